Source: an optimization exercise on an open RTL-to-GDS flow (aim: small area and a short achievable clock period). Production flows keep margins and buffers that such runs may drop. At most, simulation tests tie the RTL to the original design; equivalence was not proved. Runs are listed by start time; runs that overlapped did not see each other's results, and the first one shown may already differ from the original design. Not every run is shown, and edits may drop behaviour that the tests do not exercise. For run 1, only the layout was checked, not whether the RTL still works. No activity file was given, so power comes from the tool's default toggle rates.

File: flow/config.mk
export PLATFORM = sky130hd
export DESIGN_NAME = Risc_32_bit
export DESIGN_NICKNAME = Risc_32_bit
export VERILOG_FILES = /design/flow/design.v
export SDC_FILE = /design/flow/constraint.sdc
export NUM_CORES = 4
export LEC_CHECK = 0
export CAP_MARGIN = 20
export CORE_MARGIN = 2
export CORE_UTILIZATION = 40
export SLEW_MARGIN = 20
File: flow/constraint.sdc
create_clock -name core_clock -period 8.5 [get_ports {clk}]
set_input_delay 1.7000 -clock core_clock [delete_from_list [all_inputs] [get_ports {clk}]]
set_output_delay 1.7000 -clock core_clock [all_outputs]
set_load 0.01 [all_outputs]
File: flow/design.v
module mux4_1 #(parameter BIT_WIDTH = 32)
(
  input      [1:0]           sel,
  input      [BIT_WIDTH-1:0] in0,
  input      [BIT_WIDTH-1:0] in1,
  input      [BIT_WIDTH-1:0] in2,
  input      [BIT_WIDTH-1:0] in3,
  output reg [BIT_WIDTH-1:0] out 
);
always @(*) begin
  case (sel)
    2'b00: out = in0;
    2'b01: out = in1;
    2'b10: out = in2;
    2'b11: out = in3;
    default : out = 0;
  endcase
end
endmodule
module ALU(
  input  [31:0] a             ,   
  input  [31:0] b             ,   
  input  [3:0]  ALUSel        ,  
  output reg [31:0] alu_result,   
  output zero_flag             
  );
  parameter ALUadd  =  4'b0000;
  parameter ALUsub  =  4'b0001;
  parameter ALUsll  =  4'b0010;
  parameter ALUslt  =  4'b0011;
  parameter ALUsltu =  4'b0100;
  parameter ALUxor  =  4'b0101;
  parameter ALUsrl  =  4'b0110;
  parameter ALUsra  =  4'b0111;
  parameter ALUor   =  4'b1000;
  parameter ALUand  =  4'b1001;
  parameter ALUnop  =  4'b1111;
  assign zero_flag = (alu_result == 32'd0) ? 1'b1: 1'b0;
  always @(*)
    begin 
    case(ALUSel)
      ALUadd : alu_result = a + b;  
      ALUsub : alu_result = a - b;  
      ALUsll : alu_result = a << b[4:0];
      ALUslt : alu_result = $signed(a) < $signed(b);
      ALUsltu: alu_result = a < b;
      ALUxor : alu_result = a ^ b;
      ALUsrl : alu_result = a >> b[4:0];
      ALUsra : alu_result = ({32{a[31]}} << {6'd32 - {1'b0, a[4:0]}}) |
                (a >> b[4:0]);
      ALUor  : alu_result = a | b;
      ALUand : alu_result = a & b;
      ALUnop : alu_result = 0;
      default:alu_result = 0;  
    endcase
  end
endmodule
module Branch_Comparator
(
  input        BrUn    ,
  input  [31:0]ex_DataA,
  input  [31:0]ex_DataB,
  output  reg  BrEq    ,
  output  reg  BrLt     
);
always @(*) begin
  if (BrUn) begin
      BrEq = (ex_DataA == ex_DataB) ? 1'b1 : 1'b0;
      BrLt = (ex_DataA < ex_DataB) ? 1'b1 : 1'b0;
  end
  else begin
      BrEq = ($signed(ex_DataA) == $signed(ex_DataB)) ? 1'b1 : 1'b0;
      BrLt = ($signed(ex_DataA) <  $signed(ex_DataB)) ? 1'b1 : 1'b0;
  end
end
endmodule
module Imm_Gen (
  input     [31:0] inst       ,
  input     [2:0]  ImmSel     ,
  output reg[31:0] imm         
);
  always @(*) begin : proc_imm
    case (ImmSel)
      3'b000: imm = {{20{inst[31]}},inst[31:20]};
      3'b001: imm = {{20{inst[31]}},inst[31:25], inst[11:7]};
      3'b010: imm = {{20{inst[31]}}, inst[7], inst[30:25], inst[11:8], 1'b0};
      3'b011: imm = {{12{inst[31]}}, inst[19:12], inst[20], inst[30:21], 1'b0};
      3'b100: imm = {inst[31:12],12'b0};
      default : imm = 32'b0;
    endcase
  end
endmodule
module Control_Unit(
    input            clk    ,
    input            rst_n  ,
    input            BrEq   ,
    input            BrLT   ,
    input      [6:0] opcode ,
    input      [6:0] funct7 ,
    input      [2:0] funct3 ,
    output reg [2:0] ImmSel ,
    output reg [1:0] PCSel  ,
    output reg       BrUn   ,
    output reg       ASel   ,
    output reg       BSel   ,
    output reg       MemRW  ,
    output reg       RegWEn ,
    output reg [1:0] WBSel  ,
    output reg [3:0] ALUSel  
);
parameter ImmSelI = 3'b000;
parameter ImmSelS = 3'b001;
parameter ImmSelB = 3'b010;
parameter ImmSelJ = 3'b011;
parameter ImmSelU = 3'b100;
parameter ImmSelR = 3'b111;
parameter ALUadd  =  4'b0000;
parameter ALUsub  =  4'b0001;
parameter ALUsll  =  4'b0010;
parameter ALUslt  =  4'b0011;
parameter ALUsltu =  4'b0100;
parameter ALUxor  =  4'b0101;
parameter ALUsrl  =  4'b0110;
parameter ALUsra  =  4'b0111;
parameter ALUor   =  4'b1000;
parameter ALUand  =  4'b1001;
parameter ALUnop  =  4'b1111;
parameter NoP     = 7'b0000000;
parameter R       = 7'b0110011;
parameter addi    = 7'b0010011;
parameter lw      = 7'b0000011;
parameter sw      = 7'b0100011;
parameter SB      = 7'b1100011;
parameter jalr    = 7'b1100111;
parameter jal     = 7'b1101111;
parameter auipc   = 7'b0010111;
always @(*)
begin
    ImmSel      = ImmSelR;
    PCSel       = 0;
    BrUn        = 0;
    ASel        = 0;
    BSel        = 0;
    MemRW       = 0;
    RegWEn      = 0;
    WBSel       = 2'b00;
    ALUSel      = ALUnop;
    case(opcode)
    R:
        case(funct3)
        3'b000:
            case(funct7)
            7'b0000000:  
                begin
                    PCSel       = 0;  
                    ImmSel      = ImmSelR;
                    ASel        = 0;  
                    BSel        = 0;  
                    ALUSel      = ALUadd;
                    MemRW       = 0;  
                    RegWEn      = 1;
                    WBSel       = 2'b01;  
                end
            7'b0100000:  
                begin
                    PCSel       = 0;  
                    ImmSel      = ImmSelR;
                    ASel        = 0;  
                    BSel        = 0;  
                    ALUSel      = ALUsub;
                    MemRW       = 0;  
                    RegWEn      = 1;
                    WBSel       = 2'b01;  
                end
            endcase
        3'b001:  
            begin
                PCSel           = 0;  
                ImmSel          = ImmSelR;
                ASel            = 0;  
                BSel            = 0;  
                ALUSel          = ALUsll;
                MemRW           = 0; 
                RegWEn          = 1;
                WBSel           = 2'b01;  
            end
        3'b010:  
            begin
                PCSel           = 0;  
                ImmSel          = ImmSelR;
                ASel            = 0;  
                BSel            = 0;  
                ALUSel          = ALUslt;
                MemRW           = 0;  
                RegWEn          = 1;
                WBSel           = 2'b01;  
            end
        3'b011:  
            begin
                PCSel           = 0;  
                ImmSel          = ImmSelR;
                ASel            = 0;  
                BSel            = 0;  
                ALUSel          = ALUsltu;
                MemRW           = 0;  
                RegWEn          = 1;
                WBSel           = 2'b01;  
            end
        3'b100:  
            begin
                PCSel           = 0;  
                ImmSel          = ImmSelR;
                ASel            = 0;  
                BSel            = 0;  
                ALUSel          = ALUxor;
                MemRW           = 0;  
                RegWEn          = 1;
                WBSel           = 2'b01;  
            end
        3'b101:
            case(funct7)
            7'b0000000:  
                begin
                    PCSel       = 0;  
                    ImmSel      = ImmSelR;
                    ASel        = 0;  
                    BSel        = 0;  
                    ALUSel      = ALUsrl;
                    MemRW       = 0;  
                    RegWEn      = 1;
                    WBSel       = 2'b01;  
                end
            7'b0100000:  
                begin
                    PCSel       = 0;  
                    ImmSel      = ImmSelR;
                    ASel        = 0;  
                    BSel        = 0;  
                    ALUSel      = ALUsra;
                    MemRW       = 0;  
                    RegWEn      = 1;
                    WBSel       = 2'b01;  
                end
            endcase
        3'b110:  
            begin
                PCSel           = 0;  
                ImmSel          = ImmSelR;
                ASel            = 0;  
                BSel            = 0;  
                ALUSel          = ALUor;
                MemRW           = 0;  
                RegWEn          = 1;
                WBSel           = 2'b01;  
            end
        3'b111:  
            begin
                PCSel           = 0;  
                ImmSel          = ImmSelR;
                ASel            = 0;  
                BSel            = 0;  
                ALUSel          = ALUand;
                MemRW           = 0;  
                RegWEn          = 1;
                WBSel           = 2'b01;  
            end
        endcase
    addi:
        begin
            PCSel               = 0;  
            ImmSel              = ImmSelI;  
            ASel                = 0;  
            BSel                = 1;  
            ALUSel              = ALUadd;
            MemRW               = 0;  
            RegWEn              = 1;
            WBSel               = 2'b01;  
        end
    lw:
        begin
            PCSel               = 0;  
            ImmSel              = ImmSelI;  
            BrUn                = 1'b0;
            ASel                = 0;  
            BSel                = 1;  
            ALUSel              = ALUadd;
            MemRW               = 0;  
            RegWEn              = 1;
            WBSel               = 2'b00;  
            end
    sw:
        begin
            PCSel               = 0;  
            ImmSel              = ImmSelS;  
            BrUn                = 1'b0;
            ASel                = 0;  
            BSel                = 1;  
            ALUSel              = ALUadd;
            MemRW               = 1;  
            RegWEn              = 0;
            WBSel               = 2'b00;
            end
    SB:
        case(funct3)
        3'b000:  
            begin
                PCSel           = (BrEq) ? 1 : 0;  
                ImmSel          = ImmSelB;  
                ASel            = 1;  
                BSel            = 1;  
                ALUSel          = ALUadd;
                MemRW           = 0;  
                RegWEn          = 0;
                WBSel           = 2'b00;
            end
        3'b001:  
            begin
                PCSel           = (BrLT) ? 0 : 1;  
                ImmSel          = ImmSelB;  
                ASel            = 1;  
                BSel            = 1;  
                ALUSel          = ALUadd;
                MemRW           = 0;  
                RegWEn          = 0;
                WBSel           = 2'b00;
            end
        3'b100:  
            begin
                PCSel           = (BrLT) ? 1 : 0;  
                ImmSel          = ImmSelB;  
                BrUn            = 0;
                ASel            = 1;  
                BSel            = 1;  
                ALUSel          = ALUadd;
                MemRW           = 0; 
                RegWEn          = 0;
                WBSel           = 2'b00;
            end
        3'b101:  
            begin
                PCSel           = (BrLT) ? 1 : 0;  
                ImmSel          = ImmSelB;  
                BrUn            = 1;
                ASel            = 1;  
                BSel            = 1;  
                ALUSel          = ALUadd;
                MemRW           = 0;  
                RegWEn          = 0;
                WBSel           = 2'b00;
            end
        endcase
    jalr:
        begin
            PCSel               = 2;  
            ImmSel              = ImmSelI;  
            ASel                = 0;  
            BSel                = 1;  
            ALUSel              = ALUadd;
            MemRW               = 0;  
            RegWEn              = 1;
            WBSel               = 2'b10;  
        end
    jal:
        begin
            PCSel               = 2;  
            ImmSel              = ImmSelJ;  
            ASel                = 1;  
            BSel                = 1;  
            ALUSel              = ALUadd;
            MemRW               = 0;  
            RegWEn              = 1;
            WBSel               = 2'b10;  
        end
    auipc:
        begin
            PCSel               = 0;  
            ImmSel              = ImmSelU;  
            BrUn                = 1'b0;
            ASel                = 1;  
            BSel                = 1;  
            ALUSel              = ALUadd;
            MemRW               = 0;  
            RegWEn              = 1;
            WBSel               = 2'b01;  
        end
    default: ALUSel             = ALUnop;
    endcase
end
endmodule
module Forwarding_Unit(
      input  wire [4:0]  ex_rs1     ,
      input  wire [4:0]  ex_rs2     ,
      input  wire [4:0]  mem_rd     ,
      input  wire [4:0]  wb_rd      ,
      input              mem_RegWEn ,
      input              wb_RegWEn  ,
      input              mem_MemRW  ,
      output reg  [1:0]  ForwardASel,
      output reg  [1:0]  ForwardBSel 
  );
always @(*)
  begin
    if ((mem_RegWEn == 1)&&(mem_MemRW == 1)&&(mem_rd!=5'b00000)&&(mem_rd==ex_rs1))
      begin
        ForwardASel = 2'b10;
      end
    else
      begin
        ForwardASel = 2'b00;
      end
    if ((mem_RegWEn == 1)&&(mem_MemRW == 1)&&(mem_rd!= 5'b00000)&&(mem_rd==ex_rs2))
      begin
        ForwardBSel = 2'b10;
      end
    else
      begin
        ForwardBSel = 2'b00;
      end
    if ((wb_RegWEn == 1)&&(mem_MemRW == 0)&&(wb_rd!= 5'b00000)&&(wb_rd==ex_rs1))
      begin
        ForwardASel = 2'b01;
      end
    else
      begin
        ForwardASel = 2'b00;
      end
    if ((wb_RegWEn == 1)&&(mem_MemRW == 0)&&(wb_rd!= 5'b00000)&&(wb_rd==ex_rs2))
      begin
        ForwardBSel = 2'b01;
      end
    else
      begin
        ForwardBSel = 2'b00;
      end
  end
endmodule
module Hazard_Detection_Unit(
      input              clk            ,
      input              rst_n          ,
      input  wire[4:0]   id_rs1         ,
      input  wire[4:0]   id_rs2         ,
      input  wire[4:0]   ex_rd          ,
      input      [6:0]   opcode         ,
      input              ex_MemRW       ,
      output reg         PCWrite        ,
      output             Reg_IF_ID_Data  
);
parameter NoP     = 7'b0000000;
parameter R       = 7'b0110011;
parameter addi    = 7'b0010011;
parameter lw      = 7'b0000011;
parameter sw      = 7'b0100011;
parameter SB      = 7'b1100011;
parameter jalr    = 7'b1100111;
parameter jal     = 7'b1101111;
parameter auipc   = 7'b0010111;
  reg [1:0] cnt0    ;
  reg [1:0] cnt1    ;
  wire      cnt_en0 ;
  reg       cnt_en1 ;
  wire      PCWrite0;
  wire      PCWrite1;
  assign cnt_en0 = ((opcode == SB) || (opcode == jalr)) ? 1 : 0;
  assign PCWrite0= ((cnt0 == 1) || (cnt0 == 2)) ? 0 : 1;
  assign PCWrite1= (cnt1 == 1) ? 0 : 1;
  assign Reg_IF_ID_Data = ((cnt0 == 1) || (cnt0 == 2)) ? 0 : 1;
  always @(posedge clk or negedge rst_n) begin
    if(~rst_n) begin
      cnt0 <= 0;
    end else begin
      if (cnt_en0) begin
        if (cnt0 < 2) begin
          cnt0 <= cnt0 +1;
        end else cnt0 <= 0;
      end 
      else cnt0 <= 0;
    end
  end
  always @(posedge clk or negedge rst_n) begin
    if(~rst_n) begin
      cnt1 <= 0;
    end else begin
      if (cnt_en1) begin
        if (cnt1 < 1) begin
          cnt1 <= cnt1 +1;
        end else cnt1 <= 0;
      end 
      else cnt1 <= 0;
    end
  end
  always @(*) begin
    if((ex_MemRW == 0) && (ex_rd == id_rs1) && (ex_rd != 0)) begin
      cnt_en1          = 1;
    end
    else begin
      cnt_en1          = 0;
    end
    if((ex_MemRW == 0) && (ex_rd == id_rs2) && (ex_rd != 0)) begin
      cnt_en1          = 1;
    end
    else begin
      cnt_en1          = 0;
    end
  end
  always @(*) begin : proc_PCWrite
    if ((opcode == SB) || (opcode == jalr)) begin
      PCWrite = PCWrite0;
    end 
    else PCWrite = PCWrite1;
  end
endmodule
module Register_Array (
    input  wire               clk    ,
    input  wire               rst_n  ,
    input  wire               RegWEn ,
    input  wire [4:0]         AddrD  ,
    input  wire [31:0]        DataD  ,
    input  wire [4:0]         AddrA  ,
    output reg  [31:0]        DataA  ,
    input  wire [4:0]         AddrB  ,
    output reg  [31:0]        DataB   
);
    reg[31:0]  regs[0:31];
    always @ (posedge clk) begin
        if (!rst_n) begin
            regs[0]  <=0;
            regs [1] <=0;
            regs [2] <=0;
            regs [3] <=0;
            regs [4] <=0;
            regs [5] <=0;
            regs [6] <=0;
            regs [7] <=0;
            regs [8] <=0;
            regs [9] <=0;
            regs [10]<=0;
            regs [11]<=0;
            regs [12]<=0;
            regs [13]<=0;
            regs [14]<=0;
            regs [15]<=0;
            regs [16]<=0;
            regs [17]<=0;
            regs [18]<=0;
            regs [19]<=0;
            regs [20]<=0;
            regs [21]<=0;
            regs [22]<=0;
            regs [23]<=0;
            regs [24]<=0;
            regs [25]<=0;
            regs [26]<=0;
            regs [27]<=0;
            regs [28]<=0;
            regs [29]<=0;
            regs [30]<=0;
            regs [31]<=0;
        end
        else begin
            if (RegWEn && AddrD != 0) begin
                regs[AddrD] <= DataD;
            end
        end
    end
    always @ (*) begin
        if (!rst_n || AddrA == 0) begin
            DataA <= 0;
        end else if (!RegWEn && AddrA == AddrD) begin
            DataA <= DataD;
        end else begin
            DataA <= regs[AddrA];
        end
    end
    always @ (*) begin
        if (!rst_n || AddrB == 0) begin
            DataB <= 0;
        end else if (!RegWEn && AddrB == AddrD) begin
            DataB <= DataD;
        end else begin
            DataB <= regs[AddrB];
        end
    end
endmodule
module Reg_IF_ID (
  input  wire        clk    ,
  input  wire        rst_n  ,
  input  wire [31:0] if_pc  ,
  input  wire [31:0] if_inst,
  output reg  [31:0] id_pc  ,
  output reg  [31:0] id_inst 
);
  always @ (posedge clk or negedge rst_n) begin
    if (!rst_n) begin
      id_pc   <= 0;
      id_inst <= 0;
    end else begin
      id_pc   <= if_pc;
      id_inst <= if_inst;
    end
  end
endmodule  
module Reg_ID_EX (
  input  wire        clk        ,
  input  wire        rst_n      ,
  input  wire [31:0] id_inst    ,
  input  wire [31:0] id_pc      ,
  input  wire [31:0] id_DataA   ,
  input  wire [31:0] id_DataB   ,
  input  wire [4:0]  id_rd      ,
  input  wire [4:0]  id_rs1     ,
  input  wire [4:0]  id_rs2     ,
  input       [2:0]  id_ImmSel  ,
  input       [1:0]  id_PCSel   ,
  input              id_BrUn    ,
  input              id_ASel    ,
  input              id_BSel    ,
  input              id_MemRW   ,
  input              id_RegWEn  ,
  input       [1:0]  id_WBSel   ,
  input       [3:0]  id_ALUSel  ,
  input       [31:0] id_imm     ,
  output reg  [31:0] ex_inst    ,
  output reg  [31:0] ex_DataA   ,
  output reg  [31:0] ex_DataB   ,
  output reg  [31:0] ex_pc      ,
  output reg  [4:0]  ex_rd      ,
  output reg  [4:0]  ex_rs1     ,
  output reg  [4:0]  ex_rs2     ,
  output reg  [2:0]  ex_ImmSel  ,
  output reg  [31:0] ex_imm     ,
  output reg  [1:0]  ex_PCSel   ,
  output reg         ex_BrUn    ,
  output reg         ex_ASel    ,
  output reg         ex_BSel    ,
  output reg         ex_MemRW   ,
  output reg         ex_RegWEn  ,
  output reg  [1:0]  ex_WBSel   ,
  output reg  [3:0]  ex_ALUSel   
);
  always @ (posedge clk) begin
    if (!rst_n) begin
      ex_imm   <= 0;
      ex_inst  <= 0;
      ex_pc    <= 0;
      ex_DataA <= 0;
      ex_DataB <= 0;
      ex_PCSel <= 0;
      ex_BrUn  <= 0;
      ex_ASel  <= 0;
      ex_BSel  <= 0;
      ex_MemRW <= 0;
      ex_RegWEn<= 0;
      ex_rd    <= 0;
      ex_rs1   <= 0;
      ex_rs2   <= 0;
      ex_ALUSel<= 0;
      ex_ImmSel<= 0;
      ex_WBSel <= 0;
    end else if (1) begin
      ex_imm   <= id_imm   ;
      ex_inst  <= id_inst  ;
      ex_pc    <= id_pc    ;
      ex_DataA <= id_DataA ;
      ex_DataB <= id_DataB ;
      ex_PCSel <= id_PCSel ;
      ex_BrUn  <= id_BrUn  ;
      ex_ASel  <= id_ASel  ;
      ex_BSel  <= id_BSel  ;
      ex_MemRW <= id_MemRW ;
      ex_RegWEn<= id_RegWEn;
      ex_rd    <= id_rd    ;
      ex_rs1   <= id_rs1   ;
      ex_rs2   <= id_rs2   ;
      ex_ALUSel<= id_ALUSel;
      ex_ImmSel<= id_ImmSel;
      ex_WBSel <= id_WBSel ;
    end
  end
endmodule  
module Reg_EX_MEM (
  input  wire        clk        ,
  input  wire        rst_n      ,
  input  wire        ex_MemRW   ,
  input  wire        ex_RegWEn  ,
  input  wire [4:0]  ex_rd      ,
  input  wire [31:0] ex_pc      ,
  input  wire [31:0] ex_imm     ,
  input  wire [31:0] ex_DataB   ,
  input  wire [31:0] ex_ALU_out ,
  input  wire [1:0]  ex_WBSel   ,
  input  wire [4:0]  ex_rs2     ,
  output reg         mem_RegWEn ,
  output reg         mem_MemRW  ,
  output reg  [1:0]  mem_WBSel  ,
  output reg  [31:0] mem_imm    ,
  output reg  [4:0]  mem_rd     ,
  output reg  [4:0]  mem_rs2    ,
  output reg  [31:0] mem_ALU_out,
  output reg  [31:0] mem_DataB  ,
  output reg  [31:0] mem_pc      
);
  always @ (posedge clk) begin
    if (!rst_n) begin
      mem_RegWEn   <= 0;
      mem_pc       <= 0;
      mem_ALU_out  <= 0;
      mem_DataB    <= 0;
      mem_imm      <= 0;
      mem_MemRW    <= 0;
      mem_rd       <= 0;
      mem_WBSel    <= 0;
      mem_rs2      <= 0;
    end else if (1) begin
      mem_RegWEn   <= ex_RegWEn ;
      mem_pc       <= ex_pc     ;
      mem_ALU_out  <= ex_ALU_out;
      mem_DataB    <= ex_DataB  ;
      mem_imm      <= ex_imm    ;
      mem_MemRW    <= ex_MemRW  ;
      mem_rd       <= ex_rd     ;
      mem_WBSel    <= ex_WBSel  ;
      mem_rs2      <= ex_rs2    ;
    end
  end
endmodule  
module Reg_MEM_WB (
  input  wire        clk        ,
  input  wire        rst_n      ,
  input  wire        mem_RegWEn ,
  input  wire [4:0]  mem_rd     ,
  input  wire [31:0] mem_pc     ,
  input  wire [31:0] mem_imm    ,
  input  wire [31:0] mem_DataB  ,
  input  wire [31:0] mem_ALU_out,
  input  wire [31:0] mem_WBData ,
  output reg         wb_RegWEn  ,
  output reg  [31:0] wb_WBData  ,
  output reg  [4:0]  wb_rd      , 
  output reg  [31:0] wb_ALU_out , 
  output reg  [31:0] wb_DataB   , 
  output reg  [31:0] wb_pc      ,
  output reg  [31:0] wb_imm     
);
  always @ (posedge clk) begin
    if (!rst_n) begin
      wb_WBData   <= 0;
      wb_RegWEn   <= 0;
      wb_pc       <= 0;
      wb_ALU_out  <= 0;
      wb_DataB    <= 0;
      wb_imm      <= 0;
      wb_rd       <= 0;
    end
    else begin
      wb_WBData   <= mem_WBData ;
      wb_RegWEn   <= mem_RegWEn ;
      wb_pc       <= mem_pc     ;
      wb_ALU_out  <= mem_ALU_out;
      wb_DataB    <= mem_DataB  ;
      wb_imm      <= mem_imm    ;
      wb_rd       <= mem_rd     ;
    end
  end
endmodule  
module Reg_PC(
  input         clk             ,
  input         rst_n           ,
  input  [31:0] ALU_out         ,
  input  [31:0] jump_pc         ,
  input         PCWrite         , 
  input  [1:0]  PCSel           , 
  output [31:0] pc_next           
  );
  reg [31:0] pc_curr;
  wire[31:0] pc_plus_1;
  assign pc_plus_1 = pc_curr + 32'h0001;
  assign pc_next = PCWrite ? pc_curr : 0; 
  always @(posedge clk or negedge rst_n) begin : proc_pc
    if(~rst_n) begin
      pc_curr <= 0;
    end else begin
      if (PCWrite == 0) begin
        pc_curr <=  pc_curr;
      end
      else begin
        if (PCSel == 1) begin
          pc_curr <= ALU_out;
        end
        else begin
          if (PCSel == 0) begin
            pc_curr <= pc_plus_1;
          end
          else pc_curr <= jump_pc;
        end
      end
    end
  end
endmodule
module State_IF (
  input        clk         ,   
  input        rst_n       ,   
  input [31:0] ex_ALU_out  ,
  input        PCWrite     ,
  input [31:0] jump_pc     ,
  input [1:0]  PCSel       ,
  input [31:0] imem_rdata  ,
  output[31:0] instruction ,
  output[31:0] pc           
);
  wire [31:0] pc_next;
  assign pc = pc_next;
  Reg_PC Reg_PC_i
  (
  .clk         (clk        ),
  .rst_n       (rst_n      ),
  .ALU_out     (ex_ALU_out ),
  .jump_pc     (jump_pc    ),
  .PCWrite     (PCWrite    ),
  .PCSel       (PCSel      ),
  .pc_next     (pc_next    ) 
  );
  assign instruction = imem_rdata;
endmodule
module Execute_Unit(
  input        clk        ,
  input        rst_n      ,
  input        id_BrUn    ,
  input        id_ASel    ,
  input        id_BSel    ,
  input [31:0] ex_pc      ,
  input [31:0] mem_ALU_out,
  input [1:0]  ForwardASel, 
  input [1:0]  ForwardBSel, 
  input [31:0] ex_DataA   ,
  input [31:0] ex_DataB   ,
  input [31:0] imm        ,
  input [31:0] wb_WBData  ,
  input [3:0]  ex_ALUSel      ,
  output[31:0] ex_ALU_out     ,
  output       ex_BrEq        ,
  output       ex_BrLT        ,
  output[31:0] ex_ForwardDataB 
);
  wire [31:0] ALU_DataA   ;
  wire [31:0] ALU_DataB   ;
  wire [31:0] ForwardDataA;
  wire [31:0] ForwardDataB;
  wire zero_flag;
  assign ex_ForwardDataB = ForwardDataB;
  assign ALU_DataA = id_ASel ? ex_pc : ForwardDataA;
  assign ALU_DataB = id_BSel ? imm   : ForwardDataB;
  mux4_1 ForwardA_mux
  (
  .sel(ForwardASel ),
  .in0(ex_DataA    ),
  .in1(wb_WBData   ),
  .in2(mem_ALU_out ),
  .in3(32'd0       ),
  .out(ForwardDataA) 
  );
  mux4_1 ForwardB_mux
  (
  .sel(ForwardBSel ),
  .in0(ex_DataB    ),
  .in1(wb_WBData   ),
  .in2(mem_ALU_out ),
  .in3(32'd0       ),
  .out(ForwardDataB) 
  );
  Branch_Comparator Branch_Comparator_i
  (
  .BrUn       (id_BrUn    ),
  .ex_DataA   (ex_DataA   ),
  .ex_DataB   (ex_DataB   ),
  .BrEq       (ex_BrEq    ),
  .BrLt       (ex_BrLT    ) 
  );
  ALU ALU_Unit
  (
  .a          (ALU_DataA   ),
  .b          (ALU_DataB   ),
  .ALUSel     (ex_ALUSel   ),
  .alu_result (ex_ALU_out  ),
  .zero_flag  (zero_flag   ) 
  );
endmodule
module Risc_32_bit
(
  input         clk       ,
  input         rst_n     ,
  output [31:0] imem_addr ,
  input  [31:0] imem_rdata,
  output [31:0] dmem_addr ,
  output [31:0] dmem_wdata,
  output        dmem_we   ,
  input  [31:0] dmem_rdata
);
  parameter ImmSelI = 3'b000;
  parameter ImmSelS = 3'b001;
  parameter ImmSelB = 3'b010;
  parameter ImmSelJ = 3'b011;
  parameter ImmSelU = 3'b100;
  parameter ImmSelR = 3'b111;
  wire [31:0] if_inst;
  wire [31:0] if_pc  ;
  wire [31:0] id_pc    ;
  wire [6:0]  id_opcode;
  wire [31:0] id_inst  ;
  wire [4:0]  id_rd    ;
  wire [4:0]  id_rs1   ;
  wire [4:0]  id_rs2   ;
  wire [2:0]  id_funct3;
  wire [6:0]  id_funct7;
  wire [2:0]  id_ImmSel;
  wire [31:0] id_imm   ;
  wire [1:0]  id_PCSel ;
  wire        id_BrUn  ;
  wire        id_ASel  ;
  wire        id_BSel  ;
  wire        id_MemRW ;
  wire        id_RegWEn;
  wire [1:0]  id_WBSel ;
  wire [3:0]  id_ALUSel;
  wire [31:0] id_DataA ;
  wire [31:0] id_DataB ;
  wire [31:0] id_jump_pc;
  wire [31:0] ex_imm         ;
  wire        ex_we          ;
  wire [31:0] ex_DataA       ;
  wire [31:0] ex_DataB       ;
  wire [31:0] ex_pc          ;
  wire [4:0]  ex_rd          ;
  wire [4:0]  ex_rs1         ;
  wire [4:0]  ex_rs2         ;
  wire [2:0]  ex_ImmSel      ;
  wire        ex_BrEq        ;
  wire        ex_BrLT        ;
  wire [1:0]  ex_PCSel       ;
  wire        ex_BrUn        ;
  wire        ex_ASel        ;
  wire        ex_BSel        ;
  wire        ex_MemRW       ;
  wire        ex_RegWEn      ;
  wire [1:0]  ex_WBSel       ;
  wire [3:0]  ex_ALUSel      ;
  wire [31:0] ex_inst        ;
  wire [31:0] ex_ALU_out     ;
  wire [31:0] ex_ForwardDataB;
  wire        mem_RegWEn ;
  wire        mem_MemRW  ;
  wire [4:0]  mem_rd     ;
  wire [31:0] mem_imm    ;
  wire [31:0] mem_ALU_out;
  wire [31:0] mem_DataB  ;
  wire [31:0] mem_pc     ;
  wire [31:0] mem_WBData ;
  wire [1:0]  mem_WBSel  ;
  wire [4:0]  mem_rs2    ;
  wire        wb_RegWEn  ;
  wire [4:0]  wb_rd      ;
  wire [31:0] wb_ALU_out ;
  wire [31:0] wb_DataB   ;
  wire [31:0] wb_pc      ;
  wire [31:0] wb_WBData  ;
  wire [31:0] wb_imm     ;
  wire        PCWrite    ;
  wire        Reg_IF_ID_Data  ;
  wire [1:0]  ForwardASel;
  wire [1:0]  ForwardBSel;
  State_IF State_IF_if
  (
  .clk        (clk         ),
  .rst_n      (rst_n       ),
  .ex_ALU_out (ex_ALU_out  ),
  .PCWrite    (PCWrite     ),
  .jump_pc    (id_jump_pc  ),
  .PCSel      (id_PCSel    ),
  .imem_rdata (imem_rdata  ),
  .instruction(if_inst     ),
  .pc         (if_pc       ) 
  );
  assign imem_addr = if_pc;
  Reg_IF_ID Reg_IF_ID_i
  (
  .clk    (clk    ),
  .rst_n  (rst_n  ),
  .if_pc  (if_pc  ),
  .if_inst(if_inst),
  .id_pc  (id_pc  ),
  .id_inst(id_inst) 
  );
  assign id_opcode = id_inst[6:0];
  assign id_rd     = ((id_ImmSel != ImmSelS) || (id_ImmSel != ImmSelB)) ? id_inst[11:7] : 0;
  assign id_rs1    = ((id_ImmSel != ImmSelJ) || (id_ImmSel != ImmSelU)) ? id_inst[19:15]: 0;
  assign id_rs2    = ((id_ImmSel == ImmSelR) || (id_ImmSel == ImmSelB) || (id_ImmSel== ImmSelS)) ? id_inst[24:20] : 0; 
  assign id_funct3 = id_inst[14:12];
  assign id_funct7 = id_inst[31:25];
  assign id_jump_pc= (id_ImmSel == ImmSelB) ? (id_pc + id_imm) : 0;
  Control_Unit Control_Unit_i
  (
   .clk        (clk        ),
   .rst_n      (rst_n      ),
   .funct7     (id_funct7  ),
   .funct3     (id_funct3  ),
   .BrEq       (ex_BrEq    ),
   .BrLT       (ex_BrLT    ),
   .ImmSel     (id_ImmSel  ),
   .opcode     (id_opcode  ),
   .PCSel      (id_PCSel   ),
   .BrUn       (id_BrUn    ),
   .ASel       (id_ASel    ),
   .BSel       (id_BSel    ),
   .RegWEn     (id_RegWEn  ),
   .MemRW      (id_MemRW   ),
   .WBSel      (id_WBSel   ),
   .ALUSel     (id_ALUSel  ) 
  );
  Register_Array Register_Array_i
  (
  .clk          (clk       ),
  .rst_n        (rst_n     ),
  .RegWEn       (wb_RegWEn ),
  .AddrD        (wb_rd     ),
  .DataD        (wb_WBData ),
  .AddrA        (id_rs1    ),
  .AddrB        (id_rs2    ),
  .DataA        (id_DataA  ),
  .DataB        (id_DataB  ) 
  );
  Imm_Gen ImmGen_i
  (
  .inst       (id_inst    ),
  .ImmSel     (id_ImmSel  ),
  .imm        (id_imm     ) 
  );
  Reg_ID_EX Reg_ID_EX
  (
  .clk      (clk      ),
  .rst_n    (rst_n    ),
  .id_inst  (id_inst  ),
  .id_pc    (id_pc    ),
  .id_DataA (id_DataA ),
  .id_DataB (id_DataB ),
  .id_rd    (id_rd    ),
  .id_rs1   (id_rs1   ),
  .id_rs2   (id_rs2   ),
  .id_imm   (id_imm   ),
  .id_ImmSel(id_ImmSel),
  .id_PCSel (id_PCSel ),
  .id_BrUn  (id_BrUn  ),
  .id_ASel  (id_ASel  ),
  .id_BSel  (id_BSel  ),
  .id_MemRW (id_MemRW ),
  .id_RegWEn(id_RegWEn),
  .id_WBSel (id_WBSel ),
  .id_ALUSel(id_ALUSel),
  .ex_inst  (ex_inst  ),
  .ex_DataA (ex_DataA ),
  .ex_DataB (ex_DataB ),
  .ex_pc    (ex_pc    ),
  .ex_rd    (ex_rd    ),
  .ex_rs1   (ex_rs1   ),
  .ex_rs2   (ex_rs2   ),
  .ex_imm   (ex_imm   ),
  .ex_ImmSel(ex_ImmSel),
  .ex_PCSel (ex_PCSel ),
  .ex_BrUn  (ex_BrUn  ),
  .ex_ASel  (ex_ASel  ),
  .ex_BSel  (ex_BSel  ),
  .ex_MemRW (ex_MemRW ),
  .ex_RegWEn(ex_RegWEn),
  .ex_WBSel (ex_WBSel ),
  .ex_ALUSel(ex_ALUSel) 
  );
  Execute_Unit Execute_Unit_i
  (
  .clk            (clk            ),
  .rst_n          (rst_n          ),
  .id_BrUn        (ex_BrUn        ),
  .id_ASel        (ex_ASel        ),
  .id_BSel        (ex_BSel        ),
  .ex_pc          (ex_pc          ),
  .mem_ALU_out    (mem_ALU_out    ),
  .ForwardASel    (ForwardASel    ),
  .ForwardBSel    (ForwardBSel    ),
  .ex_DataA       (ex_DataA       ),
  .ex_DataB       (ex_DataB       ),
  .imm            (ex_imm         ),
  .wb_WBData      (wb_WBData      ),
  .ex_ALUSel      (ex_ALUSel      ),
  .ex_ALU_out     (ex_ALU_out     ),
  .ex_ForwardDataB(ex_ForwardDataB),
  .ex_BrEq        (ex_BrEq        ),
  .ex_BrLT        (ex_BrLT        ) 
  );
  Reg_EX_MEM Reg_EX_MEM
  (
  .clk        (clk        ),
  .rst_n      (rst_n      ),
  .ex_RegWEn  (ex_RegWEn  ),
  .ex_imm     (ex_imm     ),
  .ex_MemRW   (ex_MemRW   ),
  .ex_rd      (ex_rd      ),
  .ex_rs2     (ex_rs2     ),
  .ex_pc      (ex_pc      ),
  .ex_DataB   (ex_DataB   ),
  .ex_ALU_out (ex_ALU_out ),
  .ex_WBSel   (ex_WBSel   ),
  .mem_imm    (mem_imm    ),
  .mem_RegWEn (mem_RegWEn ),
  .mem_MemRW  (mem_MemRW  ),
  .mem_rd     (mem_rd     ),
  .mem_rs2    (mem_rs2    ),
  .mem_ALU_out(mem_ALU_out),
  .mem_DataB  (mem_DataB  ),
  .mem_pc     (mem_pc     ),
  .mem_WBSel  (mem_WBSel  ) 
  );
  wire [31:0] DataB_out;
  assign dmem_addr  = mem_ALU_out;
  assign dmem_wdata = ex_ForwardDataB;
  assign dmem_we    = mem_MemRW;
  assign DataB_out  = (mem_MemRW == 0) ? dmem_rdata : 32'd0;
  Reg_MEM_WB Reg_MEM_WB_i
  (
  .clk        (clk        ),
  .rst_n      (rst_n      ),
  .mem_RegWEn (mem_RegWEn ),
  .mem_rd     (mem_rd     ),
  .mem_pc     (mem_pc     ),
  .mem_imm    (mem_imm    ),
  .mem_WBData (mem_WBData ),
  .mem_DataB  (DataB_out  ),  
  .mem_ALU_out(mem_ALU_out),
  .wb_imm     (wb_imm     ),
  .wb_RegWEn  (wb_RegWEn  ),
  .wb_rd      (wb_rd      ),
  .wb_ALU_out (wb_ALU_out ),
  .wb_DataB   (wb_DataB   ),
  .wb_WBData  (wb_WBData  ),
  .wb_pc      (wb_pc      ) 
  );
  wire [31:0] mem_pc_plus_1 = mem_pc + 32'h0001;
  mux4_1 WBMux_i
  (
  .sel(mem_WBSel    ),
  .in0(DataB_out    ),
  .in1(mem_ALU_out  ),
  .in2(mem_pc_plus_1),
  .in3(32'd0        ),
  .out(mem_WBData    ) 
  );
  Hazard_Detection_Unit Hazard_Detection_Unit_i
  (
  .clk            (clk           ),
  .rst_n          (rst_n         ),
  .opcode         (id_opcode     ),
  .id_rs1         (id_rs1        ),
  .id_rs2         (id_rs2        ),
  .ex_rd          (ex_rd         ),
  .ex_MemRW       (ex_MemRW      ),
  .PCWrite        (PCWrite       ),
  .Reg_IF_ID_Data (Reg_IF_ID_Data) 
  );
  Forwarding_Unit Forwarding_Unit_i
  (
  .ex_rs1     (ex_rs1     ),
  .ex_rs2     (ex_rs2     ),
  .mem_rd     (mem_rd     ),
  .wb_rd      (wb_rd      ),
  .mem_RegWEn (mem_RegWEn ),
  .wb_RegWEn  (wb_RegWEn  ),
  .mem_MemRW  (mem_MemRW  ),
  .ForwardASel(ForwardASel),
  .ForwardBSel(ForwardBSel) 
  );
endmodule
File: flow/run.sh
#!/bin/bash
# synth_recipe.tcl (not shown) runs the flow's synth.tcl, then flattens the netlist and writes it again
# the make line also repeats each setting of config.mk as NAME=value (left out here)
make -C /OpenROAD-flow-scripts/flow DESIGN_CONFIG=/design/flow/config.mk WORK_HOME=/design/flow/orfs CLKGATE_MAP_FILE= SYNTH_SCRIPT=/design/flow/synth_recipe.tcl finish
==> key figures, run 1 <==
Final layout
  • Area delta synth->final: 12.1%
  • Layout net count: about 7,300
  • Share of layout cells above drive strength 1: 14.5%

Flow run
  • Maxcap violations: 0

Timing
  • Final Hold Fails: 0
  • Crit path time final: slightly above 7 ns
  • Slew Viols, Final: 0
  • Fmax: 141 MHz
  • Headroom to the max-slew limit: between 10% and 20%
  • Final Skew: 0.0685 ns
  • Hold_ws: slightly above 0.4 ns
  • Period utilisation layout: a little over four fifths
  • Worst-Margin Slew: ~1.3 ns
  • RSZ-0062 raised after global routing: no
  • Setup TNS: 0 ns
  • Finish-stage setup viols: 0

Synthesis
  • Synthesized area per cell: roughly 11 sq um
  • Post-synth ARST share: under 10%
  • Ranking of synthesized cells by area: edfxtp_1, mux4_2, and2_1
  • Yosys cell types: approximately 110
  • Synth Cell Area: 79,600 sq um
  • Top FF cell, synth: edfxtp_1
  • Synthesized flop and latch total: 1,389
  • Synth warn: 13
  • Share of the synthesized area in the top cell type: roughly 39%
  • Synth area leader: edfxtp_1
  • Seq/Total Area, Yosys: 48.4%
  • Synthesized instance count: roughly 7,300
  • Post-synth EDFFs: ~1,000

Clock network
  • Resized Gates After CTS: 0
  • Number of CTS-inserted buffers: 158
  • Clk sinks: roughly 1,400
  • Clock slew at reported path FFs: approximately 0.060 ns
  • CTS Root Cell: clkbuf_16
  • CTS tree: built
  • H-Tree Depth: 4
  • Clock Latency Late Sink: ~0.86 ns
  • Bufs on Longest Clock Path: 3
  • Cts hold-fix bufs: 0
  • # Post-CTS Setup Buffers: 0

Floorplanning
  • DIE AREA: about 200,000 sq um
  • Die width: approximately 450 microns
  • CORE AREA: approximately 200,000 sq um
  • Initial core utilization: approximately two fifths
  • Die H: 450 microns
  • # rows: ~160
  • I/O pin count: between 150 and 200

Routing
  • DRT iter0 DRCs: between 9,000 and 10,000
  • Vias: around 64,000
  • Avg WL per Cell: about 36 microns
  • First-pass DRT Iterations: 7
  • Vias per cell: around 6.5
  • Final ANT Viol Nets: 0
  • Final WL: 356 mm
  • DRC errors left: 0

Global route
  • Largest net degree at the start of global routing: 131
  • GRT Util Overall: 34.2%
  • Global-route wire length before repair: just under 500 mm
  • Initial antenna violation count: 35
  • Vias in the first global route: slightly above 60,000
  • Gr ovfl total: 0

Run status
  • Status: no timing/DRC/antenna violations

Place
  • PortBufs: around 160
  • Placer Congestion: around 1.0
  • Detailed placer's ending HPWL: around 230 mm

Worst setup path
  • R2R Setup Slk: roughly 1.4 ns
  • CP Max Fanout: 24
  • Crit path launch type: flip-flop
  • CP required: 9.18 ns
  • WS Path Type: flip-flop to flip-flop
  • Arr. time, crit path: roughly 7.8 ns
  • Worst R2R Start: Reg_MEM_WB_i.wb_rd[1]
  • Cells on worst reg2reg path: 17
  • Reg-to-reg endpoint: State_IF_if.Reg_PC_i.pc_curr[30]
  • Setup crit end kind: flip-flop

Worst hold path
  • Hold crit path type: flip-flop to flip-flop
  • Hold EP: Reg_MEM_WB_i.wb_rd[0]
  • HP Start: Reg_EX_MEM.mem_rd[0]
  • Hold path cells: 1

Power and ir drop
  • Pwr/cell area: just over 200 nW/um^2
  • Worst vdd ir: 0.232 mV
  • Leak Pwr: 32.9 nW
[flip-flops by register name (all words and copies together), names as in the netlist, 4 cells and up]
register,count
Reg_EX_MEM.mem_pc,32
Reg_ID_EX.ex_pc,32
Reg_ID_EX.ex_DataA,32
Reg_MEM_WB_i.wb_WBData,32
Reg_ID_EX.ex_ALUSel,4
Reg_MEM_WB_i.wb_rd,5
State_IF_if.Reg_PC_i.pc_curr,32
Reg_ID_EX.ex_rd,5
Reg_ID_EX.ex_rs1,5
Reg_ID_EX.ex_rs2,5
Reg_ID_EX.ex_imm,32
Reg_EX_MEM.mem_rd,5
Register_Array_i.regs,1024
Reg_IF_ID_i.id_pc,32
Reg_EX_MEM.mem_ALU_out,32
Reg_ID_EX.ex_DataB,32
Reg_IF_ID_i.id_inst,32
[power breakdown]
part | switching, mW | leakage [nW] | internal [mW]
registers | 0.401 | 14.4 | 7.59
logic | 2.21 | 16.0 | 1.13
clock network | 3.04 | 2.47 | 3.79
total | 5.66 | 32.9 | 12.5
[cells by family after synthesis]
kind of cell	Yosys count	share of synthesized area, %
multiplexers	678	13.9
XOR/XNOR	83	0.913
AO/OA/AOI/OAI	1334	11.7
flip-flops	1389	48.4
other	1	0.00471
buffers and inverters	833	4.20
AND/OR/NAND/NOR	2811	18.6
adder cells (fa/ha/maj)	138	2.19
[layout make-up]
cell class                      count  area [sq um]
Sequential cell                  1389         38600
Clock inverter                     62           632
Antenna cell                       15          37.5
Clock buffer                      227          4480
Multi-Input combinational cell   5076         38400
Timing Repair Buffer              344          3190
Inverter                          161           619
Fill cell                       18161        108000
Tap cell                         2640          3300
[cells in the mapped netlist (136+ instances only)]
| library cell | number |
|---|---|
| a21oi_1 | 304 |
| and2_1 | 1142 |
| clkbuf_1 | 505 |
| dfxtp_1 | 265 |
| edfxtp_1 | 1024 |
| ha_1 | 136 |
| inv_1 | 148 |
| mux2i_1 | 235 |
| mux4_2 | 331 |
| nand2_1 | 669 |
| nand3_1 | 302 |
| nor2_1 | 350 |
| o21ai_0 | 242 |
[through the flow]
stage / utilization, % / cells / instance area (sq um) / setup WS [ns] / power [mW]
floorplan: - / 7298 / 79700 / 3.27 / 9.82
detailed placement: 42.6 / 9610 / 84100 / 1.51 / 11.4
finish: 45.2 / 9914 / 89200 / 1.41 / 18.2
CTS: 45.1 / 9899 / 89200 / 1.46 / 18.1
global placement: 42.5 / 9609 / 84100 / 1.70 / 11.4
global route: 45.1 / 9901 / 89200 / 1.08 / 18.6
[routing by layer]
layer	global-route usage [%]	up-vias	wire (microns)
met5	0	-	66
met4	19.1	10	23400
met3	8.29	965	40200
met2	52.5	4466	158000
met1	44.5	32184	134000
li1	-	26604	-
[worst max-delay path: stages, from the launching register on]
cell and delay (ns):
dfxtp_1 0.69, xor2_1 0.23, or4_4 0.56, nor2_4 0.78, o311a_1 0.40, inv_1 0.21, ha_1 0.49, or3_1 0.45
or3_1 0.41, a21oi_1 0.34, nor4_1 0.17, a221oi_1 0.71, a41oi_1 0.27, a21oi_1 0.29, a32oi_1 0.13, xor2_1 0.21
a211oi_1 0.40, o21ai_1 0.12
[placed cells by master, fill, tap and decap left out, drive strengths merged, types with 32 or more instances in the layout]
cell type      instances
o211ai                35
conb                  32
inv                  164
mux2                 111
a21oi                304
nor2                 352
and2                1148
o221ai               118
nor4                  32
dfrtp                100
nand2                670
mux4                 331
clkbuf               227
nand3                303
mux2i                236
clkdlybuf4s50        161
xnor2                 61
o32ai                 45
o22ai                 82
and3                  51
o2111ai               59
buf                  183
nor3                  60
edfxtp              1024
o21ai                256
a221oi                40
clkinv                53
a31oi                 53
a211oi                90
dfxtp                265
ha                   136
[how the worst max path moves through the flow]
stage                                     start                                to  depth (start not counted)
after detailed placement  Reg_MEM_WB_i.wb_rd[1]  State_IF_if.Reg_PC_i.pc_curr[28]                         17
after global routing      Reg_MEM_WB_i.wb_rd[1]  State_IF_if.Reg_PC_i.pc_curr[28]                         17
after floorplan           Reg_MEM_WB_i.wb_rd[3]  State_IF_if.Reg_PC_i.pc_curr[28]                         19
after global placement    Reg_MEM_WB_i.wb_rd[1]  State_IF_if.Reg_PC_i.pc_curr[28]                         17
final                     Reg_MEM_WB_i.wb_rd[1]  State_IF_if.Reg_PC_i.pc_curr[30]                         17
after CTS                 Reg_MEM_WB_i.wb_rd[1]  State_IF_if.Reg_PC_i.pc_curr[28]                         17
==> run 2, diff against run 1 <==
==> flow/design.v (replaced) <==
module Risc_32_bit
(
  input         clk       ,
  input         rst_n     ,
  output [31:0] imem_addr ,
  input  [31:0] imem_rdata,
  output [31:0] dmem_addr ,
  output [31:0] dmem_wdata,
  output        dmem_we   ,
  input  [31:0] dmem_rdata
);
  integer k;
  reg  [31:0] pc;                  
  reg  [1:0]  cnt0;                
  reg         cnt1;                
  reg  [31:0] id_inst;             
  reg  [31:0] id_pc;
  reg  [31:0] ex_a, ex_b, ex_fb;
  reg         ex_j, ex_cin, ex_sum, ex_slt, ex_sltu, ex_xor, ex_or, ex_and;
  reg         ex_srl, ex_sll, ex_sra;
  reg         ex_memrw, ex_regwen;
  reg  [1:0]  ex_wbsel;
  reg  [4:0]  ex_rd;
  reg         ex_breq, ex_brlt;
  reg  [31:0] mem_alu, mem_x;
  reg         mem_memrw, mem_regwen;
  reg  [1:0]  mem_wbsel;
  reg  [4:0]  mem_rd;
  reg  [31:0] wb_data;
  reg         wb_regwen;
  reg  [4:0]  wb_rd;
  wire [6:0] op = id_inst[6:0];
  wire [2:0] f3 = id_inst[14:12];
  wire [6:0] f7 = id_inst[31:25];
  wire opR  = (op == 7'b0110011);
  wire opI  = (op == 7'b0010011);
  wire opL  = (op == 7'b0000011);
  wire opS  = (op == 7'b0100011);
  wire opB  = (op == 7'b1100011);
  wire opJR = (op == 7'b1100111);
  wire opJ  = (op == 7'b1101111);
  wire opU  = (op == 7'b0010111);
  wire f7z  = (f7 == 7'b0000000);
  wire f7s  = (f7 == 7'b0100000);
  wire r_add  = opR & (f3 == 3'd0) & f7z;
  wire r_sub  = opR & (f3 == 3'd0) & f7s;
  wire r_sll  = opR & (f3 == 3'd1);
  wire r_slt  = opR & (f3 == 3'd2);
  wire r_sltu = opR & (f3 == 3'd3);
  wire r_xor  = opR & (f3 == 3'd4);
  wire r_srl  = opR & (f3 == 3'd5) & f7z;
  wire r_sra  = opR & (f3 == 3'd5) & f7s;
  wire r_or   = opR & (f3 == 3'd6);
  wire r_and  = opR & (f3 == 3'd7);
  wire r_val  = r_add | r_sub | r_sll | r_slt | r_sltu | r_xor | r_srl | r_sra | r_or | r_and;
  wire b_beq  = opB & (f3 == 3'd0);
  wire b_bne  = opB & (f3 == 3'd1);
  wire b_blt  = opB & (f3 == 3'd4);
  wire b_bltu = opB & (f3 == 3'd5);
  wire b_val  = b_beq | b_bne | b_blt | b_bltu;
  wire isj    = opJR | opJ;
  wire asel   = b_val | opJ | opU;
  wire bsel   = opI | opL | opS | b_val | isj | opU;
  wire addop  = r_add | bsel;
  wire cin    = r_sub | r_slt | r_sltu;
  wire regwen = r_val | opI | opL | isj | opU;
  wire [1:0] wbsel = isj ? 2'd2 : (r_val | opI | opU) ? 2'd1 : 2'd0;
  wire rs2v   = ~(opI | opL | isj | opU);
  wire [31:0] i = id_inst;
  wire [31:0] imm = opS ? {{20{i[31]}}, i[31:25], i[11:7]} :
                    b_val ? {{20{i[31]}}, i[7], i[30:25], i[11:8], 1'b0} :
                    opJ ? {{12{i[31]}}, i[19:12], i[20], i[30:21], 1'b0} :
                    opU ? {i[31:12], 12'b0} :
                          {{20{i[31]}}, i[31:20]};
  wire [4:0] rs1 = id_inst[19:15];
  wire [4:0] rs2 = id_inst[24:20];
  wire [4:0] rd  = id_inst[11:7];
  wire [31:0] wr_d = wb_data & {32{rst_n}};
  reg  [31:0] rf [1:31];
  always @(posedge clk) begin
    for (k = 1; k < 32; k = k + 1)
      if (~rst_n | (wb_regwen & (wb_rd == k))) rf[k] <= wr_d;
  end
  reg [31:0] rdA, rdB;
  always @(*) begin
    rdA = 32'd0;
    rdB = 32'd0;
    for (k = 1; k < 32; k = k + 1) begin
      rdA = rdA | ({32{rs1 == k}} & rf[k]);
      rdB = rdB | ({32{rs2 == k}} & rf[k]);
    end
  end
  wire bypA = ~wb_regwen & (rs1 == wb_rd) & (rs1 != 5'd0);
  wire bypB = ~wb_regwen & (rs2 == wb_rd) & (rs2 != 5'd0);
  wire [31:0] dataA = bypA ? wb_data : rdA;
  wire [31:0] dataB = rs2v ? (bypB ? wb_data : rdB) : 32'd0;
  wire [31:0] dout = mem_memrw ? 32'd0 : dmem_rdata;
  wire [31:0] mem_wbdata = (mem_wbsel == 2'd0) ? dout :
                           (mem_wbsel == 2'd1) ? mem_alu :
                           (mem_wbsel == 2'd2) ? (mem_x + 32'd1) : 32'd0;
  wire fwd_ok = mem_regwen & ~ex_memrw & (mem_rd != 5'd0);
  wire fwdA = fwd_ok & (mem_rd == rs1);
  wire fwdB = fwd_ok & rs2v & (mem_rd == rs2);
  wire [31:0] fa = fwdA ? mem_wbdata : dataA;
  wire [31:0] fb = fwdB ? mem_wbdata : dataB;
  reg  [31:0] fa_rev;
  always @(*) for (k = 0; k < 32; k = k + 1) fa_rev[k] = fa[31-k];
  wire breq = (dataA == dataB);
  wire brlt = b_bltu ? (dataA < dataB) : ($signed(dataA) < $signed(dataB));
  always @(posedge clk) begin
    ex_a      <= asel ? id_pc : (r_sll ? fa_rev : fa);
    ex_b      <= bsel ? imm : (cin ? ~fb : fb);
    ex_fb     <= isj ? id_pc : fb;
    ex_j      <= isj;
    ex_cin    <= cin;
    ex_sum    <= addop | r_sub;
    ex_slt    <= r_slt;
    ex_sltu   <= r_sltu;
    ex_xor    <= r_xor;
    ex_or     <= r_or;
    ex_and    <= r_and;
    ex_srl    <= r_srl | r_sra;
    ex_sll    <= r_sll;
    ex_sra    <= r_sra;
    ex_memrw  <= opS;
    ex_regwen <= regwen;
    ex_wbsel  <= wbsel;
    ex_rd     <= rd;
    ex_breq   <= breq;
    ex_brlt   <= brlt;
  end
  wire [31:0] A = ex_a;
  wire [31:0] B = ex_b;
  wire [32:0] sum = {1'b0, A} + {1'b0, B} + {32'd0, ex_cin};
  wire lt_s = (A[31] == B[31]) ? A[31] : sum[31];
  wire lt_u = ~sum[32];
  wire [31:0] shr = A >> B[4:0];
  reg  [31:0] shl, mask;
  always @(*) begin
    for (k = 0; k < 32; k = k + 1) begin
      shl[k]  = shr[31-k];
      mask[k] = ((31 - k) < A[4:0]);
    end
  end
  wire [31:0] alu = ({32{ex_sum}} & sum[31:0])
                  | {31'd0, (ex_slt & lt_s) | (ex_sltu & lt_u)}
                  | ({32{ex_xor}} & (A ^ B))
                  | ({32{ex_or}}  & (A | B))
                  | ({32{ex_and}} & (A & B))
                  | ({32{ex_srl}} & shr)
                  | ({32{ex_sll}} & shl)
                  | ({32{ex_sra & A[31]}} & mask);
  wire isbj    = opB | opJR;
  wire pcw0    = ~((cnt0 == 2'd1) | (cnt0 == 2'd2));
  wire pcwrite = isbj ? pcw0 : ~cnt1;
  wire cnt_en1 = ~ex_memrw & (ex_rd != 5'd0) & rs2v & (ex_rd == rs2);
  wire take    = (b_beq & ex_breq) | (b_bne & ~ex_brlt) | ((b_blt | b_bltu) & ex_brlt);
  assign imem_addr = pcwrite ? pc : 32'd0;
  always @(posedge clk or negedge rst_n) begin
    if (!rst_n) begin
      pc      <= 32'd0;
      cnt0    <= 2'd0;
      cnt1    <= 1'b0;
      id_inst <= 32'd0;
    end else begin
      if (pcwrite) pc <= take ? alu : isj ? 32'd0 : (pc + 32'd1);
      cnt0    <= isbj ? ((cnt0 < 2'd2) ? cnt0 + 2'd1 : 2'd0) : 2'd0;
      cnt1    <= cnt_en1 & ~cnt1;
      id_inst <= imem_rdata;
    end
  end
  always @(posedge clk) id_pc <= imem_addr;
  always @(posedge clk) begin
    mem_alu <= alu;
    mem_x   <= ex_fb;
    wb_data <= mem_wbdata;
  end
  always @(posedge clk or negedge rst_n) begin
    if (!rst_n) begin
      mem_memrw  <= 1'b0;
      mem_regwen <= 1'b0;
      mem_wbsel  <= 2'd0;
      mem_rd     <= 5'd0;
      wb_regwen  <= 1'b0;
      wb_rd      <= 5'd0;
    end else begin
      mem_memrw  <= ex_memrw;
      mem_regwen <= ex_regwen;
      mem_wbsel  <= ex_wbsel;
      mem_rd     <= ex_rd;
      wb_regwen  <= mem_regwen;
      wb_rd      <= mem_rd;
    end
  end
  assign dmem_addr  = mem_alu;
  assign dmem_wdata = ex_j ? 32'd0 : ex_fb;
  assign dmem_we    = mem_memrw;
endmodule
==> key figures, run 2 <==
Run status
  • Status: no timing/DRC/antenna violations

Worst setup path
  • CP delay by family, top: simple AND/OR/NAND/NOR gates
  • Crit path from: id_inst[18]
  • Worst R2R Start: id_inst[18]
  • Cells on worst reg2reg path: 16 (-1)
  • Worst Path Buf+Inv: 1 (unchanged)
  • Crit path launch type: flip-flop
  • Arr. time, crit path: 6.89 ns (-0.88 ns)
  • CP required: 9.19 ns (about the same)
  • Reg-to-reg endpoint: ex_brlt
  • Crit-path max cell delay: 0.97 ns (+0.19 ns)
  • Crit-path slowest cell: and2_2
  • Crit path to: ex_brlt
  • WS Path Type: flip-flop to flip-flop
  • R2R Setup Slk: 2.30 ns (+0.90 ns)
  • WP depth: 16 (-1)
  • Setup crit end kind: flip-flop
  • Critical Path Most Common Cell: nor2b_1
  • CP Max Fanout: 16 (-33%)
  • Critical path, cell by cell: nor2b_1, and2_2, buf_4, a222oi_1, nand3_1, nor2_1, a31oi_1, ha_1, nor2b_1, o21a_1, o21ai_0, a21oi_1, o2111ai_1, o211ai_1, a221oi_1, mux2_2

Synthesis
  • Share of the synthesized area in the top cell type: 47.7% (+9.0 points)
  • Synth Cell Area: 62,500 sq um (-22%)
  • Post-synth EDFFs: 992 (-3.1%)
  • Most common cell in the netlist: edfxtp_1
  • Synthesized area per cell: 11.6 sq um (+6.1%)
  • Synth warn: 2 (-11)
  • Synthesized flop and latch total: 1,320 (-5.0%)
  • Ranking of synthesized cells by area: edfxtp_1, a22oi_1, dfxtp_1
  • Synth area leader: edfxtp_1
  • Yosys cell types: 104 (-3.7%)
  • Synthesized instance count: 5,379 (-26%)
  • Post-synth ARST share: 6.21% (-0.99 points)
  • Seq/Total Area, Yosys: 58.9% (+10 points)
  • Synth cell count leaders: edfxtp_1, a22oi_1, nand2_1
  • Top FF cell, synth: edfxtp_1

Clock network
  • Number of CTS-inserted buffers: 143 (-9.5%)
  • Cts hold-fix bufs: 0 (unchanged)
  • H-Tree Depth: 4 (unchanged)
  • Resized Gates After CTS: 0 (unchanged)
  • Clock Latency Late Sink: 0.82 ns (-0.04 ns)
  • Clk sinks: 1,320 (-5.0%)
  • CTS tree: built
  • Clock slew at reported path FFs: 0.06 ns (about the same)
  • CTS Root Cell: clkbuf_16
  • Bufs on Longest Clock Path: 3 (unchanged)
  • # Post-CTS Setup Buffers: 0 (unchanged)

Timing
  • Hold_ws: 0.328 ns (-0.0741 ns)
  • Final Skew: 0.0401 ns (-0.0284 ns)
  • Setup TNS: 0 ns (unchanged)
  • Final Hold Fails: 0 (unchanged)
  • Final worst slack: 2.30 ns (+0.897 ns)
  • Fmax: 161 MHz (+14%)
  • Headroom to the max-slew limit: 16.7% (+3.4 points)
  • Slew Viols, Final: 0 (unchanged)
  • RSZ-0062 raised after global routing: no
  • Crit path time final: 6.20 ns (-0.897 ns)
  • Finish-stage setup viols: 0 (unchanged)
  • Worst-Margin Slew: 1.23 ns (-0.0574 ns)
  • Period utilisation layout: 72.9% (-11 points)

Floorplanning
  • Initial core utilization: 40.1% (-0.14 points)
  • CORE AREA: 156,000 sq um (-21%)
  • # rows: 145 (-11%)
  • I/O pin count: 163 (unchanged)
  • DIE AREA: 159,000 sq um (-21%)
  • Die H: 399 microns (-11%)
  • Die width: 399 microns (-11%)

Global route
  • Gr ovfl total: 0 (unchanged)
  • Initial antenna violation count: 10 (-71%)
  • GRT Util Overall: 39.0% (+4.8 points)
  • Vias in the first global route: 51,834 (-16%)
  • Global-route wire length before repair: 429 mm (-13%)
  • Largest net degree at the start of global routing: 60 (-54%)

Final layout
  • Share of layout cells above drive strength 1: 10.8% (-3.6 points)
  • Area delta synth->final: 14.7%
  • Non-Filler Instances: 7,632 (-23%)
  • Most frequent cells in the layout: edfxtp_1, a22oi_1, nand2_1
  • Most common cell after layout, fill and taps aside: edfxtp_1
  • Largest Register: rf
  • Layout net count: 5,620 (-23%)
  • Post-route cell area: 71,600 sq um (-20%)
  • Fin util: 46.0% (+0.86 points)
  • Largest register FFs: 992 (-3.1%)

Routing
  • First-pass DRT Iterations: 14 (+7)
  • DRC errors left: 0 (unchanged)
  • Met3 WL: 50.2 mm (+25%)
  • Vias per cell: 7.27 (+12%)
  • DRT iter0 DRCs: 12,605 (+31%)
  • Vias: 55,458 (-14%)
  • Uppermost layer routed: met5
  • Final ANT Viol Nets: 0 (unchanged)
  • Routed met2 length: 132 mm (-16%)
  • Final WL: 319 mm (-10%)
  • Wl on met1: 107 mm (-21%)
  • Avg WL per Cell: 41.8 microns (+16%)

Flow run
  • Maxcap violations: 0 (unchanged)

Place
  • Detailed placer's ending HPWL: 199 mm (-15%)
  • DP Area: 66,800 sq um (-21%)
  • Inst Count DP: 7,364 (-23%)
  • DP Worst Slack: 2.77 ns (+1.27 ns)
  • PortBufs: 162 (unchanged)
  • Placer Congestion: 1.03 (-0.55%)

Worst hold path
  • Hold crit path type: flip-flop to flip-flop
  • Hold path cells: 0 (-1)
  • HP Start: ex_wbsel[0]

Power and ir drop
  • Leak Pwr: 25.6 nW (-22%)
  • NetSw: 5.28 mW (-6.6%)
  • Pwr/cell area: 242 nW/um^2 (+19%)
  • Switching share of total power: 30.4% (-0.69 points)
  • Sequential power share: 46.4% (+2.4 points)
  • Combinational Power Share: 16.5% (-1.9 points)
  • Internal power: 12.1 mW (-3.5%)
  • Part of the total power dissipated in the clock network: 37.2% (-0.4 points)
  • Worst vdd ir: 0.215 mV (-7.3%)
  • Total power: 17.4 mW (-4.5%)
-- run 2: cell types whose count changed in the layout (fill, tap and decap cells not counted), moves of 78 or more --
cell,before,now
nand2_1,661,493
and2_1,1139,90
mux2_2,111,24
mux2i_1,234,57
nand4_1,27,139
a21oi_1,303,143
o221ai_1,118,31
o21ai_0,208,130
a22oi_1,18,768
mux4_2,331,28
nor2_1,314,191
-- run 2: layout make-up --
class                           count  area (sq um)
Tap cell                         2058          2570
Antenna cell                        7          17.5
Inverter                           99           372
Timing Repair Buffer              341          3020
Sequential cell                  1320         36800
Clock buffer                      183          3920
Clock inverter                     77           866
Fill cell                       14148         84000
Multi-Input combinational cell   3547         24100
-- run 2: layer usage --
layer  GRT usage [%]  vias to the layer above
met5           0.333                        -
met1            46.9                    26599
li1                -                    21292
met4            28.4                        8
met3            15.7                     1710
met2            56.4                     5849
-- run 2: cell families (layout without fill, tap and decap cells) --
logic type      after synthesis  after routing  share of synthesized area [%]
buf+inv                     512            700                           3.63
flops                      1320           1320                           58.9
simple gates               1710           1710                           14.0
compound gates             1539           1539                           17.9
other cells                   0              7                              0
fa+ha+maj                   102            102                           2.07
mux                         111            111                           2.41
xor+xnor                     85             85                           1.19
-- run 2: worst min path at each step --
stage                              end  slack, ns
after floorplan             mem_regwen       0.32
after global placement    mem_wbsel[1]       0.32
after detailed placement  mem_wbsel[0]       0.32
after CTS                 mem_wbsel[0]       0.33
after global routing      mem_wbsel[0]       0.33
final                     mem_wbsel[0]       0.33
-- run 2: power by group through the flow --
stage	clock [mW]	combinational (mW)	sequential (mW)
5_1_grt	6.70	2.95	8.06
3_3_place_gp	0	2.70	8.14
6_report	6.45	2.86	8.05
2_1_floorplan	0	1.57	7.87
4_1_cts	6.44	2.72	8.00
3_5_place_dp	0	2.71	8.13
-- run 2: worst register-to-register path: cells and delay by family, from the launching register on --
family | cells | cell delay [ns]
AO/OA/AOI/OAI | 8 | 1.96
adder cells (fa/ha/maj) | 1 | 0.38
buffers and inverters | 1 | 0.57
flip-flops | 1 | 0.83
multiplexers | 1 | 0.36
AND/OR/NAND/NOR | 5 | 1.99
==> run 3, diff against run 2 <==
--- a/flow/design.v
+++ b/flow/design.v
@@ -15,6 +15,14 @@
   reg         cnt1;                
+  reg         stall;               
+  reg  [31:0] imem_q;              
   reg  [31:0] id_inst;             
   reg  [31:0] id_pc;
+  reg  [3:0]  r1lo, r2lo;          
+  reg  [7:0]  r1hi, r2hi;          
+  reg         bypA, bypB;          
+  reg         fwdA, fwdB;          
+  reg         cnt_en1;             
   reg  [31:0] ex_a, ex_b, ex_fb;
-  reg         ex_j, ex_cin, ex_sum, ex_slt, ex_sltu, ex_xor, ex_or, ex_and;
+  reg  [31:0] ex_pc;
+  reg         ex_cin, ex_sum, ex_slt, ex_sltu, ex_xor, ex_or, ex_and;
   reg         ex_srl, ex_sll, ex_sra;
@@ -23,3 +31,5 @@
   reg  [4:0]  ex_rd;
-  reg         ex_breq, ex_brlt;
+  reg  [7:0]  ex_eqg, ex_ltg;      
+  reg  [4:0]  ex_sh;               
+  reg  [4:0]  ex_am;               
   reg  [31:0] mem_alu, mem_x;
@@ -67,3 +77,2 @@
   wire [1:0] wbsel = isj ? 2'd2 : (r_val | opI | opU) ? 2'd1 : 2'd0;
-  wire rs2v   = ~(opI | opL | isj | opU);
   wire [31:0] i = id_inst;
@@ -88,10 +97,8 @@
     for (k = 1; k < 32; k = k + 1) begin
-      rdA = rdA | ({32{rs1 == k}} & rf[k]);
-      rdB = rdB | ({32{rs2 == k}} & rf[k]);
-    end
-  end
-  wire bypA = ~wb_regwen & (rs1 == wb_rd) & (rs1 != 5'd0);
-  wire bypB = ~wb_regwen & (rs2 == wb_rd) & (rs2 != 5'd0);
+      rdA = rdA | ({32{r1lo[k%4] & r1hi[k/4]}} & rf[k]);
+      rdB = rdB | ({32{r2lo[k%4] & r2hi[k/4]}} & rf[k]);
+    end
+  end
   wire [31:0] dataA = bypA ? wb_data : rdA;
-  wire [31:0] dataB = rs2v ? (bypB ? wb_data : rdB) : 32'd0;
+  wire [31:0] dataB = bypB ? wb_data : rdB;    
   wire [31:0] dout = mem_memrw ? 32'd0 : dmem_rdata;
@@ -100,5 +107,2 @@
                            (mem_wbsel == 2'd2) ? (mem_x + 32'd1) : 32'd0;
-  wire fwd_ok = mem_regwen & ~ex_memrw & (mem_rd != 5'd0);
-  wire fwdA = fwd_ok & (mem_rd == rs1);
-  wire fwdB = fwd_ok & rs2v & (mem_rd == rs2);
   wire [31:0] fa = fwdA ? mem_wbdata : dataA;
@@ -107,4 +111,11 @@
   always @(*) for (k = 0; k < 32; k = k + 1) fa_rev[k] = fa[31-k];
-  wire breq = (dataA == dataB);
-  wire brlt = b_bltu ? (dataA < dataB) : ($signed(dataA) < $signed(dataB));
+  wire [31:0] cmpA = {dataA[31] ^ ~b_bltu, dataA[30:0]};
+  wire [31:0] cmpB = {dataB[31] ^ ~b_bltu, dataB[30:0]};
+  reg  [7:0] eqg, ltg;
+  always @(*) begin
+    for (k = 0; k < 8; k = k + 1) begin
+      eqg[k] = (cmpA[4*k +: 4] == cmpB[4*k +: 4]);
+      ltg[k] = (cmpA[4*k +: 4] <  cmpB[4*k +: 4]);
+    end
+  end
   always @(posedge clk) begin
@@ -112,4 +123,4 @@
     ex_b      <= bsel ? imm : (cin ? ~fb : fb);
-    ex_fb     <= isj ? id_pc : fb;
-    ex_j      <= isj;
+    ex_fb     <= fb;       
+    ex_pc     <= id_pc;
     ex_cin    <= cin;
@@ -128,4 +139,6 @@
     ex_rd     <= rd;
-    ex_breq   <= breq;
-    ex_brlt   <= brlt;
+    ex_eqg    <= eqg;
+    ex_ltg    <= ltg;
+    ex_sh     <= fb[4:0];
+    ex_am     <= fa[4:0];
   end
@@ -133,6 +146,27 @@
   wire [31:0] B = ex_b;
-  wire [32:0] sum = {1'b0, A} + {1'b0, B} + {32'd0, ex_cin};
+  reg  [31:0] pg_g, pg_p, pg_gn, pg_pn;
+  reg  [32:0] cy;
+  integer l;
+  always @(*) begin
+    pg_g = A & B;
+    pg_p = A ^ B;
+    pg_g[0] = pg_g[0] | (pg_p[0] & ex_cin);
+    for (l = 0; l < 5; l = l + 1) begin
+      pg_gn = pg_g;
+      pg_pn = pg_p;
+      for (k = 0; k < 32; k = k + 1)
+        if (((k >> l) & 1) == 1) begin
+          pg_gn[k] = pg_g[k] | (pg_p[k] & pg_g[((k >> l) << l) - 1]);
+          pg_pn[k] = pg_p[k] & pg_p[((k >> l) << l) - 1];
+        end
+      pg_g = pg_gn;
+      pg_p = pg_pn;
+    end
+    cy[0] = ex_cin;
+    for (k = 0; k < 32; k = k + 1) cy[k+1] = pg_g[k];
+  end
+  wire [32:0] sum = {cy[32], (A ^ B) ^ cy[31:0]};
   wire lt_s = (A[31] == B[31]) ? A[31] : sum[31];
   wire lt_u = ~sum[32];
-  wire [31:0] shr = A >> B[4:0];
+  wire [31:0] shr = A >> ex_sh;
   reg  [31:0] shl, mask;
@@ -141,3 +175,3 @@
       shl[k]  = shr[31-k];
-      mask[k] = ((31 - k) < A[4:0]);
+      mask[k] = ((31 - k) < ex_am);
     end
@@ -153,7 +187,39 @@
   wire isbj    = opB | opJR;
-  wire pcw0    = ~((cnt0 == 2'd1) | (cnt0 == 2'd2));
-  wire pcwrite = isbj ? pcw0 : ~cnt1;
-  wire cnt_en1 = ~ex_memrw & (ex_rd != 5'd0) & rs2v & (ex_rd == rs2);
+  wire pcwrite = ~stall;
+  wire [1:0] cnt0_n = isbj ? ((cnt0 < 2'd2) ? cnt0 + 2'd1 : 2'd0) : 2'd0;
+  wire       cnt1_n = cnt_en1 & ~cnt1;
+  wire [6:0] op_n   = imem_rdata[6:0];
+  wire [4:0] rs1_n  = imem_rdata[19:15];
+  wire [4:0] rs2_n  = imem_rdata[24:20];
+  wire rs2v_n = ~((op_n == 7'b0010011) | (op_n == 7'b0000011) | (op_n == 7'b1100111) |
+                  (op_n == 7'b1101111) | (op_n == 7'b0010111));
+  wire bypA_n = ~mem_regwen & (rs1_n == mem_rd) & (rs1_n != 5'd0);
+  wire bypB_n = ~mem_regwen & (rs2_n == mem_rd) & (rs2_n != 5'd0) & rs2v_n;
+  wire fok_n  = ex_regwen & ~opS & (ex_rd != 5'd0);
+  wire fwdA_n = fok_n & (ex_rd == rs1_n);
+  wire fwdB_n = fok_n & rs2v_n & (ex_rd == rs2_n);
+  wire cen1_n = ~opS & (rd != 5'd0) & rs2v_n & (rd == rs2_n);
+  reg  [3:0] r1lo_n, r2lo_n;
+  reg  [7:0] r1hi_n, r2hi_n;
+  always @(*) begin
+    for (k = 0; k < 4; k = k + 1) begin
+      r1lo_n[k] = (rs1_n[1:0] == k);
+      r2lo_n[k] = (rs2_n[1:0] == k);
+    end
+    for (k = 0; k < 8; k = k + 1) begin
+      r1hi_n[k] = (rs1_n[4:2] == k);
+      r2hi_n[k] = (rs2_n[4:2] == k) & rs2v_n;
+    end
+  end
+  wire       isbj_n = (op_n == 7'b1100011) | (op_n == 7'b1100111);
+  wire       stall_n = isbj_n ? ((cnt0_n == 2'd1) | (cnt0_n == 2'd2)) : cnt1_n;
+  reg ex_brlt;
+  always @(*) begin
+    ex_brlt = 1'b0;
+    for (k = 0; k < 8; k = k + 1) ex_brlt = ex_ltg[k] | (ex_eqg[k] & ex_brlt);
+  end
+  wire ex_breq = &ex_eqg;
   wire take    = (b_beq & ex_breq) | (b_bne & ~ex_brlt) | ((b_blt | b_bltu) & ex_brlt);
-  assign imem_addr = pcwrite ? pc : 32'd0;
+  wire [31:0] pc_n = pcwrite ? (take ? alu : isj ? 32'd0 : (pc + 32'd1)) : pc;
+  assign imem_addr = imem_q;
   always @(posedge clk or negedge rst_n) begin
@@ -163,8 +229,30 @@
       cnt1    <= 1'b0;
+      stall   <= 1'b0;
+      imem_q  <= 32'd0;
       id_inst <= 32'd0;
+      r1lo    <= 4'd0;
+      r1hi    <= 8'd0;
+      r2lo    <= 4'd0;
+      r2hi    <= 8'd0;
+      bypA    <= 1'b0;
+      bypB    <= 1'b0;
+      fwdA    <= 1'b0;
+      fwdB    <= 1'b0;
+      cnt_en1 <= 1'b0;
     end else begin
-      if (pcwrite) pc <= take ? alu : isj ? 32'd0 : (pc + 32'd1);
-      cnt0    <= isbj ? ((cnt0 < 2'd2) ? cnt0 + 2'd1 : 2'd0) : 2'd0;
-      cnt1    <= cnt_en1 & ~cnt1;
+      pc      <= pc_n;
+      imem_q  <= stall_n ? 32'd0 : pc_n;
+      cnt0    <= cnt0_n;
+      cnt1    <= cnt1_n;
+      stall   <= stall_n;
       id_inst <= imem_rdata;
+      r1lo    <= r1lo_n;
+      r1hi    <= r1hi_n;
+      r2lo    <= r2lo_n;
+      r2hi    <= r2hi_n;
+      bypA    <= bypA_n;
+      bypB    <= bypB_n;
+      fwdA    <= fwdA_n;
+      fwdB    <= fwdB_n;
+      cnt_en1 <= cen1_n;
     end
@@ -174,3 +262,3 @@
     mem_alu <= alu;
-    mem_x   <= ex_fb;
+    mem_x   <= ex_pc;
     wb_data <= mem_wbdata;
@@ -195,3 +283,3 @@
   assign dmem_addr  = mem_alu;
-  assign dmem_wdata = ex_j ? 32'd0 : ex_fb;
+  assign dmem_wdata = ex_fb;
   assign dmem_we    = mem_memrw;
--- a/flow/config.mk
+++ b/flow/config.mk
@@ -9,3 +9,4 @@
 export CORE_MARGIN = 2
-export CORE_UTILIZATION = 40
+export CORE_UTILIZATION = 45
+export SETUP_SLACK_MARGIN = 5
 export SLEW_MARGIN = 20
==> key figures, run 3 <==
Timing
  • Setup TNS: 0 ns (unchanged)
  • Period utilisation layout: 43.5% (-29 points)
  • Headroom to the max-slew limit: 22.6% (+6.0 points)
  • RSZ-0062 raised after global routing: yes
  • Fmax: 270 MHz (+68%)
  • Final Hold Fails: 0 (unchanged)
  • Worst-Margin Slew: 1.16 ns (-0.0778 ns)
  • Final Skew: 0.0666 ns (+0.0265 ns)
  • Final worst slack: 4.80 ns (+2.50 ns)
  • Finish-stage setup viols: 0 (unchanged)
  • Crit path time final: 3.70 ns (-2.50 ns)
  • Slew Viols, Final: 0 (unchanged)

Routing
  • DRC errors left: 0 (unchanged)
  • Vias per cell: 7.84 (+7.9%)
  • Final ANT Viol Nets: 0 (unchanged)
  • Final WL: 348 mm (+9.2%)
  • DRT iter0 DRCs: 15,678 (+24%)
  • Vias: 57,982 (+4.6%)
  • First-pass DRT Iterations: 14 (unchanged)
  • Avg WL per Cell: 47.1 microns (+13%)

Worst setup path
  • Crit path from: ex_b[0]
  • Setup crit end kind: flip-flop
  • Reg-to-reg endpoint: imem_q[16]
  • Critical path, cell by cell: fa_2, inv_2, fa_2, nor2b_2, o31a_1, o21ai_4, o21ai_4, a211oi_4, fa_1, o22ai_2, a221oi_2, nand2_1, nor3_1, buf_4, o32a_1, o22ai_1, and2_1
  • CP delay by family, top: compound AO/OA/AOI/OAI gates
  • Worst R2R Start: ex_b[0]
  • Worst Path Buf+Inv: 2 (+1)
  • Crit path launch type: flip-flop
  • CP required: 9.26 ns (+0.07 ns)
  • WS Path Type: flip-flop to flip-flop
  • CP Max Fanout: 3 (-13)
  • Arr. time, crit path: 4.46 ns (-2.43 ns)
  • Crit-path max cell delay: 0.46 ns (-0.51 ns)
  • R2R Setup Slk: 4.80 ns (+2.50 ns)
  • Crit-path slowest cell: fa_1
  • Cells on worst reg2reg path: 17 (+1)

Clock network
  • CTS Root Cell: clkbuf_16
  • Clock slew at reported path FFs: 0.06 ns (about the same)
  • Number of CTS-inserted buffers: 155 (+8.4%)
  • Bufs on Longest Clock Path: 3 (unchanged)
  • H-Tree Depth: 4 (unchanged)
  • CTS tree: built
  • Cts hold-fix bufs: 0 (unchanged)
  • Clk sinks: 1,432 (+8.5%)
  • Clock Latency Late Sink: 0.83 ns (about the same)

Synthesis
  • Synth Area in Compound Gates: 21.2% (+3.4 points)
  • Share of the synthesized area in the top cell type: 46.2% (-1.5 points)
  • Multiplexer share of the synthesized area: 3.21% (+0.80 points)
  • Synth warn: 2 (unchanged)
  • Post-synth EDFFs: 992 (unchanged)
  • Seq/Total Area, Yosys: 60.9% (+2.1 points)
  • Post-Synth Simple-Gate Area: 8.32% (-5.6 points)
  • Synth area leader: edfxtp_1
  • Synthesized flop and latch total: 1,432 (+8.5%)
  • Adder-Cell Fraction of Synth Area: 2.09% (+0.020 points)
  • XOR/XNOR share of the synthesized area: 0.774% (-0.42 points)
  • Ranking of synthesized cells by area: edfxtp_1, dfxtp_1, a22oi_1
  • Synthesized instance count: 5,155 (-4.2%)
  • Synth cell count leaders: edfxtp_1, a22oi_1, clkbuf_1
  • Largest family of logic cells by synthesized area: compound AO/OA/AOI/OAI gates
  • Synth Cell Area: 64,500 sq um (+3.3%)
  • Top FF cell, synth: edfxtp_1
  • Synthesized area per cell: 12.5 sq um (+7.8%)
  • Yosys cell types: 96 (-7.7%)
  • Most common cell in the netlist: edfxtp_1
  • Post-synth ARST share: 10.1% (+3.8 points)

Final layout
  • Largest Register: rf
  • Largest register FFs: 992 (unchanged)
  • Non-Filler Instances: 7,393 (-3.1%)
  • Share of layout cells above drive strength 1: 16.3% (+5.4 points)
  • Post-route cell area: 76,400 sq um (+6.7%)
  • Area delta synth->final: 18.4%
  • Most frequent cells in the layout: edfxtp_1, a22oi_1, dfxtp_1
  • Most common cell after layout, fill and taps aside: edfxtp_1
  • Layout net count: 5,535 (-1.5%)

Flow run
  • Maxcap violations: 0 (unchanged)

Place
  • Detailed placer's ending HPWL: 217 mm (+9.1%)
  • DP Area: 69,000 sq um (+3.3%)
  • DP Worst Slack: 4.14 ns (+1.37 ns)
  • Inst Count DP: 7,005 (-4.9%)
  • Placer Congestion: 1.03 (-0.40%)
  • PortBufs: 162 (unchanged)

Floorplanning
  • Initial core utilization: 45.5% (+5.3 points)
  • Die H: 383 microns (-4.1%)
  • DIE AREA: 146,000 sq um (-8.1%)
  • I/O pin count: 163 (unchanged)
  • Die width: 383 microns (-4.1%)
  • # rows: 138 (-4.8%)
  • CORE AREA: 142,000 sq um (-8.8%)

Power and ir drop
  • Pwr/cell area: 248 nW/um^2 (+2.3%)
  • Worst vdd ir: 0.206 mV (-4.4%)
  • Leak Pwr: 27.6 nW (+7.8%)

Global route
  • Global-route wire length before repair: 461 mm (+7.5%)
  • Initial antenna violation count: 25 (+15)
  • GRT Util Overall: 46.1% (+7.1 points)
  • Largest net degree at the start of global routing: 111 (+85%)
  • Gr ovfl total: 0 (unchanged)
  • Vias in the first global route: 53,029 (+2.3%)

Run status
  • Status: no timing/DRC/antenna violations

Worst hold path
  • HP Start: ex_pc[13]
  • Hold path cells: 0 (unchanged)
  • Hold EP: mem_x[13]
  • Hold crit path type: flip-flop to flip-flop
## run 3: how the worst max path moves through the flow
stage | endpoint | slack, ns | cells after the start
final | imem_q[16] | 4.80 | 17
after global routing | imem_q[8] | 4.72 | 18
after CTS | ex_a[5] | 4.83 | 7
after detailed placement | ex_a[6] | 4.14 | 6
after global placement | ex_a[6] | 4.19 | 6
after floorplan | rf[12][0] | 4.92 | 2
## run 3: report_power, final
group	internal, mW	total [mW]	switching, mW
combinational	1.14	3.24	2.11
clock	3.85	6.88	3.03
sequential	8.12	8.82	0.701
total	13.1	19.0	5.84
## run 3: repair_timing
item	in CTS	in global routing
buffers inserted	47	34
resized for setup	254	128
cloned	8	0
pin swaps	12	26
endpoints found under the setup margin	211	112
## run 3: cell type report
class / count / area [sq um]
diodes: 14 / 35.0
clock buffers: 207 / 4220
clock inverters: 74 / 861
fillers: 11941 / 65500
inverters: 177 / 677
multi-input cells: 3149 / 24100
flip-flops and latches: 1432 / 39500
well taps: 1890 / 2360
repair buffers: 450 / 4680
## run 3: metal layers
layer | part of all wire, % | routed length (microns) | vias to the layer above | global-route usage, %
li1 | - | - | 21338 | -
met1 | 36 | 126000 | 28396 | 62.8
met2 | 38 | 131000 | 6576 | 59.9
met3 | 18 | 62300 | 1660 | 20.5
met4 | 8.1 | 28200 | 12 | 27.1
met5 | 0.027 | 94 | - | 0.694
## run 3: metrics by stage
stage / utilization (%) / hold slack [ns] / total power, mW
final: 53.8 / 0.321 / 19.0
after global routing: 53.8 / 0.326 / 19.3
after CTS: 53.2 / 0.321 / 18.6
after detailed placement: 48.6 / 0.312 / 11.7
after global placement: 48.5 / 0.310 / 11.7
after floorplan: - / 0.310 / 10.1
## run 3: cell families (layout without fill, tap and decap cells)
kind of cell / after synthesis / count (layout)
buffers and inverters: 574 / 908
adders and majority gates: 104 / 104
xor gates and xnor gates: 57 / 57
AOI/OAI and AO/OA: 1801 / 1801
other: 0 / 14
and+or+nand+nor: 1038 / 1038
DFF: 1432 / 1432
muxes: 149 / 149
==> run 4, diff against run 3 <==
--- a/flow/config.mk
+++ b/flow/config.mk
@@ -10,2 +10,5 @@
 export CORE_UTILIZATION = 45
+export CTS_BUF_LIST = sky130_fd_sc_hd__clkbuf_16
+export CTS_CLUSTER_DIAMETER = 100
+export CTS_CLUSTER_SIZE = 20
 export SETUP_SLACK_MARGIN = 5
==> key figures, run 4 <==
Worst hold path
  • Hold crit path type: flip-flop to flip-flop
  • Hold path cells: 0 (unchanged)
  • Hold EP: mem_x[1]
  • HP Start: ex_pc[1]

Synthesis
  • Synthesized area per cell: 12.5 sq um (unchanged)
  • Top FF cell, synth: edfxtp_1
  • Yosys cell types: 96 (unchanged)
  • Ranking of synthesized cells by area: edfxtp_1, dfxtp_1, a22oi_1
  • Post-synth EDFFs: 992 (unchanged)
  • Synth Cell Area: 64,500 sq um (unchanged)
  • Synth cell count leaders: edfxtp_1, a22oi_1, clkbuf_1
  • Seq/Total Area, Yosys: 60.9% (unchanged)
  • Synthesized flop and latch total: 1,432 (unchanged)
  • Most common cell in the netlist: edfxtp_1
  • Synth warn: 2 (unchanged)
  • Share of the synthesized area in the top cell type: 46.2% (unchanged)
  • Synthesized instance count: 5,155 (unchanged)
  • Synth area leader: edfxtp_1
  • Post-synth ARST share: 10.1% (unchanged)

Power and ir drop
  • Pwr/cell area: 221 nW/um^2 (-11%)
  • NetSw: 5.27 mW (-9.7%)
  • Leak Pwr: 26.4 nW (-4.5%)
  • Sequential power share: 54.0% (+7.4 points)
  • Part of the total power dissipated in the clock network: 26.2% (-10 points)
  • Internal power: 11.0 mW (-16%)
  • Switching share of total power: 32.3% (+1.5 points)
  • Combinational Power Share: 19.8% (+2.7 points)
  • Worst vdd ir: 0.212 mV (+3.2%)

Clock network
  • Clock slew at reported path FFs: 0.09 ns (+0.03 ns)
  • CTS tree: built
  • H-Tree Depth: 3 (-1)
  • Clk sinks: 1,432 (unchanged)
  • Number of CTS-inserted buffers: 82 (-47%)
  • Cts hold-fix bufs: 0 (unchanged)
  • CTS Root Cell: clkbuf_16
  • Bufs on Longest Clock Path: 3 (unchanged)
  • Clock Latency Late Sink: 0.78 ns (-0.05 ns)

Global route
  • Largest net degree at the start of global routing: 111 (unchanged)
  • GRT Util Overall: 45.8% (-0.37 points)
  • Vias in the first global route: 52,198 (-1.6%)
  • Initial antenna violation count: 30 (+20%)
  • Global-route wire length before repair: 457 mm (-0.80%)
  • Gr ovfl total: 0 (unchanged)

Timing
  • Crit path time final: 3.75 ns (+0.0514 ns)
  • Fmax: 267 MHz (-1.4%)
  • Headroom to the max-slew limit: 18.9% (-3.7 points)
  • Final Skew: 0.0658 ns (-0.000754 ns)
  • RSZ-0062 raised after global routing: yes
  • Period utilisation layout: 44.1% (+0.60 points)
  • Slew Viols, Final: 0 (unchanged)
  • Finish-stage setup viols: 0 (unchanged)
  • Worst-Margin Slew: 1.21 ns (+0.0556 ns)
  • Setup TNS: 0 ns (unchanged)
  • Final Hold Fails: 0 (unchanged)

Flow run
  • Maxcap violations: 0 (unchanged)

Final layout
  • Largest register FFs: 992 (unchanged)
  • Most frequent cells in the layout: edfxtp_1, a22oi_1, dfxtp_1
  • Filler cell count: 12,161 (+1.8%)
  • Fin util: 51.9% (-1.9 points)
  • Layout net count: 5,458 (-1.4%)
  • Area delta synth->final: 14.2%
  • Share of layout cells above drive strength 1: 14.2% (-2.1 points)
  • Non-Filler Instances: 7,260 (-1.8%)
  • Largest Register: rf
  • Most common cell after layout, fill and taps aside: edfxtp_1

Place
  • Placer Congestion: 1.03 (unchanged)
  • Detailed placer's ending HPWL: 217 mm (unchanged)
  • Inst Count DP: 7,005 (unchanged)
  • PortBufs: 162 (unchanged)

Run status
  • Status: no timing/DRC/antenna violations

Floorplanning
  • Initial core utilization: 45.5% (unchanged)
  • # rows: 138 (unchanged)
  • Die H: 383 microns (unchanged)
  • I/O pin count: 163 (unchanged)
  • CORE AREA: 142,000 sq um (unchanged)
  • Die width: 383 microns (unchanged)
  • DIE AREA: 146,000 sq um (unchanged)

Worst setup path
  • WS Path Type: flip-flop to flip-flop
  • CP Max Fanout: 29 (+26)
  • Setup crit end kind: flip-flop
  • Crit path launch type: flip-flop
  • R2R Setup Slk: 4.75 ns (-0.05 ns)
  • Reg-to-reg endpoint: ex_eqg[3]
  • Worst R2R Start: r1lo[3]
  • Arr. time, crit path: 4.39 ns (-0.07 ns)
  • CP required: 9.14 ns (-0.12 ns)
  • Cells on worst reg2reg path: 9 (-8)

Routing
  • DRC errors left: 0 (unchanged)
  • Vias: 57,436 (-0.94%)
  • Final WL: 347 mm (-0.34%)
  • Vias per cell: 7.91 (+0.87%)
  • Avg WL per Cell: 47.8 microns (+1.5%)
  • DRT iter0 DRCs: 15,384 (-1.9%)
  • Final ANT Viol Nets: 0 (unchanged)
  • First-pass DRT Iterations: 13 (-1)
-- run 4: cell count changes in the layout (fill, tap and decap cells not counted), moves of 10 or more --
cell             change
clkinv_2            -17
clkbuf_1            -41
inv_1               +51
clkinv_1            -11
clkdlybuf4s50_1     +24
dlygate4sd2_1       -24
bufinv_16           -10
clkbuf_16           -76
-- run 4: power groups by stage --
stage / combinational [mW] / sequential [mW] / clock (mW)
3_3_place_gp: 2.80 / 8.91 / 0
6_report: 3.23 / 8.81 / 4.27
2_1_floorplan: 1.56 / 8.53 / 0
3_5_place_dp: 2.80 / 8.89 / 0
5_1_grt: 3.30 / 8.81 / 4.47
4_1_cts: 2.99 / 8.74 / 4.25
-- run 4: kinds of logic after synthesis --
logic type | count (synthesis) | synth area share, %
adder cells (fa/ha/maj) | 104 | 2.09
AND/OR/NAND/NOR | 1038 | 8.32
flip-flops | 1432 | 60.9
multiplexers | 149 | 3.21
XOR/XNOR | 57 | 0.774
AO/OA/AOI/OAI | 1801 | 21.2
buffers and inverters | 574 | 3.43
-- run 4: how the worst max path moves through the flow --
stage,from,end,slack (ns)
global route,ex_cin,imem_q[16],4.82
finish,r1lo[3],ex_eqg[3],4.75
detailed placement,id_inst[3],ex_a[6],4.14
CTS,r1hi[2],ex_a[6],4.83
floorplan,rst_n,rf[12][0],4.92
global placement,id_inst[3],ex_a[6],4.19
-- run 4: layer usage --
metal / GRT usage (%) / vias up / wire length, microns
met5: 0 / - / 207
met4: 27.4 / 22 / 28300
met3: 21.0 / 1671 / 60600
met2: 59.4 / 6393 / 130000
met1: 61.7 / 28230 / 127000
li1: - / 21120 / -
-- run 4: critical path, cell delays in order, from the launching register on --
cell and delay, ns:
dfrtp_2 0.45, buf_6 0.39, and2_2 0.87, a222oi_1 0.29
o21ai_0 0.13, nor2_1 0.08, nand4_1 0.10, a2bb2oi_1 0.69
ha_1 0.37, and4_1 0.20
-- run 4: cell type report --
cell class / count / area, sq um / area share [%]
flip-flops and latches: 1432 / 39500 / 53.6
multi-input cells: 3149 / 24100 / 32.7
repair buffers: 446 / 4590 / 6.23
well taps: 1890 / 2360 / 3.21
clock buffers: 82 / 2050 / 2.78
inverters: 177 / 677 / 0.919
clock inverters: 62 / 377 / 0.511
diodes: 22 / 55.1 / 0.0747
-- run 4: stage by stage --
| stage | cell area (sq um) | hold slack [ns] | setup slack, ns | power, mW |
|---|---|---|---|---|
| 6_report | 73700 | 0.325 | 4.75 | 16.3 |
| 5_1_grt | 73600 | 0.318 | 4.82 | 16.6 |
| 4_1_cts | 72800 | 0.311 | 4.83 | 16.0 |
| 3_5_place_dp | 69000 | 0.312 | 4.14 | 11.7 |
| 3_3_place_gp | 68900 | 0.310 | 4.19 | 11.7 |
| 2_1_floorplan | 64500 | 0.310 | 4.92 | 10.1 |
-- run 4: repair_timing --
item	CTS	global route
buffers inserted	46	33
cloned	7	2
resized for setup	232	119
endpoints found under the setup margin	204	103
pin swaps	13	26
==> run 5, diff against run 4 <==
--- a/flow/design.v
+++ b/flow/design.v
@@ -178,10 +178,14 @@
   end
-  wire [31:0] alu = ({32{ex_sum}} & sum[31:0])
-                  | {31'd0, (ex_slt & lt_s) | (ex_sltu & lt_u)}
-                  | ({32{ex_xor}} & (A ^ B))
-                  | ({32{ex_or}}  & (A | B))
-                  | ({32{ex_and}} & (A & B))
-                  | ({32{ex_srl}} & shr)
-                  | ({32{ex_sll}} & shl)
-                  | ({32{ex_sra & A[31]}} & mask);
+  wire [31:0] ax   = A ^ B;
+  wire [31:0] rest = ({32{ex_xor}} & ax)
+                   | ({32{ex_or}}  & (A | B))
+                   | ({32{ex_and}} & (A & B))
+                   | ({32{ex_srl}} & shr)
+                   | ({32{ex_sll}} & shl)
+                   | ({32{ex_sra & A[31]}} & mask);
+  wire [31:0] r0   = ({32{ex_sum}} &  ax) | rest;
+  wire [31:0] r1   = ({32{ex_sum}} & ~ax) | rest;
+  reg  [31:0] alu_s;
+  always @(*) for (k = 0; k < 32; k = k + 1) alu_s[k] = cy[k] ? r1[k] : r0[k];
+  wire [31:0] alu = alu_s | {31'd0, (ex_slt & lt_s) | (ex_sltu & lt_u)};
   wire isbj    = opB | opJR;
==> key figures, run 5 <==
Run status
  • Status: no timing/DRC/antenna violations

Final layout
  • Most common cell after layout, fill and taps aside: edfxtp_1
  • Largest register FFs: 992 (unchanged)
  • Layout net count: 5,462 (+0.073%)
  • Post-route cell area: 73,800 sq um (about the same)
  • Share of layout cells above drive strength 1: 13.5% (-0.62 points)
  • Most frequent cells in the layout: edfxtp_1, a22oi_1, dfxtp_1
  • Area delta synth->final: 13.8%
  • Largest Register: rf
  • Non-Filler Instances: 7,297 (+0.51%)
  • Filler cell count: 12,411 (+2.1%)

Synthesis
  • Synthesized area per cell: 12.5 sq um (-0.22%)
  • Post-synth ARST share: 10.1% (unchanged)
  • Synth cell count leaders: edfxtp_1, a22oi_1, clkbuf_1
  • Seq/Total Area, Yosys: 60.6% (-0.30 points)
  • Synthesized flop and latch total: 1,432 (unchanged)
  • Share of the synthesized area in the top cell type: 45.9% (-0.23 points)
  • Synthesized instance count: 5,192 (+0.72%)
  • Most common cell in the netlist: edfxtp_1
  • Post-synth EDFFs: 992 (unchanged)
  • Synth warn: 2 (unchanged)
  • Yosys cell types: 87 (-9.4%)
  • Synth Cell Area: 64,800 sq um (+0.49%)
  • Top FF cell, synth: edfxtp_1
  • Ranking of synthesized cells by area: edfxtp_1, dfxtp_1, dfrtp_1
  • Synth area leader: edfxtp_1

Global route
  • Gr ovfl total: 0 (unchanged)
  • Vias in the first global route: 53,259 (+2.0%)
  • Global-route wire length before repair: 473 mm (+3.4%)
  • GRT Util Overall: 47.6% (+1.8 points)
  • Initial antenna violation count: 33 (+10%)
  • Largest net degree at the start of global routing: 58 (-48%)

Timing
  • Period utilisation layout: 43.2% (-0.96 points)
  • Headroom to the max-slew limit: 20.6% (+1.7 points)
  • Fmax: 273 MHz (+2.2%)
  • Final Hold Fails: 0 (unchanged)
  • Final Skew: 0.0654 ns (-0.000450 ns)
  • Finish-stage setup viols: 0 (unchanged)
  • RSZ-0062 raised after global routing: yes
  • Setup TNS: 0 ns (unchanged)
  • Crit path time final: 3.67 ns (-0.0814 ns)
  • Slew Viols, Final: 0 (unchanged)
  • Worst-Margin Slew: 1.19 ns (-0.0205 ns)

Clock network
  • Cts hold-fix bufs: 0 (unchanged)
  • CTS Root Cell: clkbuf_16
  • H-Tree Depth: 3 (unchanged)
  • Clk sinks: 1,432 (unchanged)
  • Number of CTS-inserted buffers: 81 (-1.2%)
  • Clock slew at reported path FFs: 0.09 ns (about the same)
  • CTS tree: built
  • Clock Latency Late Sink: 0.77 ns (about the same)
  • Bufs on Longest Clock Path: 3 (unchanged)

Power and ir drop
  • Worst vdd ir: 0.155 mV (-27%)
  • Pwr/cell area: 221 nW/um^2 (-0.18%)
  • Leak Pwr: 26.7 nW (+1.4%)

Worst hold path
  • Hold crit path type: flip-flop to flip-flop
  • Hold path cells: 0 (unchanged)

Routing
  • Final WL: 362 mm (+4.5%)
  • Vias: 59,426 (+3.5%)
  • Vias per cell: 8.14 (+2.9%)
  • Final ANT Viol Nets: 0 (unchanged)
  • DRT iter0 DRCs: 16,100 (+4.7%)
  • Avg WL per Cell: 49.7 microns (+3.9%)
  • First-pass DRT Iterations: 19 (+6)
  • DRC errors left: 0 (unchanged)

Place
  • Inst Count DP: 7,054 (+0.70%)
  • Detailed placer's ending HPWL: 226 mm (+4.1%)
  • DP Area: 69,300 sq um (+0.43%)
  • Placer Congestion: 1.04 (+1.4%)
  • PortBufs: 162 (unchanged)

Floorplanning
  • Initial core utilization: 45.2% (-0.21 points)
  • I/O pin count: 163 (unchanged)
  • Die H: 384 microns (+0.24%)
  • CORE AREA: 143,000 sq um (+0.97%)
  • Die width: 384 microns (+0.24%)
  • DIE AREA: 147,000 sq um (+0.49%)
  • # rows: 139 (+0.72%)

Worst setup path
  • Crit path launch type: flip-flop
  • WS Path Type: flip-flop to flip-flop
  • Cells on worst reg2reg path: 13 (+4)
  • Setup crit end kind: flip-flop
  • CP required: 9.14 ns (about the same)
  • Arr. time, crit path: 4.31 ns (-0.08 ns)
  • R2R Setup Slk: 4.83 ns (+0.08 ns)
  • CP Max Fanout: 19 (-34%)

Flow run
  • Maxcap violations: 0 (unchanged)
[run 5: what timing repair did]
action / CTS / global route
setup buffers: 34 / 18
pin swaps: 7 / 11
resized for setup: 247 / 149
cloned: 8 / 1
endpoints found under the setup margin: 194 / 988
[run 5: area by class of cell]
type | count | area (sq um) | area share, %
multi-input cells | 3167 | 24400 | 33.1
clock inverters | 57 | 235 | 0.319
diodes | 38 | 95.1 | 0.129
repair buffers | 431 | 4370 | 5.92
inverters | 185 | 712 | 0.965
well taps | 1903 | 2380 | 3.23
clock buffers | 84 | 2100 | 2.85
flip-flops and latches | 1432 | 39400 | 53.5
[run 5: kinds of logic after synthesis]
| family | share of synthesized area, % |
|---|---|
| AND/OR/NAND/NOR | 8.94 |
| buffers and inverters | 3.54 |
| flip-flops | 60.6 |
| AO/OA/AOI/OAI | 21.1 |
| multiplexers | 2.82 |
| XOR/XNOR | 1.03 |
| adder cells (fa/ha/maj) | 1.89 |
[run 5: stage by stage]
stage                     util, %  total power, mW  worst slack (ns)  hold WS (ns)
after floorplan                 -             10.1              4.92         0.310
after global placement       48.3             11.7              4.18         0.310
after detailed placement     48.3             11.7              4.13         0.312
after CTS                    50.9             15.9              4.95         0.309
after global routing         51.4             16.5              4.93         0.330
final                        51.5             16.3              4.83         0.320
[run 5: power by group]
part	internal, mW	leakage (nW)	switching (mW)
Clock	1.80	1.33	2.41
Combinational	1.12	11.0	2.23
Sequential	8.08	14.4	0.671
[run 5: final timing paths]
kind,startpoint,end
setup / recovery,r1lo[3],ex_ltg[6]
hold / removal,ex_pc[18],mem_x[18]
setup reg to reg,r1lo[3],ex_ltg[6]
hold reg to reg,ex_pc[18],mem_x[18]
max in group asynchronous,rst_n,r1hi[3]
min in group asynchronous,rst_n,mem_regwen
[run 5: per-layer routing]
layer | part of all wire (%) | track usage (%) | routed length, microns
met5 | 0.092 | 1.04 | 335
met1 | 35 | 62.0 | 128000
met2 | 37 | 61.4 | 136000
met4 | 8.7 | 28.9 | 31500
met3 | 18 | 25.0 | 66800
[run 5: worst max-delay path, stage by stage (launching register included)]
cell	delay, ns
dfrtp_1	0.33
buf_4	0.40
buf_6	0.40
and2_2	0.41
buf_6	0.40
a22oi_1	0.14
and3_1	0.23
a41oi_2	0.45
inv_1	0.18
ha_1	0.25
nor2b_1	0.10
o21ai_0	0.08
nand2b_1	0.08
a21oi_1	0.07

separate check: timing with driven ports:
No port has a modelled driver above. Below, the same layouts with a new extraction and two added sets of constraints. Step 1, drivers: a clkbuf_16 drives clk and a buf_2 each remaining input, both assumed. Step 2 times the ports against the registers' clock, not the clock port: input delays grow and output delays shrink by t, the midpoint of the rising clock arrivals with the driver on. Three values: ideal, step 1, step 2; two values: the first two.
run	t, ns	setup WS [ns]	slew at the worst register clock pin (ns)	worst slew at a driven data input, ns
run 1	0.908	1.408 / 1.408 / 1.408	0.09 / 0.09	0.08
run 2	0.886	2.304 / 2.304 / 2.304	0.07 / 0.07	0.05
run 3	0.893	4.802 / 4.802 / 4.194	0.07 / 0.07	0.09
run 4	0.852	4.750 / 4.750 / 4.386	0.12 / 0.12	0.09
run 5	0.822	4.832 / 4.832 / 4.277	0.10 / 0.10	0.06
After both steps every run listed still meets setup and hold. For run 3, which loses most, drivers alone change the setup slack by 0.000 ns; drivers and shift together by -0.608 ns.
